What follows belongs to an exercise in optimizing a design on an open flow for small area; a production flow would make more cautious choices.
Function was checked by simulation only, so behaviour that the tests miss may differ from the original.
Runs are listed by start time; runs that overlapped did not see each other's results, and the first one shown may already differ from the original design.
The series may have gaps, and a smaller design here may also do less where the tests do not look.
No activity file was given, so power comes from the tool's default toggle rates.

`flow/design.v`:
```
module dec_7seg(hex_digit,seg);
input [3:0] hex_digit;
output [6:0] seg;
reg [6:0] seg;
always @ (hex_digit)
case (hex_digit)
		4'h0: seg = 7'b1000000;
		4'h1: seg = 7'b1111001; 	 
		4'h2: seg = 7'b0100100; 	 
		4'h3: seg = 7'b0110000; 	 
		4'h4: seg = 7'b0011001; 	 
		4'h5: seg = 7'b0010010; 	 
		4'h6: seg = 7'b0000010; 	 
		4'h7: seg = 7'b1111000; 	 
		4'h8: seg = 7'b0000000; 	 
		4'h9: seg = 7'b0011000; 	 
		4'ha: seg = 7'b1111111;
		4'hb: seg = 7'b1111111;
		4'hc: seg = 7'b1111111;
		4'hd: seg = 7'b1111111;
		4'he: seg = 7'b1111111;
		4'hf: seg = 7'b1111111;
endcase
endmodule
module display_time (hour2, hour1, minute2, minute1, second2, second1, HEX5, HEX4, HEX3, HEX2, HEX1, HEX0);
	input [3:0] hour2, hour1, minute2, minute1, second2, second1;
	output [6:0] HEX5, HEX4, HEX3, HEX2, HEX1, HEX0;
	dec_7seg h5 (hour2, HEX5);
	dec_7seg h4 (hour1, HEX4);
	dec_7seg h3 (minute2, HEX3);
	dec_7seg h2 (minute1, HEX2);
	dec_7seg h1 (second2, HEX1);
	dec_7seg h0 (second1, HEX0);
endmodule
module LCD_display_string(index,out,state_code);
input [4:0] index;
input [4:0] state_code;
output [7:0] out;
reg [7:0] out;
   always @*
     case (index)
	5'h00: case (state_code)
			 5'b10000: out = 8'h44; 
			 default: out = 8'h53; 
			 endcase
	5'h01: case (state_code)
			 5'b00000: out = 8'h74; 
			 5'b10000: out = 8'h6F; 
			 default: out = 8'h65; 
			 endcase
	5'h02: case (state_code)
			 5'b00000: out = 8'h61; 
			 5'b10000: out = 8'h6E; 
			 default: out = 8'h74; 
			 endcase
	5'h03: case (state_code)
			 5'b00000: out = 8'h72; 
			 5'b10000: out = 8'h65; 
			 default: out = 8'h20; 
			 endcase
	5'h04: case (state_code)
			 5'b00000: out = 8'h74; 
			 5'b00001: out = 8'h43; 
			 5'b00010: out = 8'h4D; 
			 5'b00100: out = 8'h54; 
			 5'b01000: out = 8'h53; 
			 5'b10000: out = 8'h20; 
			 default: out = 8'h20; 
			 endcase
	5'h05: case (state_code)
			 5'b00001: out = 8'h6C; 
			 5'b00010: out = 8'h65; 
			 5'b00100: out = 8'h69; 
			 5'b01000: out = 8'h69; 
			 default: out = 8'h20; 
			 endcase
	5'h06: case (state_code)
			 5'b00001: out = 8'h6F; 
			 5'b00010: out = 8'h61; 
			 5'b00100: out = 8'h6D; 
			 5'b01000: out = 8'h7A; 
			 default: out = 8'h20; 
			 endcase
	5'h07: case (state_code)
			 5'b00001: out = 8'h63; 
			 5'b00010: out = 8'h6C; 
			 5'b00100: out = 8'h65; 
			 5'b01000: out = 8'h65; 
			 default: out = 8'h20; 
			 endcase
	5'h08: case (state_code)
			 5'b00001: out = 8'h6B; 
			 default: out = 8'h20; 
			 endcase
	5'h10: out = 8'h50; 
	5'h11: out = 8'h72; 
	5'h12: out = 8'h65; 
	5'h13: out = 8'h73; 
	5'h14: out = 8'h73; 
	5'h15: out = 8'h20; 
	5'h16: out = 8'h4F; 
	5'h17: out = 8'h6B; 
	default: out = 8'h20;
   endcase
endmodule
module LCD_Display(iCLK_50MHZ, iRST_N, state_code, 
	LCD_RS,LCD_E,LCD_RW,DATA_BUS);
input iCLK_50MHZ, iRST_N;  
input [4:0] state_code;
output LCD_RS, LCD_E, LCD_RW;
output [7:0] DATA_BUS;
parameter
HOLD = 4'h0,
FUNC_SET = 4'h1,
DISPLAY_ON = 4'h2,
MODE_SET = 4'h3,
Print_String = 4'h4,
LINE2 = 4'h5,
RETURN_HOME = 4'h6,
DROP_LCD_E = 4'h7,
RESET1 = 4'h8,
RESET2 = 4'h9,
RESET3 = 4'ha,
DISPLAY_OFF = 4'hb,
DISPLAY_CLEAR = 4'hc;
parameter LCD_DIV = 20'h0003E;
reg [3:0] state, next_command;
reg [7:0] DATA_BUS_VALUE;
wire [7:0] Next_Char;
reg [19:0] CLK_COUNT_400HZ;
reg [4:0] CHAR_COUNT;
reg CLK_400HZ, LCD_RW_INT, LCD_E, LCD_RS;
assign DATA_BUS = DATA_BUS_VALUE;
wire LCD_STEP = (CLK_COUNT_400HZ >= LCD_DIV) & ~CLK_400HZ;
LCD_display_string u1(
.index(CHAR_COUNT),
.out(Next_Char),
.state_code(state_code));
assign LCD_RW = LCD_RW_INT;
always @(posedge iCLK_50MHZ)
	if (!iRST_N)
	begin
	   CLK_COUNT_400HZ <= 20'h00000;
	   CLK_400HZ <= 1'b0;
	end
	else if (CLK_COUNT_400HZ < LCD_DIV)
	begin
	   CLK_COUNT_400HZ <= CLK_COUNT_400HZ + 1'b1;
	end
	else
	begin
	  CLK_COUNT_400HZ <= 20'h00000;
	  CLK_400HZ <= ~CLK_400HZ;
	end
always @(posedge iCLK_50MHZ)
	if (!iRST_N)
	begin
	 state <= RESET1;
	 next_command <= HOLD;
	 LCD_E <= 1'b0;
	 LCD_RS <= 1'b0;
	 LCD_RW_INT <= 1'b0;
	 DATA_BUS_VALUE <= 8'h00;
	 CHAR_COUNT <= 5'b00000;
	end
	else if (LCD_STEP)
	case (state)
	RESET1:			
	begin
	  LCD_E <= 1'b1;
	  LCD_RS <= 1'b0;
	  LCD_RW_INT <= 1'b0;
	  DATA_BUS_VALUE <= 8'h38;
	  state <= DROP_LCD_E;
	  next_command <= RESET2;
	  CHAR_COUNT <= 5'b00000;
	end
	RESET2:
	begin
	  LCD_E <= 1'b1;
	  LCD_RS <= 1'b0;
	  LCD_RW_INT <= 1'b0;
	  DATA_BUS_VALUE <= 8'h38;
	  state <= DROP_LCD_E;
	  next_command <= RESET3;
	end
	RESET3:
	begin
	  LCD_E <= 1'b1;
	  LCD_RS <= 1'b0;
	  LCD_RW_INT <= 1'b0;
	  DATA_BUS_VALUE <= 8'h38;
	  state <= DROP_LCD_E;
	  next_command <= FUNC_SET;
	end
	FUNC_SET:
	begin
	  LCD_E <= 1'b1;
	  LCD_RS <= 1'b0;
	  LCD_RW_INT <= 1'b0;
	  DATA_BUS_VALUE <= 8'h38;
	  state <= DROP_LCD_E;
	  next_command <= DISPLAY_OFF;
	end
	DISPLAY_OFF:
	begin
	  LCD_E <= 1'b1;
	  LCD_RS <= 1'b0;
	  LCD_RW_INT <= 1'b0;
	  DATA_BUS_VALUE <= 8'h08;
	  state <= DROP_LCD_E;
	  next_command <= DISPLAY_CLEAR;
	end
	DISPLAY_CLEAR:
	begin
	  LCD_E <= 1'b1;
	  LCD_RS <= 1'b0;
	  LCD_RW_INT <= 1'b0;
	  DATA_BUS_VALUE <= 8'h01;
	  state <= DROP_LCD_E;
	  next_command <= DISPLAY_ON;
	end
	DISPLAY_ON:
	begin
	  LCD_E <= 1'b1;
	  LCD_RS <= 1'b0;
	  LCD_RW_INT <= 1'b0;
	  DATA_BUS_VALUE <= 8'h0C;
	  state <= DROP_LCD_E;
	  next_command <= MODE_SET;
	end
	MODE_SET:
	begin
	  LCD_E <= 1'b1;
	  LCD_RS <= 1'b0;
	  LCD_RW_INT <= 1'b0;
	  DATA_BUS_VALUE <= 8'h06;
	  state <= DROP_LCD_E;
	  next_command <= Print_String;
	end
	Print_String:
	begin
	  state <= DROP_LCD_E;
	  LCD_E <= 1'b1;
	  LCD_RS <= 1'b1;
	  LCD_RW_INT <= 1'b0;
	  if (Next_Char[7:4] != 4'h0)
		DATA_BUS_VALUE <= Next_Char;
	  else if (Next_Char[3:0] >9)
		 DATA_BUS_VALUE <= {4'h4,Next_Char[3:0]-4'h9};
	  else
		 DATA_BUS_VALUE <= {4'h3,Next_Char[3:0]};
	  if ((CHAR_COUNT < 31) && (Next_Char != 8'hFE))
	     CHAR_COUNT <= CHAR_COUNT + 1'b1;
	  else
	     CHAR_COUNT <= 5'b00000; 
	  if (CHAR_COUNT == 15)
	    next_command <= LINE2;
	  else if ((CHAR_COUNT == 31) || (Next_Char == 8'hFE))
	    next_command <= RETURN_HOME;
	  else
	    next_command <= Print_String;
	end
	LINE2:
	begin
	  LCD_E <= 1'b1;
	  LCD_RS <= 1'b0;
	  LCD_RW_INT <= 1'b0;
	  DATA_BUS_VALUE <= 8'hC0;
	  state <= DROP_LCD_E;
	  next_command <= Print_String;
	end
	RETURN_HOME:
	begin
	  LCD_E <= 1'b1;
	  LCD_RS <= 1'b0;
	  LCD_RW_INT <= 1'b0;
	  DATA_BUS_VALUE <= 8'h80;
	  state <= DROP_LCD_E;
	  next_command <= Print_String;
	end
	DROP_LCD_E:
	begin
	  LCD_E <= 1'b0;
	  state <= HOLD;
	end
	HOLD:
	begin
	  state <= next_command;
	end
	endcase
endmodule
module set_time (clk, rst_n, add, set_hour, set_minute, hour2, hour1, minute2, minute1, second2, second1);
	input clk, rst_n;
	input add, set_hour, set_minute;
	output reg [3:0] hour2, hour1, minute2, minute1;
	output [3:0] second2, second1;
	assign second2 = 4'd0;
	assign second1 = 4'd0;
	always @(posedge clk)
	begin
	if (~rst_n)
		begin
		hour2 <= 0; hour1 <= 0; minute2 <= 0; minute1 <= 0;
		end
	else if (add)
	begin
	if(set_minute & ~set_hour)
		begin
		minute1 <= minute1 + 1;
		if (minute1 > 8)
			begin
			minute2 <= minute2 + 1;
			minute1 <= 0;
			end
		if (minute2 > 5)
			minute2 <= 0;
		if((minute2 == 5)&(minute1 == 9))
			begin
			minute2 <= 0;
			minute1 <= 0;
			end
		end
	else if (~set_minute & set_hour)
		begin
		hour1 <= hour1 + 1;
			if (hour1 > 8)
				begin
				hour2 <= hour2 + 1;
				hour1 <= 0;
				end
		if (hour2 == 2)
			if (hour1 > 2)
				begin
				hour2 <= 0;
				hour1 <= 0;
				end
		end
	else ;
	end
	end
endmodule
module run_clock (clk, rst_n, nLoad, tick, hour2, hour1, minute2, minute1, second2, second1, 
						chour2, chour1, cminute2, cminute1, csecond2, csecond1);
	input clk, rst_n, tick, nLoad;
	input [3:0] hour2, hour1, minute2, minute1, second2, second1;
	output reg [3:0] chour2, chour1, cminute2, cminute1, csecond2, csecond1;
	always @ (posedge clk)
	begin
	if (~rst_n)
	begin
		chour2 <= 0; chour1 <= 0; cminute2 <= 0; cminute1 <= 0; csecond2 <= 0; csecond1 <= 0;
	end
	else if (~nLoad)
	begin
		chour2 <= hour2; chour1 <= hour1; cminute2 <= minute2; cminute1 <= minute1; csecond2 <= second2; csecond1 <= second1;
	end
	else if (tick)
	begin
	csecond1 <= csecond1 + 1;
	if (csecond1 > 8)
		begin
		csecond2 <= csecond2 + 1;
		csecond1 <= 0;
		end
	if ((csecond2 == 5)&(csecond1 == 9))
		begin
		cminute1 <= cminute1 + 1;
		csecond2 <= 0;
		csecond1 <= 0;
		end
	if ((cminute2 < 5) & (cminute1 == 9) & (csecond2 == 5) & (csecond1 == 9))
		begin
		cminute2 <= cminute2 + 1;
		cminute1 <= 0;
		end
	if ((cminute2 == 5)&(cminute1 == 9)&(csecond2 == 5)&(csecond1 == 9))
		begin
		chour1 <= chour1 + 1;
		cminute2 <= 0;
		cminute1 <= 0;
		end
	if ((chour2 < 2) & (chour1 == 9) & (cminute2 == 5) & (cminute1 == 9) & (csecond2 == 5) & (csecond1 == 9))
			begin
			chour2 <= chour2 + 1;
			chour1 <= 0;
			end
	if ((chour2 == 2)&(chour1 == 3)&(cminute2 == 5)&(cminute1 == 9)&(csecond2==5)&(csecond1==9))
		begin
		chour2 <= 0;
		chour1 <= 0;
		end
	end
	end
endmodule
module executer (
	input Clk, rst_n, nLoad,
	input [31:0] delay, PulseAngleRot,
	input [3:0] shour2, shour1, sminute2, sminute1, ssecond2, ssecond1, 
	input [3:0] chour2, chour1, cminute2, cminute1, csecond2, csecond1,
	output reg ME, MT1, MT2);
	reg [3:0] thour2, thour1, tminute2, tminute1, tsecond2, tsecond1; 
	reg [31:0] count;
	reg active;
	always @ (posedge Clk)
	begin
	if (~rst_n)
	begin
		thour2 <= 3; thour1 <= 0; tminute2 <= 0; tminute1 <= 0; tsecond2 <= 0; tsecond1 <= 0;
		count <= 0; active <= 0;
		ME <= 0; MT1 <= 0; MT2 <= 0;
	end
	else if (~nLoad)
	begin
		thour2 <= shour2; thour1 <= shour1; tminute2 <= sminute2; tminute1 <= sminute1; tsecond2 <= ssecond2; tsecond1 <= ssecond1;
	end
	else
	begin
	if((thour2 == chour2)&(thour1 == chour1)&(tminute2 == cminute2)&(tminute1 == cminute1)&(tsecond2 == csecond2)&(tsecond1 == csecond1))
		active <= 1;
	if(active)
		begin
		count <= count + 1;
		if (count < PulseAngleRot) begin
			ME <= 1; MT1 <= 1; MT2 <= 0;
			end
		if((count >= PulseAngleRot) & (count < (PulseAngleRot + delay))) begin
			ME <= 0; MT1 <= 0; MT2 <= 0;
			end
		if((count >= (PulseAngleRot + delay)) & (count <(PulseAngleRot + delay + (PulseAngleRot + 700) ))) begin
			ME <= 1; MT1 <= 0; MT2 <= 1;
			end
		if(count >= (PulseAngleRot + delay + (PulseAngleRot + 700))) begin
			ME <= 0; MT1 <= 0; MT2 <= 0;
			count <= 0; 
			active <= 0;
			end
		end
	end
	end
endmodule
module pet_feeder (
	input clk,
	input rst_n,
	input tick,
	input [3:0] KEY,
	input [3:0] SW,
	output [4:0] LED_STATE,
	output ME, MT1, MT2,
	output [6:0] HEX5,HEX4,HEX3,HEX2,HEX1,HEX0,
   output LCD_RW,
   output LCD_EN,
   output LCD_RS,
   output [7:0] LCD_DATA
	);
	parameter [31:0] PULSE_ANGLE_ROT = 32'd2333;
	parameter [31:0] DELAY_SHORT = 32'd100000;
	parameter [31:0] DELAY_LONG = 32'd250000;
	reg [3:0] KEY_Q;
	always @(posedge clk)
		if (~rst_n) KEY_Q <= 4'b1111;
		else KEY_Q <= KEY;
	wire [3:0] KEY_REL = KEY & ~KEY_Q;
	reg [4:0] STATE;
	LCD_Display u1(
   .iCLK_50MHZ(clk),
   .iRST_N(rst_n),
   .state_code(STATE),
   .DATA_BUS(LCD_DATA),
   .LCD_RW(LCD_RW),
   .LCD_E(LCD_EN),
   .LCD_RS(LCD_RS)
	);
	wire O;
	assign O = KEY_REL[0];
	parameter [4:0] A = 5'b00000, B = 5'b00001,
						  C = 5'b00010, D = 5'b00100,
	 					  E = 5'b01000, F = 5'b10000;
	assign LED_STATE = STATE;
	always @(posedge clk)
		if (~rst_n) STATE <= A;
		else
		case(STATE)
			A: 
				if(O) STATE<=B;
				else STATE<=A;
			B: 
				if(O) STATE<=C;
				else STATE<=B;
			C: 
				if(O) STATE<=D;
				else STATE<=C;
			D: 
				if(O) STATE<=E;
				else STATE<=D;
			E: 
				if(O) STATE<=F;
				else STATE<=E;
			F: 
				if(O) STATE<=A;
				else STATE<=F;
		default: STATE<=A;
		endcase
	wire 
	RExe = KEY[3], Add = KEY_REL[1], RClk = KEY[2], SDispl = SW[0];
	wire [3:0] hour2, hour1, minute2, minute1, second2, second1; 
	wire [3:0] chour2, chour1, cminute2, cminute1, csecond2, csecond1; 
	wire [3:0] mhour2, mhour1, mminute2, mminute1, msecond2, msecond1; 
	reg [3:0] dhour2, dhour1, dminute2, dminute1, dsecond2, dsecond1; 
	set_time s0 (clk, rst_n, Add, SW[2]&(STATE[0]|STATE[2]), SW[1]&(STATE[0]|STATE[2]), hour2, hour1, minute2, minute1, second2, second1);
	set_time s1 (clk, rst_n, Add, SW[2]&STATE[1], SW[1]&STATE[1], mhour2, mhour1, mminute2, mminute1, msecond2, msecond1);
	run_clock rclk0 (clk, rst_n, RClk, tick, hour2, hour1, minute2, minute1, second2, second1, chour2, chour1, cminute2, cminute1, csecond2, csecond1);
	wire [31:0] delay;
	assign delay = SW[3] ? DELAY_LONG : DELAY_SHORT;
	executer e0 (clk, rst_n, RExe, delay, PULSE_ANGLE_ROT, 
	mhour2, mhour1, mminute2, mminute1, msecond2, msecond1, 
	chour2, chour1, cminute2, cminute1, csecond2, csecond1,
	ME, MT1, MT2);
	always @ (*)
	if (~SDispl)
		begin
		dhour2 = hour2; dhour1 = hour1; dminute2 = minute2; dminute1 = minute1; dsecond2 = second2; dsecond1 = second1;
		end
	else
		begin
		dhour2 = chour2; dhour1 = chour1; dminute2 = cminute2; dminute1 = cminute1; dsecond2 = csecond2; dsecond1 = csecond1;
		end
	display_time d0 (dhour2, dhour1, dminute2, dminute1, dsecond2, dsecond1, HEX5,HEX4,HEX3,HEX2,HEX1,HEX0);
endmodule
```
`flow/run.sh`:
```
#!/bin/bash
# synth_recipe.tcl (not shown) runs the flow's synth.tcl, then flattens the netlist and writes it again
# the make line also repeats each setting of config.mk as NAME=value (left out here)
make -C /OpenROAD-flow-scripts/flow DESIGN_CONFIG=/design/flow/config.mk WORK_HOME=/design/flow/orfs CLKGATE_MAP_FILE= SYNTH_SCRIPT=/design/flow/synth_recipe.tcl finish
```
`flow/constraint.sdc`:
```
create_clock -name core_clock -period 10.0 [get_ports {clk}]
set_input_delay 2.0000 -clock core_clock [delete_from_list [all_inputs] [get_ports {clk}]]
set_output_delay 2.0000 -clock core_clock [all_outputs]
set_load 0.01 [all_outputs]
```
`flow/config.mk`:
```
export PLATFORM = sky130hd
export DESIGN_NAME = pet_feeder
export DESIGN_NICKNAME = pet_feeder
export VERILOG_FILES = /design/flow/design.v
export SDC_FILE = /design/flow/constraint.sdc
export NUM_CORES = 4
export LEC_CHECK = 0
export CAP_MARGIN = 20
export CORE_MARGIN = 2
export CORE_UTILIZATION = 40
export SLEW_MARGIN = 20
```
==> flow_summary.yaml, run 1 <==
setup_path:
  regToRegStartpoint: "rclk0.csecond2[2]$_SDFFE_PN0P_"
  critical_path_launch_point_type: "input port"
  worstPathArrival_ps: 4990
  cp-end-kind: "output pin"
  r2r_setup_slack_ps: 7400
  worstRegToRegCells: 6
  required_ps: 8000
  rr_endpoint: "rclk0.chour2[2]$_SDFFE_PN0P_"
  cp_max_fo: 43
  crit_type: "input port to output pin"
run:
  drv_cap: 0
global_routing:
  total_routing_usage_gr: 0.186
  antenna_found_initial: 0
  first_global_vias: 8392
  aggregate_global_routing_overflow: 0
  grt_first_pass_wirelength_um: 41500
  grt_start_max_net_pins: 44
yosys:
  synth_area_leader_cell: "sky130_fd_sc_hd__dfxtp_1"
  synthesized_area_fraction_occupied_by_adder_cells: 0.106
  xor_xnor_fraction_of_synth_area: 0.0527
  synth.top_cell.area_share: 0.309
  yosys_cell_types: 75
  post_synth_instance_area_sq_mm: 0.0103
  synth.avg_cell_area_sq_um: 7.82
  ys_ff_latch: 159
  count_of_flip_flops_with_a_built_in_enable_after_synthesis: 0
  post_synth_mux_area_share: 0.0316
  postSynth.topFlopCell: "sky130_fd_sc_hd__dfxtp_1"
  netlist_instances: 1318
  ys_top_cells_by_area: "sky130_fd_sc_hd__dfxtp_1, sky130_fd_sc_hd__ha_1, sky130_fd_sc_hd__nor2_1"
  synth_top_family_by_area: "simple AND/OR/NAND/NOR gates"
  synth_seq_area_share: 0.309
  yosysWarnings: 7
  synth-compound-area-share: 0.196
  synthSimpleGateAreaFrac: 0.250
  synth-async-reset-ratio: 0
cells_and_area:
  num-nets-final: 1449
  fillerInstances: 2522
  n_antenna_cell: 0
  instances_no_fill: 1694
  layout_stage_area_growth_over_the_synthesis_result_pct: 15.5
  final_cell_mix: "sky130_fd_sc_hd__nor2_1, sky130_fd_sc_hd__dfxtp_1, sky130_fd_sc_hd__nand2_1, sky130_fd_sc_hd__o21ai_0, sky130_fd_sc_hd__ha_1"
  most_common_cell_after_layout_fill_and_taps_aside: "sky130_fd_sc_hd__nor2_1"
  drive_above_1_share: 0.0491
cts:
  cts.root.buffer_cell: "sky130_fd_sc_hd__clkbuf_16"
  cts-root-to-sink-buffers: 2
  ctsResizeCount: 0
  post_cts_buffers: 0
  clock_latency_ps: 430
  cts.reportedPaths.clkPinSlew_ps: 70
  number_of_levels_in_the_clock_h_tree: 4
  cts-buffers-inserted: 17
  cts_hold_repair.buffers: 0
  cts_num_sinks: 159
  cts_tree: "yes"
placed_design:
  hpwl_um: 17700
  port_buffers: 70
  place.gp.congestion: 0.846
  placed_cells_incl_taps: 1662
die:
  design.portCount: 72
  die_h_um: 165
  std_cell_rows: 58
  core_area_sq_mm: 0.0253
  die_footprint_sq_mm: 0.0271
  effective_utilization_at_floorplan: 0.408
  die_width_um: 165
routing:
  detail_route.iter0.violations: 588
  postRouteAntennaNets: 0
  post_drt_wl_per_cell_um: 14.6
  avgViaCountPerCell: 5.42
  first_pass_iters: 7
  totalWireLength_um: 24700
  drc: 0
  num_vias: 9184
sta:
  fin_crit_ps: 6990
  grt_setup_unrepaired: "false"
  post-route-period-util: 0.699
  timing_hold_violations_final: 0
  finalClockSkew_ps: 9.12
  setup_tns_ps: 0
  max_clock_freq_mhz: 143
  max_transition_margin: 0.323
  setup_viols_final: 0
  slew_violations: 0
  timing_worst_slew_pin_value_ps: 1000
outcome:
  status: "no timing/DRC/antenna violations"
hold_path:
  worstHoldPathType: "register to register"
  whs_endpoint: "e0.MT2$_SDFFE_PN0P_"
  hold_sp: "e0.MT2$_SDFFE_PN0P_"
  hold_path_depth: 2
pwr:
  ir_drop_uv: 108
  powerDensity_mw_per_mm2: 132
  power.leakage_nw: 4.76
-- per-stage QoR --
stage	util	total power, mW	hold WS, ps	worst slack (ps)	area, sq um
final	0.471	1.57	466	3010	11900
after global routing	0.471	1.64	502	2770	11900
after global placement	0.444	0.821	451	3060	11200
after floorplan	-	0.772	437	3780	10400
after CTS	0.471	1.59	469	2990	11900
after detailed placement	0.444	0.822	453	2980	11200
-- how the worst max path moves through the flow --
stage	depth (start not counted)	startpoint	to
global placement	8	SW[0]	HEX5[6]
global route	8	SW[0]	HEX5[6]
floorplan	9	SW[0]	HEX0[3]
finish	8	SW[0]	HEX5[6]
detailed placement	8	SW[0]	HEX5[6]
CTS	8	SW[0]	HEX5[6]
-- worst max-delay path, cell delays in order --
cell and delay [ps]:
sky130_fd_sc_hd__buf_2 610, sky130_fd_sc_hd__inv_1 430, sky130_fd_sc_hd__a21boi_1 640, sky130_fd_sc_hd__inv_1 180, sky130_fd_sc_hd__ha_1 240, sky130_fd_sc_hd__nor3_1 280
sky130_fd_sc_hd__a21oi_1 80, sky130_fd_sc_hd__clkdlybuf4s50_1 520
-- registers in the layout, summed over array words and instances, names as in the netlist, 5 cells and up --
name and cells:
u1.DATA_BUS_VALUE 8, STATE 5, u1.CHAR_COUNT 5, e0.count 32, u1.CLK_COUNT_400HZ 20
-- metal layers --
metal / share of wire / global-route usage / vias to the layer above
li1: - / - / 4732
met1: 0.49 / 0.255 / 4206
met2: 0.46 / 0.302 / 221
met3: 0.042 / 0.0314 / 25
met4: 0.014 / 0.0506 / 0
met5: 0 / 0 / -
-- cells in the mapped netlist (7+ instances only) --
cell type	instances
sky130_fd_sc_hd__a211oi_1	15
sky130_fd_sc_hd__dfxtp_1	159
sky130_fd_sc_hd__a21boi_0	7
sky130_fd_sc_hd__or4_1	7
sky130_fd_sc_hd__xnor2_1	30
sky130_fd_sc_hd__inv_1	67
sky130_fd_sc_hd__nand2b_1	12
sky130_fd_sc_hd__nand2_1	121
sky130_fd_sc_hd__nor2b_1	21
sky130_fd_sc_hd__a22oi_1	13
sky130_fd_sc_hd__nor2_1	169
sky130_fd_sc_hd__xor2_1	32
sky130_fd_sc_hd__nor3b_1	8
sky130_fd_sc_hd__a31oi_1	18
sky130_fd_sc_hd__clkbuf_1	59
sky130_fd_sc_hd__ha_1	87
sky130_fd_sc_hd__o22ai_1	9
sky130_fd_sc_hd__mux2i_1	28
sky130_fd_sc_hd__o21ai_0	89
sky130_fd_sc_hd__nor3_1	44
sky130_fd_sc_hd__a21oi_1	64
sky130_fd_sc_hd__nand3_1	38
sky130_fd_sc_hd__nand4_1	21
sky130_fd_sc_hd__o21a_1	8
sky130_fd_sc_hd__nor4_1	14
sky130_fd_sc_hd__and2_1	12
sky130_fd_sc_hd__a221oi_1	7
sky130_fd_sc_hd__buf_2	10
sky130_fd_sc_hd__and3_1	17
-- final cells by class --
| type | instances | area [sq um] | area share |
|---|---|---|---|
| Sequential cell | 159 | 3180 | 0.267 |
| Clock inverter | 15 | 267 | 0.0224 |
| Multi-Input combinational cell | 1027 | 6610 | 0.555 |
| Tap cell | 330 | 413 | 0.0347 |
| Inverter | 68 | 255 | 0.0214 |
| Timing Repair Buffer | 78 | 751 | 0.0631 |
| Clock buffer | 17 | 425 | 0.0357 |
-- cells by family after synthesis --
logic type	Yosys count
compound gates	306
xor+xnor	62
fa+ha+maj	87
buf+inv	145
flops	159
mux	32
other cells	1
simple gates	526
-- where the power goes --
| part | switching [mW] | internal [mW] | leakage (nW) |
|---|---|---|---|
| Sequential | 0.0198 | 0.648 | 1.29 |
| Clock | 0.289 | 0.478 | 0.339 |
| Combinational | 0.0797 | 0.0605 | 3.12 |
==> run 2, diff against run 1 <==
==> flow/design.v (replaced) <==
module dec_7seg (hex_digit, seg);
	input [3:0] hex_digit;
	output reg [6:0] seg;
	always @*
		case (hex_digit)
		4'h0: seg = 7'b1000000;
		4'h1: seg = 7'b1111001;
		4'h2: seg = 7'b0100100;
		4'h3: seg = 7'b0110000;
		4'h4: seg = 7'b0011001;
		4'h5: seg = 7'b0010010;
		4'h6: seg = 7'b0000010;
		4'h7: seg = 7'b1111000;
		4'h8: seg = 7'b0000000;
		4'h9: seg = 7'b0011000;
		default: seg = 7'b1111111;
		endcase
endmodule
module display_time (sel, hour2, hour1, minute2, minute1,
		chour2, chour1, cminute2, cminute1, csecond2, csecond1,
		HEX5, HEX4, HEX3, HEX2, HEX1, HEX0);
	input sel;
	input [1:0] hour2, chour2;
	input [3:0] hour1, chour1, minute1, cminute1, csecond1;
	input [2:0] minute2, cminute2, csecond2;
	output [6:0] HEX5, HEX4, HEX3, HEX2, HEX1, HEX0;
	dec_7seg h5 ({2'b00, sel ? chour2 : hour2}, HEX5);
	dec_7seg h4 (sel ? chour1 : hour1, HEX4);
	dec_7seg h3 ({1'b0, sel ? cminute2 : minute2}, HEX3);
	dec_7seg h2 (sel ? cminute1 : minute1, HEX2);
	dec_7seg h1 ({1'b0, sel ? csecond2 : 3'd0}, HEX1);
	dec_7seg h0 (sel ? csecond1 : 4'd0, HEX0);
endmodule
module LCD_display_string(index, out, state_code);
	input [4:0] index;
	input [2:0] state_code;
	output reg [7:0] out;
	always @*
		case (index)
		5'h00: out = (state_code == 3'd5) ? 8'h44 : 8'h53;	 
		5'h01: case (state_code)
			3'd0: out = 8'h74;	 
			3'd5: out = 8'h6F;	 
			default: out = 8'h65;	 
			endcase
		5'h02: case (state_code)
			3'd0: out = 8'h61;	 
			3'd5: out = 8'h6E;	 
			default: out = 8'h74;	 
			endcase
		5'h03: case (state_code)
			3'd0: out = 8'h72;	 
			3'd5: out = 8'h65;	 
			default: out = 8'h20;
			endcase
		5'h04: case (state_code)
			3'd0: out = 8'h74;	 
			3'd1: out = 8'h43;	 
			3'd2: out = 8'h4D;	 
			3'd3: out = 8'h54;	 
			3'd4: out = 8'h53;	 
			default: out = 8'h20;
			endcase
		5'h05: case (state_code)
			3'd1: out = 8'h6C;	 
			3'd2: out = 8'h65;	 
			3'd3, 3'd4: out = 8'h69;	 
			default: out = 8'h20;
			endcase
		5'h06: case (state_code)
			3'd1: out = 8'h6F;	 
			3'd2: out = 8'h61;	 
			3'd3: out = 8'h6D;	 
			3'd4: out = 8'h7A;	 
			default: out = 8'h20;
			endcase
		5'h07: case (state_code)
			3'd1: out = 8'h63;	 
			3'd2: out = 8'h6C;	 
			3'd3, 3'd4: out = 8'h65;	 
			default: out = 8'h20;
			endcase
		5'h08: out = (state_code == 3'd1) ? 8'h6B : 8'h20;	 
		5'h10: out = 8'h50;	 
		5'h11: out = 8'h72;	 
		5'h12: out = 8'h65;	 
		5'h13: out = 8'h73;	 
		5'h14: out = 8'h73;	 
		5'h16: out = 8'h4F;	 
		5'h17: out = 8'h6B;	 
		default: out = 8'h20;
		endcase
endmodule
module LCD_Display (clk, rst_n, state_code, LCD_RS, LCD_E, LCD_RW, DATA_BUS);
	input clk, rst_n;
	input [4:0] state_code;
	output LCD_RS, LCD_E, LCD_RW;
	output [7:0] DATA_BUS;
	reg [5:0] lfsr;
	reg half;
	wire tap = ~|lfsr[5:1];	 
	wire step = tap & ~half;
	always @(posedge clk)
		if (~rst_n) begin
			lfsr <= 6'b000010;
			half <= 1'b0;
		end else begin
			lfsr <= {lfsr[4:0], lfsr[5] ^ lfsr[4]};
			if (tap) half <= ~half;
		end
	reg [5:0] pos;
	reg e_hi, hold;
	reg [2:0] cap;	 
	wire [2:0] code = {state_code[3] | state_code[4],
		state_code[1] | state_code[2],
		state_code[0] | state_code[2] | state_code[4]};
	reg [5:0] next_pos;
	always @*
		if (~pos[5])
			next_pos = (pos[3:0] == 4'hf) ? {1'b1, pos[4:0]} : pos + 1'b1;
		else if (pos[3:0] == 4'hf)
			next_pos = {1'b0, pos[4:0] + 1'b1};
		else if (pos[3])
			next_pos = 6'd0;
		else
			next_pos = pos + 1'b1;
	always @(posedge clk)
		if (~rst_n) begin
			pos <= 6'b100000;
			e_hi <= 1'b0;
			hold <= 1'b0;
			cap <= 3'd0;
		end else if (step) begin
			if (e_hi) begin
				e_hi <= 1'b0;
				hold <= 1'b1;
			end else if (hold)
				hold <= 1'b0;
			else begin
				e_hi <= 1'b1;
				pos <= next_pos;
				cap <= code;
			end
		end
	wire [7:0] ch;
	LCD_display_string u1 (.index(pos[4:0]), .out(ch), .state_code(cap));
	wire [4:0] x = pos[4:0];
	wire lo = ~x[3];		 
	wire c38 = lo & (x[2] ? ~x[1] & ~x[0] : x[1] | x[0]);	 
	wire [7:0] cmd;
	assign cmd[7] = x[3] & x[2];			 
	assign cmd[6] = x[3] & x[2] & ~x[4];		 
	assign cmd[5] = c38;
	assign cmd[4] = c38;
	assign cmd[3] = lo & (x[2:0] != 3'd0) & (x[2:0] != 3'd6);	 
	assign cmd[2] = (lo & (&x[2:0])) | (x[3] & ~x[2]);	 
	assign cmd[1] = x[3] & ~x[2];			 
	assign cmd[0] = lo & x[2] & x[1] & ~x[0];	 
	assign DATA_BUS = pos[5] ? cmd : ch;
	assign LCD_RS = ~pos[5];
	assign LCD_E = e_hi;
	assign LCD_RW = 1'b0;
endmodule
module set_time (clk, rst_n, inc_min, inc_hour, hour2, hour1, minute2, minute1);
	input clk, rst_n, inc_min, inc_hour;
	output reg [1:0] hour2;
	output reg [3:0] hour1;
	output reg [2:0] minute2;
	output reg [3:0] minute1;
	wire m1_9 = minute1[3] & minute1[0];
	wire m2_5 = minute2[2] & minute2[0];
	wire h1_9 = hour1[3] & hour1[0];
	wire h_23 = hour2[1] & hour1[1] & hour1[0];
	always @(posedge clk)
		if (~rst_n) begin
			hour2 <= 0; hour1 <= 0; minute2 <= 0; minute1 <= 0;
		end else begin
			if (inc_min) begin
				if (m1_9) begin
					minute1 <= 0;
					minute2 <= m2_5 ? 3'd0 : minute2 + 1'b1;
				end else
					minute1 <= minute1 + 1'b1;
			end
			if (inc_hour) begin
				if (h_23) begin
					hour2 <= 0; hour1 <= 0;
				end else if (h1_9) begin
					hour1 <= 0; hour2 <= hour2 + 1'b1;
				end else
					hour1 <= hour1 + 1'b1;
			end
		end
endmodule
module run_clock (clk, rst_n, nLoad, tick, hour2, hour1, minute2, minute1,
		chour2, chour1, cminute2, cminute1, csecond2, csecond1);
	input clk, rst_n, nLoad, tick;
	input [1:0] hour2;
	input [3:0] hour1;
	input [2:0] minute2;
	input [3:0] minute1;
	output reg [1:0] chour2;
	output reg [3:0] chour1;
	output reg [2:0] cminute2, csecond2;
	output reg [3:0] cminute1, csecond1;
	wire s1_9 = csecond1[3] & csecond1[0];
	wire s2_5 = csecond2[2] & csecond2[0];
	wire m1_9 = cminute1[3] & cminute1[0];
	wire m2_5 = cminute2[2] & cminute2[0];
	wire h1_9 = chour1[3] & chour1[0];
	wire h_23 = chour2[1] & chour1[1] & chour1[0];
	wire c_s2 = s1_9;
	wire c_m1 = c_s2 & s2_5;
	wire c_m2 = c_m1 & m1_9;
	wire c_h1 = c_m2 & m2_5;
	always @(posedge clk)
		if (~rst_n) begin
			chour2 <= 0; chour1 <= 0; cminute2 <= 0; cminute1 <= 0; csecond2 <= 0; csecond1 <= 0;
		end else if (~nLoad) begin
			chour2 <= hour2; chour1 <= hour1; cminute2 <= minute2; cminute1 <= minute1;
			csecond2 <= 0; csecond1 <= 0;
		end else if (tick) begin
			csecond1 <= s1_9 ? 4'd0 : csecond1 + 1'b1;
			if (c_s2) csecond2 <= s2_5 ? 3'd0 : csecond2 + 1'b1;
			if (c_m1) cminute1 <= m1_9 ? 4'd0 : cminute1 + 1'b1;
			if (c_m2) cminute2 <= m2_5 ? 3'd0 : cminute2 + 1'b1;
			if (c_h1) begin
				if (h_23) begin
					chour2 <= 0; chour1 <= 0;
				end else if (h1_9) begin
					chour1 <= 0; chour2 <= chour2 + 1'b1;
				end else
					chour1 <= chour1 + 1'b1;
			end
		end
endmodule
module executer (clk, rst_n, nLoad, long_wait, shour2, shour1, sminute2, sminute1,
		chour2, chour1, cminute2, cminute1, csecond2, csecond1, ME, MT1, MT2);
	input clk, rst_n, nLoad, long_wait;
	input [1:0] shour2, chour2;
	input [3:0] shour1, chour1;
	input [2:0] sminute2, cminute2, csecond2;
	input [3:0] sminute1, cminute1, csecond1;
	output ME;
	output reg MT1, MT2;
	localparam [17:0] P = 18'd2333;
	localparam [17:0] CLOSE_S = 18'd102333, CLOSE_L = 18'd252333;
	localparam [17:0] END_S = 18'd105366, END_L = 18'd255366;
	reg [1:0] thour2;	 
	reg [3:0] thour1, tminute1;
	reg [2:0] tminute2;
	reg [17:0] count;
	reg active;
	wire match = (thour2 == chour2) & (thour1 == chour1) & (tminute2 == cminute2) &
		(tminute1 == cminute1) & (csecond2 == 3'd0) & (csecond1 == 4'd0);
	wire open_ph = count < P;
	wire before_close = long_wait ? (count < CLOSE_L) : (count < CLOSE_S);
	wire done = long_wait ? ((count & END_L) == END_L) : (count >= END_S);
	wire run = active & nLoad;
	assign ME = MT1 | MT2;
	always @(posedge clk) begin
		if (~rst_n | (run & done)) count <= 0;
		else count <= count + run;
		if (~rst_n) begin
			thour2 <= 2'd3; thour1 <= 0; tminute2 <= 0; tminute1 <= 0;
			active <= 0; MT1 <= 0; MT2 <= 0;
		end else if (~nLoad) begin
			thour2 <= shour2; thour1 <= shour1; tminute2 <= sminute2; tminute1 <= sminute1;
		end else begin
			active <= active ? ~done : match;
			if (active) begin
				MT1 <= open_ph;
				MT2 <= ~before_close & ~done;
			end
		end
	end
endmodule
module pet_feeder (
	input clk,
	input rst_n,
	input tick,
	input [3:0] KEY,
	input [3:0] SW,
	output [4:0] LED_STATE,
	output ME, MT1, MT2,
	output [6:0] HEX5,HEX4,HEX3,HEX2,HEX1,HEX0,
	output LCD_RW,
	output LCD_EN,
	output LCD_RS,
	output [7:0] LCD_DATA
	);
	reg [1:0] KEY_Q;
	always @(posedge clk)
		if (~rst_n) KEY_Q <= 2'b11;
		else KEY_Q <= KEY[1:0];
	wire next_step = KEY[0] & ~KEY_Q[0];
	wire add = KEY[1] & ~KEY_Q[1];
	reg [4:0] STATE;
	always @(posedge clk)
		if (~rst_n) STATE <= 5'b00000;
		else if (next_step) STATE <= {STATE[3:0], ~|STATE};
	assign LED_STATE = STATE;
	wire en_clk = STATE[0] | STATE[2];
	wire en_meal = STATE[1];
	wire inc_m = add & SW[1] & ~SW[2];
	wire inc_h = add & SW[2] & ~SW[1];
	wire [1:0] h2; wire [3:0] h1; wire [2:0] m2; wire [3:0] m1;
	wire [1:0] mh2; wire [3:0] mh1; wire [2:0] mm2; wire [3:0] mm1;
	wire [1:0] ch2; wire [3:0] ch1; wire [2:0] cm2; wire [3:0] cm1; wire [2:0] cs2; wire [3:0] cs1;
	set_time s0 (clk, rst_n, inc_m & en_clk, inc_h & en_clk, h2, h1, m2, m1);
	set_time s1 (clk, rst_n, inc_m & en_meal, inc_h & en_meal, mh2, mh1, mm2, mm1);
	run_clock rclk0 (clk, rst_n, KEY[2], tick, h2, h1, m2, m1, ch2, ch1, cm2, cm1, cs2, cs1);
	executer e0 (clk, rst_n, KEY[3], SW[3], mh2, mh1, mm2, mm1,
		ch2, ch1, cm2, cm1, cs2, cs1, ME, MT1, MT2);
	display_time d0 (SW[0], h2, h1, m2, m1, ch2, ch1, cm2, cm1, cs2, cs1,
		HEX5, HEX4, HEX3, HEX2, HEX1, HEX0);
	LCD_Display u1 (.clk(clk), .rst_n(rst_n), .state_code(STATE),
		.DATA_BUS(LCD_DATA), .LCD_RW(LCD_RW), .LCD_E(LCD_EN), .LCD_RS(LCD_RS));
endmodule
--- a/flow/config.mk
+++ b/flow/config.mk
@@ -6,4 +6,5 @@
 export NUM_CORES = 4
 export LEC_CHECK = 0
+export ABC_AREA = 1
 export CAP_MARGIN = 20
 export CORE_MARGIN = 2
==> run 2 against run 1 <==
Net effect:
- non-clock buffer count shrank 8
- clock-buffer cell count is 8 lower
- sequential share of layout area is 0.13 points higher
- critical path depth stayed put
- final cell count down 23%
- global-route usage fell by 0.41 points
- clock power is 56% lower
- first-iteration DRC count shrank 41%
- die area decreased by 34%
- clock skew fell by 0.92 ps
- critical path type unchanged
==> flow_summary.yaml, run 2 <==
yosys:
  synth-compound-area-share: 0.188
  xor_xnor_fraction_of_synth_area: 0.0327
  yosys_cell_types: 39
  synth_area_leader_cell: "sky130_fd_sc_hd__dfxtp_1"
  synth-async-reset-ratio: 0
  post_synth_mux_area_share: 0.00149
  synth_top_family_by_area: "simple AND/OR/NAND/NOR gates"
  synthesized_area_fraction_occupied_by_adder_cells: 0.0878
  count_of_flip_flops_with_a_built_in_enable_after_synthesis: 0
  synth_seq_area_share: 0.314
  post_synth_instance_area_sq_mm: 0.00670
  post-synth-top-count-cell: "sky130_fd_sc_hd__nand2_1"
  postSynth.topFlopCell: "sky130_fd_sc_hd__dfxtp_1"
  ys_top_cells_by_area: "sky130_fd_sc_hd__dfxtp_1, sky130_fd_sc_hd__nand2_1, sky130_fd_sc_hd__ha_1"
  synth.avg_cell_area_sq_um: 6.51
  yosysWarnings: 7
  synth.top_cell.area_share: 0.314
  netlist_instances: 1029
  ys_ff_latch: 105
  synthSimpleGateAreaFrac: 0.270
  synth_commonest_cells: "sky130_fd_sc_hd__nand2_1, sky130_fd_sc_hd__inv_1, sky130_fd_sc_hd__nor2_1"
cts:
  cts_tree: "yes"
  number_of_levels_in_the_clock_h_tree: 3
  cts-root-to-sink-buffers: 2
  post_cts_buffers: 0
  cts_hold_repair.buffers: 0
  ctsResizeCount: 0
  cts.root.buffer_cell: "sky130_fd_sc_hd__clkbuf_16"
  clock_latency_ps: 360
  cts.reportedPaths.clkPinSlew_ps: 70
  cts_num_sinks: 105
  cts-buffers-inserted: 9
cells_and_area:
  final_cell_mix: "sky130_fd_sc_hd__nand2_1, sky130_fd_sc_hd__inv_1, sky130_fd_sc_hd__nor2_1, sky130_fd_sc_hd__o21ai_0, sky130_fd_sc_hd__dfxtp_1"
  drive_above_1_share: 0.0321
  reg_top3: "e0.count: 18 flops, u1.lfsr: 6 flops, u1.pos: 6 flops"
  largest_register_ff_count: 18
  most_common_cell_after_layout_fill_and_taps_aside: "sky130_fd_sc_hd__nand2_1"
  fillerInstances: 1787
  seqCellArea_sq_mm: 0.00210
  layout_stage_area_growth_over_the_synthesis_result_pct: 16.8
  num-nets-final: 1145
  multi_input_comb_area_sq_mm: 0.00389
  n_antenna_cell: 0
  layout.core_utilization: 0.475
  post_layout_inst_area_sq_mm: 0.00782
  largest_reg_by_ff_count: "e0.count"
run:
  drv_cap: 0
sta:
  max_clock_freq_mhz: 165
  max_transition_margin: 0.354
  grt_setup_unrepaired: "false"
  post-route-period-util: 0.605
  fin_crit_ps: 6050
  finalClockSkew_ps: 8.20
  setup_viols_final: 0
  slew_violations: 0
  timing_worst_slew_pin_value_ps: 969
  setup_tns_ps: 0
  timing_hold_violations_final: 0
setup_path:
  worstRegToRegCells: 10
  worst_path_largest_cell_delay_ps: 540
  r2r_setup_slack_ps: 7810
  path_delay_family: "buffers and inverters"
  worstPathArrival_ps: 4050
  regToRegStartpoint: "e0.active$_SDFFE_PN0P_"
  crit_type: "input port to output pin"
  cp_max_fo: 33
  cp-startpoint: "SW[0]"
  rr_endpoint: "e0.count[16]$_SDFF_PP0_"
  required_ps: 8000
  critical-path-slowest-cell: "sky130_fd_sc_hd__o21ai_0"
  worst_setup_path_endpoint: "HEX2[4]"
  cp-end-kind: "output pin"
  timing.critical_path.mode_cell: "sky130_fd_sc_hd__o21ai_0"
  critical_path_launch_point_type: "input port"
  crit_cells: 8
  critical_path.cell_chain: "buf_2, o21ai_0, inv_1, ha_1, a21oi_1, o21ai_0, nand2_1, clkdlybuf4s50_1"
  crit_buf_inv: 3
hold_path:
  worstHoldPathType: "register to register"
routing:
  detail_route.iter0.violations: 349
  totalWireLength_um: 16000
  avgViaCountPerCell: 4.97
  first_pass_iters: 5
  drc: 0
  postRouteAntennaNets: 0
  num_vias: 6515
  post_drt_wl_per_cell_um: 12.2
placed_design:
  dpl_cell_area_sq_mm: 0.00755
  port_buffers: 69
  hpwl_um: 12100
  place.gp.congestion: 0.884
global_routing:
  antenna_found_initial: 0
  busiest_layer: "met2"
  grt_start_max_net_pins: 51
  total_routing_usage_gr: 0.182
  grt_use_met2: 0.290
  use_met1: 0.256
  first_global_vias: 5799
  aggregate_global_routing_overflow: 0
  met3_usage_grt: 0.0255
  grt_first_pass_wirelength_um: 27000
die:
  die_h_um: 133
  die_footprint_sq_mm: 0.0178
  die_width_um: 133
  core_area_sq_mm: 0.0165
  design.portCount: 72
  std_cell_rows: 47
  effective_utilization_at_floorplan: 0.407
pwr:
  power.leakage_nw: 3.50
  powerDensity_mw_per_mm2: 122
  ir_drop_uv: 85.7
  p_total_uw: 957
outcome:
  status: "no timing/DRC/antenna violations"
run 2: changes by cell type after synthesis, sizes merged, moves of 17 or more:
cell    delta
xor2      -17
mux2i     -27
o21ai     +20
dfxtp     -54
nand2    +112
xnor2     -20
nor3      -27
nor2      -32
clkbuf    -47
and3      -17
nor2b     -21
ha        -40
inv       +88
run 2: stage by stage:
step / hold slack (ps) / instances / setup slack, ps
global route: 439 / 1312 / 3630
detailed placement: 403 / 1296 / 3030
global placement: 394 / 1296 / 3120
CTS: 421 / 1312 / 3030
floorplan: 393 / 1030 / 4690
finish: 415 / 1312 / 3950
run 2: final cells by class:
type | count | area share
Multi-Input combinational cell | 745 | 0.498
Sequential cell | 105 | 0.269
Timing Repair Buffer | 70 | 0.0880
Inverter | 156 | 0.0748
Tap cell | 220 | 0.0352
Clock buffer | 9 | 0.0288
Clock inverter | 7 | 0.00704
run 2: worst min path at each step:
stage / end / slack (ps) / depth (start not counted) / start
3_3_place_gp: u1.lfsr[1]$_SDFF_PN1_ / 390 / 1 / u1.lfsr[0]$_SDFF_PN0_
3_5_place_dp: u1.lfsr[1]$_SDFF_PN1_ / 400 / 1 / u1.lfsr[0]$_SDFF_PN0_
4_1_cts: u1.lfsr[1]$_SDFF_PN1_ / 420 / 1 / u1.lfsr[0]$_SDFF_PN0_
5_1_grt: u1.lfsr[1]$_SDFF_PN1_ / 440 / 1 / u1.lfsr[0]$_SDFF_PN0_
2_1_floorplan: u1.lfsr[1]$_SDFF_PN1_ / 390 / 1 / u1.lfsr[0]$_SDFF_PN0_
6_report: u1.lfsr[1]$_SDFF_PN1_ / 410 / 1 / u1.lfsr[0]$_SDFF_PN0_
run 2: kinds of logic after synthesis:
logic type	Yosys count
flip-flops	105
adder cells (fa/ha/maj)	47
AO/OA/AOI/OAI	224
AND/OR/NAND/NOR	446
other	1
buffers and inverters	180
XOR/XNOR	25
multiplexers	1
run 2: where the power goes:
group / internal [mW] / leakage, nW / switching (mW)
combinational: 0.0727 / 2.51 / 0.102
clock: 0.172 / 0.138 / 0.169
sequential: 0.429 / 0.853 / 0.0123
total: 0.674 / 3.50 / 0.283
run 2: metal layers:
metal  wire, um  up-vias  part of all wire
met1       8110     2919              0.51
met3        661       21             0.041
met2       6990      127              0.44
li1           -     3448                 -
met5          0        -                 0
met4        233        0             0.015
==> run 3, diff against run 2 <==
==> flow/flow/run.sh (new file) <==
#!/bin/bash
# Own layout flow: the standard ORFS flow, with an area-oriented ABC script for the
# technology mapping and without the half/full adder cell extraction.
set -euo pipefail
W=$(pwd)
rm -rf "$W/scripts_area"
cp -r "$FLOW_HOME/scripts" "$W/scripts_area"
cp "$W/flow/abc_area.script" "$W/scripts_area/abc_area.script"
bash "$W/standard.sh" SCRIPTS_DIR="$W/scripts_area" ABC_AREA=1 ADDER_MAP_FILE= finish > "$W/flow_make.log" 2>&1
==> flow/flow/abc_area.script (new file) <==
strash
ifraig
dc2
strash
dch -f
amap
strash
dc2
dch -f
amap
topo
==> flow/standard.sh (new file) <==
#!/bin/bash
# synth_recipe.tcl (not shown) runs the flow's synth.tcl, then flattens the netlist and writes it again
# the make line also repeats each setting of config.mk as NAME=value (left out here)
make -C /OpenROAD-flow-scripts/flow DESIGN_CONFIG=/design/flow/config.mk WORK_HOME=/design/flow/orfs CLKGATE_MAP_FILE= SYNTH_SCRIPT=/design/flow/synth_recipe.tcl "${@:-finish}"
removed: flow/run.sh
==> run 3 against run 2 <==
Net effect:
- die area down 18%
- critical path type unchanged
- worst setup slack worse by 1500 ps
- sequential share of layout area up 4.8 points
- utilization up 2.6 points
- clock power up 5%
- final cell count down 20%
- hold slack better by 8.8 ps
- sequential cell count unchanged
- highest routed layer unchanged
==> flow_summary.yaml, run 3 <==
die:
  die_width_um: 121
  effective_utilization_at_floorplan: 0.410
  core_area_sq_mm: 0.0132
  die_h_um: 121
  design.portCount: 72
  die_footprint_sq_mm: 0.0145
  std_cell_rows: 42
sta:
  grt_setup_unrepaired: "false"
  max_clock_freq_mhz: 133
  setup_viols_final: 0
  worst_slack_ps: 2490
  fin_crit_ps: 7510
  max_transition_margin: 0.525
  timing_hold_violations_final: 0
  timing_worst_slew_pin_value_ps: 711
  finalClockSkew_ps: 9.35
  post-route-period-util: 0.751
  slew_violations: 0
  setup_tns_ps: 0
cts:
  cts_tree: "yes"
  number_of_levels_in_the_clock_h_tree: 3
  cts.root.buffer_cell: "sky130_fd_sc_hd__clkbuf_16"
  cts_num_sinks: 105
  cts-root-to-sink-buffers: 2
  cts.reportedPaths.clkPinSlew_ps: 70
  cts-buffers-inserted: 9
  clock_latency_ps: 350
  ctsResizeCount: 0
  post_cts_buffers: 0
  cts_hold_repair.buffers: 0
yosys:
  netlist_instances: 792
  synth-async-reset-ratio: 0
  ys_ff_latch: 105
  synth_seq_area_share: 0.387
  postSynth.topFlopCell: "sky130_fd_sc_hd__dfxtp_1"
  yosys_cell_types: 38
  yosysWarnings: 7
  post-synth-top-count-cell: "sky130_fd_sc_hd__nor2_1"
  post_synth_mux_area_share: 0
  synth.top_cell.area_share: 0.387
  count_of_flip_flops_with_a_built_in_enable_after_synthesis: 0
  synth.avg_cell_area_sq_um: 6.86
  synthSimpleGateAreaFrac: 0.266
  xor_xnor_fraction_of_synth_area: 0
  synth_top_family_by_area: "simple AND/OR/NAND/NOR gates"
  synthesized_area_fraction_occupied_by_adder_cells: 0
  ys_top_cells_by_area: "sky130_fd_sc_hd__dfxtp_1, sky130_fd_sc_hd__nor2_1, sky130_fd_sc_hd__clkinv_1"
  synth_commonest_cells: "sky130_fd_sc_hd__nor2_1, sky130_fd_sc_hd__clkinv_1, sky130_fd_sc_hd__dfxtp_1"
  post_synth_instance_area_sq_mm: 0.00543
  synth-compound-area-share: 0.256
  synth_area_leader_cell: "sky130_fd_sc_hd__dfxtp_1"
setup_path:
  timing.critical_path.mode_cell: "sky130_fd_sc_hd__clkinv_1"
  cp_max_fo: 23
  worst_path_largest_cell_delay_ps: 930
  critical-path-slowest-cell: "sky130_fd_sc_hd__clkdlybuf4s50_1"
  rr_endpoint: "rclk0.chour2[0]$_SDFFE_PN0P_"
  r2r_setup_slack_ps: 6520
  required_ps: 8000
  cp-end-kind: "output pin"
  critical_path_launch_point_type: "input port"
  critical_path.cell_chain: "clkdlybuf4s50_1, clkinv_1, o22ai_1, clkinv_1, o21ai_0, clkinv_1, a21oi_1, clkdlybuf4s50_1"
  crit_buf_inv: 5
  worstPathArrival_ps: 5510
  path_delay_family: "buffers and inverters"
  regToRegStartpoint: "rclk0.csecond1[0]$_SDFFE_PN0P_"
  worstRegToRegCells: 15
  crit_type: "input port to output pin"
pwr:
  power.leakage_nw: 2.15
  ir_drop_uv: 101
  powerDensity_mw_per_mm2: 134
cells_and_area:
  largest_reg_by_ff_count: "e0.count"
  num-nets-final: 883
  drive_above_1_share: 0.0217
  multi_input_comb_area_sq_mm: 0.00285
  fillerInstances: 1332
  most_common_cell_after_layout_fill_and_taps_aside: "sky130_fd_sc_hd__nor2_1"
  final_cell_mix: "sky130_fd_sc_hd__nor2_1, sky130_fd_sc_hd__clkinv_1, sky130_fd_sc_hd__dfxtp_1, sky130_fd_sc_hd__clkdlybuf4s50_1, sky130_fd_sc_hd__o21ai_0"
  post_layout_inst_area_sq_mm: 0.00664
  reg_top3: "e0.count: 18 flops, u1.lfsr: 6 flops, u1.pos: 6 flops"
  largest_register_ff_count: 18
  seqCellArea_sq_mm: 0.00210
  instances_no_fill: 1053
  layout_stage_area_growth_over_the_synthesis_result_pct: 22.2
  n_antenna_cell: 0
placed_design:
  port_buffers: 69
  hpwl_um: 10900
  dpl_cell_area_sq_mm: 0.00634
  place.gp.congestion: 0.908
  placed_cells_incl_taps: 1037
  post-place-ws_ps: 2540
global_routing:
  antenna_found_initial: 0
  first_global_vias: 5014
  aggregate_global_routing_overflow: 0
  grt_start_max_net_pins: 56
  grt_first_pass_wirelength_um: 23600
  total_routing_usage_gr: 0.199
outcome:
  status: "no timing/DRC/antenna violations"
run:
  drv_cap: 0
routing:
  first_pass_iters: 4
  avgViaCountPerCell: 5.44
  num_vias: 5727
  drc: 0
  totalWireLength_um: 14300
  detail_route.iter0.violations: 407
  post_drt_wl_per_cell_um: 13.5
  postRouteAntennaNets: 0
hold_path:
  hold_sp: "u1.lfsr[1]$_SDFF_PN1_"
  worstHoldPathType: "register to register"
  hold_path_depth: 2
  whs_endpoint: "u1.lfsr[2]$_SDFF_PN0_"
[run 3: cell count changes after synthesis, sizes merged, moves of 26 or more]
cell | previous run | this run
clkinv | 1 | 122
nor2 | 137 | 188
inv | 155 | 0
nor3 | 18 | 51
ha | 47 | 0
o21ai | 109 | 63
a21oi | 66 | 40
nand3 | 41 | 14
nand2 | 233 | 55
[run 3: kinds of logic (layout without fill, tap and decap cells)]
group	count (synthesis)	in the layout
AND/OR/NAND/NOR	341	341
buffers and inverters	126	210
other	1	2
AO/OA/AOI/OAI	219	219
flip-flops	105	105
[run 3: worst reg2reg max path, delay by kind of cell (launching register included)]
| family | cells | cell delay (ps) |
|---|---|---|
| buffers and inverters | 3 | 500 |
| DFF | 1 | 420 |
| and+or+nand+nor | 6 | 1140 |
| AOI/OAI and AO/OA | 6 | 1270 |
[run 3: layer usage]
| metal | track usage | share of wire |
|---|---|---|
| met1 | 0.276 | 0.48 |
| met2 | 0.315 | 0.46 |
| met3 | 0.0410 | 0.054 |
| met4 | 0.0560 | 0.010 |
| met5 | 0 | 0 |
[run 3: worst max-delay path by stage]
stage | slack [ps] | cells past startpoint | end | start
floorplan | 4560 | 6 | HEX3[6] | SW[0]
global placement | 2660 | 8 | HEX3[6] | SW[0]
detailed placement | 2540 | 8 | HEX3[6] | SW[0]
CTS | 2530 | 8 | HEX3[6] | SW[0]
global route | 2190 | 8 | HEX3[6] | SW[0]
finish | 2490 | 8 | HEX3[6] | SW[0]
[run 3: through the flow]
step | total power [mW] | utilization | hold WS (ps)
2_1_floorplan | 0.502 | - | 391
3_5_place_dp | 0.543 | 0.479 | 413
3_3_place_gp | 0.542 | 0.479 | 394
5_1_grt | 0.934 | 0.502 | 453
4_1_cts | 0.898 | 0.502 | 429
6_report | 0.891 | 0.502 | 424
[run 3: final cells by class]
| class | count | share of cell area |
|---|---|---|
| clock buffer | 9 | 0.0339 |
| clock inverter | 7 | 0.0115 |
| inverter | 122 | 0.0689 |
| multi-input combinational | 562 | 0.429 |
| sequential | 105 | 0.316 |
| tap | 176 | 0.0332 |
| timing repair buffer | 72 | 0.107 |
[run 3: power breakdown]
| group | switching [mW] | internal [mW] |
|---|---|---|
| combinational | 0.0620 | 0.0387 |
| clock | 0.159 | 0.197 |
| sequential | 0.00742 | 0.427 |
==> run 4, diff against run 3 <==
--- a/flow/design.v
+++ b/flow/design.v
@@ -1,19 +1,36 @@
-module dec_7seg (hex_digit, seg);
-	input [3:0] hex_digit;
-	output reg [6:0] seg;
-	always @*
-		case (hex_digit)
-		4'h0: seg = 7'b1000000;
-		4'h1: seg = 7'b1111001;
-		4'h2: seg = 7'b0100100;
-		4'h3: seg = 7'b0110000;
-		4'h4: seg = 7'b0011001;
-		4'h5: seg = 7'b0010010;
-		4'h6: seg = 7'b0000010;
-		4'h7: seg = 7'b1111000;
-		4'h8: seg = 7'b0000000;
-		4'h9: seg = 7'b0011000;
-		default: seg = 7'b1111111;
-		endcase
+module dig_u (d, next, is9, is3);
+	input [3:0] d;
+	output [3:0] next;
+	output is9, is3;	 
+	assign next = {d[2:0], (d[0] & ~d[1]) | (~d[0] & ~d[3]) | (d[0] & d[3])};
+	assign is9 = d[0] & d[1] & d[3];
+	assign is3 = ~d[2];
+endmodule
+module seg_u (d, seg);
+	input [3:0] d;
+	output [6:0] seg;
+	assign seg[0] = (d[1] & d[2] & d[3]) | (~d[0] & ~d[1] & ~d[3]);
+	assign seg[1] = d[0] & ~d[2] & ~d[3];
+	assign seg[2] = ~d[0] & ~d[1] & d[2];
+	assign seg[3] = (d[1] & d[3]) | (~d[0] & ~d[3]);
+	assign seg[4] = (~d[1] & ~d[2]) | (~d[0] & d[1]) | (d[1] & d[3]);
+	assign seg[5] = (~d[0] & d[2]) | (~d[0] & d[3]);
+	assign seg[6] = d[1] & d[2];
+endmodule
+module seg_t (d, seg);
+	input [2:0] d;
+	output [6:0] seg;
+	assign seg[0] = d[1] ^ d[2];
+	assign seg[1] = ~d[0] & ~d[2];
+	assign seg[2] = d[0] & d[2];
+	assign seg[3] = d[1] ^ d[2];
+	assign seg[4] = ~d[0] | (d[1] & ~d[2]);
+	assign seg[5] = d[1];
+	assign seg[6] = d[0] & ~d[2];
+endmodule
+module seg_h (d, seg);
+	input [1:0] d;
+	output [6:0] seg;
+	assign seg = {~d[1], d[1] | d[0], d[0], d[0], d[1], 1'b0, d[0]};
 endmodule
 module display_time (sel, hour2, hour1, minute2, minute1,
@@ -25,10 +42,10 @@
 	input [2:0] minute2, cminute2, csecond2;
 	output [6:0] HEX5, HEX4, HEX3, HEX2, HEX1, HEX0;
-	dec_7seg h5 ({2'b00, sel ? chour2 : hour2}, HEX5);
-	dec_7seg h4 (sel ? chour1 : hour1, HEX4);
-	dec_7seg h3 ({1'b0, sel ? cminute2 : minute2}, HEX3);
-	dec_7seg h2 (sel ? cminute1 : minute1, HEX2);
-	dec_7seg h1 ({1'b0, sel ? csecond2 : 3'd0}, HEX1);
-	dec_7seg h0 (sel ? csecond1 : 4'd0, HEX0);
+	seg_h h5 (sel ? chour2 : hour2, HEX5);
+	seg_u h4 (sel ? chour1 : hour1, HEX4);
+	seg_t h3 (sel ? cminute2 : minute2, HEX3);
+	seg_u h2 (sel ? cminute1 : minute1, HEX2);
+	seg_t h1 (sel ? csecond2 : 3'b001, HEX1);	 
+	seg_u h0 (sel ? csecond1 : 4'b0111, HEX0);	 
 endmodule
 module LCD_display_string(index, out, state_code);
@@ -38,18 +55,18 @@
 	always @*
 		case (index)
-		5'h00: out = (state_code == 3'd5) ? 8'h44 : 8'h53;	 
+		5'h00: out = (state_code == 3'd4) ? 8'h44 : 8'h53;	 
 		5'h01: case (state_code)
 			3'd0: out = 8'h74;	 
-			3'd5: out = 8'h6F;	 
+			3'd4: out = 8'h6F;	 
 			default: out = 8'h65;	 
 			endcase
 		5'h02: case (state_code)
 			3'd0: out = 8'h61;	 
-			3'd5: out = 8'h6E;	 
+			3'd4: out = 8'h6E;	 
 			default: out = 8'h74;	 
 			endcase
 		5'h03: case (state_code)
 			3'd0: out = 8'h72;	 
-			3'd5: out = 8'h65;	 
+			3'd4: out = 8'h65;	 
 			default: out = 8'h20;
 			endcase
@@ -57,26 +74,26 @@
 			3'd0: out = 8'h74;	 
 			3'd1: out = 8'h43;	 
-			3'd2: out = 8'h4D;	 
-			3'd3: out = 8'h54;	 
-			3'd4: out = 8'h53;	 
+			3'd3: out = 8'h4D;	 
+			3'd7: out = 8'h54;	 
+			3'd6: out = 8'h53;	 
 			default: out = 8'h20;
 			endcase
 		5'h05: case (state_code)
 			3'd1: out = 8'h6C;	 
-			3'd2: out = 8'h65;	 
-			3'd3, 3'd4: out = 8'h69;	 
+			3'd3: out = 8'h65;	 
+			3'd7, 3'd6: out = 8'h69;	 
 			default: out = 8'h20;
 			endcase
 		5'h06: case (state_code)
 			3'd1: out = 8'h6F;	 
-			3'd2: out = 8'h61;	 
-			3'd3: out = 8'h6D;	 
-			3'd4: out = 8'h7A;	 
+			3'd3: out = 8'h61;	 
+			3'd7: out = 8'h6D;	 
+			3'd6: out = 8'h7A;	 
 			default: out = 8'h20;
 			endcase
 		5'h07: case (state_code)
 			3'd1: out = 8'h63;	 
-			3'd2: out = 8'h6C;	 
-			3'd3, 3'd4: out = 8'h65;	 
+			3'd3: out = 8'h6C;	 
+			3'd7, 3'd6: out = 8'h65;	 
 			default: out = 8'h20;
 			endcase
@@ -94,5 +111,5 @@
 module LCD_Display (clk, rst_n, state_code, LCD_RS, LCD_E, LCD_RW, DATA_BUS);
 	input clk, rst_n;
-	input [4:0] state_code;
+	input [2:0] state_code;
 	output LCD_RS, LCD_E, LCD_RW;
 	output [7:0] DATA_BUS;
@@ -112,7 +129,4 @@
 	reg e_hi, hold;
 	reg [2:0] cap;	 
-	wire [2:0] code = {state_code[3] | state_code[4],
-		state_code[1] | state_code[2],
-		state_code[0] | state_code[2] | state_code[4]};
 	reg [5:0] next_pos;
 	always @*
@@ -126,9 +140,10 @@
 			next_pos = pos + 1'b1;
 	always @(posedge clk)
+		if (step & ~e_hi & ~hold) cap <= state_code;
+	always @(posedge clk)
 		if (~rst_n) begin
 			pos <= 6'b100000;
 			e_hi <= 1'b0;
 			hold <= 1'b0;
-			cap <= 3'd0;
 		end else if (step) begin
 			if (e_hi) begin
@@ -140,5 +155,4 @@
 				e_hi <= 1'b1;
 				pos <= next_pos;
-				cap <= code;
 			end
 		end
@@ -168,26 +182,24 @@
 	output reg [2:0] minute2;
 	output reg [3:0] minute1;
-	wire m1_9 = minute1[3] & minute1[0];
-	wire m2_5 = minute2[2] & minute2[0];
-	wire h1_9 = hour1[3] & hour1[0];
-	wire h_23 = hour2[1] & hour1[1] & hour1[0];
+	wire [3:0] m1_next, h1_next;
+	wire m1_9, h1_9, h1_3, m1_3_unused, h1_unused;
+	dig_u um (minute1, m1_next, m1_9, m1_3_unused);
+	dig_u uh (hour1, h1_next, h1_9, h1_3);
+	wire h_23 = hour2[1] & h1_3;
 	always @(posedge clk)
 		if (~rst_n) begin
-			hour2 <= 0; hour1 <= 0; minute2 <= 0; minute1 <= 0;
+			hour2 <= 2'b00; hour1 <= 4'b0111; minute2 <= 3'b001; minute1 <= 4'b0111;
 		end else begin
 			if (inc_min) begin
-				if (m1_9) begin
-					minute1 <= 0;
-					minute2 <= m2_5 ? 3'd0 : minute2 + 1'b1;
-				end else
-					minute1 <= minute1 + 1'b1;
+				minute1 <= m1_next;
+				if (m1_9) minute2 <= {minute2[1:0], ~minute2[2]};
 			end
 			if (inc_hour) begin
 				if (h_23) begin
-					hour2 <= 0; hour1 <= 0;
-				end else if (h1_9) begin
-					hour1 <= 0; hour2 <= hour2 + 1'b1;
-				end else
-					hour1 <= hour1 + 1'b1;
+					hour2 <= 2'b00; hour1 <= 4'b0111;
+				end else begin
+					hour1 <= h1_next;
+					if (h1_9) hour2 <= {hour2[0], ~hour2[1] & ~hour2[0]};
+				end
 			end
 		end
@@ -204,10 +216,12 @@
 	output reg [2:0] cminute2, csecond2;
 	output reg [3:0] cminute1, csecond1;
-	wire s1_9 = csecond1[3] & csecond1[0];
-	wire s2_5 = csecond2[2] & csecond2[0];
-	wire m1_9 = cminute1[3] & cminute1[0];
-	wire m2_5 = cminute2[2] & cminute2[0];
-	wire h1_9 = chour1[3] & chour1[0];
-	wire h_23 = chour2[1] & chour1[1] & chour1[0];
+	wire [3:0] s1_next, m1_next, h1_next;
+	wire s1_9, m1_9, h1_9, h1_3, u0, u1;
+	dig_u us (csecond1, s1_next, s1_9, u0);
+	dig_u um (cminute1, m1_next, m1_9, u1);
+	dig_u uh (chour1, h1_next, h1_9, h1_3);
+	wire s2_5 = ~csecond2[0] & ~csecond2[2];
+	wire m2_5 = ~cminute2[0] & ~cminute2[2];
+	wire h_23 = chour2[1] & h1_3;
 	wire c_s2 = s1_9;
 	wire c_m1 = c_s2 & s2_5;
@@ -216,20 +230,21 @@
 	always @(posedge clk)
 		if (~rst_n) begin
-			chour2 <= 0; chour1 <= 0; cminute2 <= 0; cminute1 <= 0; csecond2 <= 0; csecond1 <= 0;
+			chour2 <= 2'b00; chour1 <= 4'b0111; cminute2 <= 3'b001; cminute1 <= 4'b0111;
+			csecond2 <= 3'b001; csecond1 <= 4'b0111;
 		end else if (~nLoad) begin
 			chour2 <= hour2; chour1 <= hour1; cminute2 <= minute2; cminute1 <= minute1;
-			csecond2 <= 0; csecond1 <= 0;
+			csecond2 <= 3'b001; csecond1 <= 4'b0111;
 		end else if (tick) begin
-			csecond1 <= s1_9 ? 4'd0 : csecond1 + 1'b1;
-			if (c_s2) csecond2 <= s2_5 ? 3'd0 : csecond2 + 1'b1;
-			if (c_m1) cminute1 <= m1_9 ? 4'd0 : cminute1 + 1'b1;
-			if (c_m2) cminute2 <= m2_5 ? 3'd0 : cminute2 + 1'b1;
+			csecond1 <= s1_next;
+			if (c_s2) csecond2 <= {csecond2[1:0], ~csecond2[2]};
+			if (c_m1) cminute1 <= m1_next;
+			if (c_m2) cminute2 <= {cminute2[1:0], ~cminute2[2]};
 			if (c_h1) begin
 				if (h_23) begin
-					chour2 <= 0; chour1 <= 0;
-				end else if (h1_9) begin
-					chour1 <= 0; chour2 <= chour2 + 1'b1;
-				end else
-					chour1 <= chour1 + 1'b1;
+					chour2 <= 2'b00; chour1 <= 4'b0111;
+				end else begin
+					chour1 <= h1_next;
+					if (h1_9) chour2 <= {chour2[0], ~chour2[1] & ~chour2[0]};
+				end
 			end
 		end
@@ -253,5 +268,5 @@
 	reg active;
 	wire match = (thour2 == chour2) & (thour1 == chour1) & (tminute2 == cminute2) &
-		(tminute1 == cminute1) & (csecond2 == 3'd0) & (csecond1 == 4'd0);
+		(tminute1 == cminute1) & (csecond2 == 3'b001) & (csecond1 == 4'b0111);
 	wire open_ph = count < P;
 	wire before_close = long_wait ? (count < CLOSE_L) : (count < CLOSE_S);
@@ -259,12 +274,16 @@
 	wire run = active & nLoad;
 	assign ME = MT1 | MT2;
+	always @(posedge clk)
+		if (~nLoad) begin
+			thour1 <= shour1; tminute2 <= sminute2; tminute1 <= sminute1;
+		end
 	always @(posedge clk) begin
 		if (~rst_n | (run & done)) count <= 0;
 		else count <= count + run;
 		if (~rst_n) begin
-			thour2 <= 2'd3; thour1 <= 0; tminute2 <= 0; tminute1 <= 0;
+			thour2 <= 2'd3;
 			active <= 0; MT1 <= 0; MT2 <= 0;
 		end else if (~nLoad) begin
-			thour2 <= shour2; thour1 <= shour1; tminute2 <= sminute2; tminute1 <= sminute1;
+			thour2 <= shour2;
 		end else begin
 			active <= active ? ~done : match;
@@ -296,10 +315,11 @@
 	wire next_step = KEY[0] & ~KEY_Q[0];
 	wire add = KEY[1] & ~KEY_Q[1];
-	reg [4:0] STATE;
+	reg [2:0] J;
 	always @(posedge clk)
-		if (~rst_n) STATE <= 5'b00000;
-		else if (next_step) STATE <= {STATE[3:0], ~|STATE};
+		if (~rst_n) J <= 3'b000;
+		else if (next_step) J <= {J[1:0], ~J[2]};
+	wire [4:0] STATE = {J[2] & ~J[1], J[1] & ~J[0], J[2] & J[0], J[1] & ~J[2], J[0] & ~J[1]};
 	assign LED_STATE = STATE;
-	wire en_clk = STATE[0] | STATE[2];
+	wire en_clk = J[0] & (J[2] | ~J[1]);	 
 	wire en_meal = STATE[1];
 	wire inc_m = add & SW[1] & ~SW[2];
@@ -315,5 +335,5 @@
 	display_time d0 (SW[0], h2, h1, m2, m1, ch2, ch1, cm2, cm1, cs2, cs1,
 		HEX5, HEX4, HEX3, HEX2, HEX1, HEX0);
-	LCD_Display u1 (.clk(clk), .rst_n(rst_n), .state_code(STATE),
+	LCD_Display u1 (.clk(clk), .rst_n(rst_n), .state_code(J),
 		.DATA_BUS(LCD_DATA), .LCD_RW(LCD_RW), .LCD_E(LCD_EN), .LCD_RS(LCD_RS));
 endmodule
==> flow/flow/run.sh (replaced) <==
#!/bin/bash
# Own layout flow: the standard ORFS flow (standard.sh), with
#  - an area-oriented ABC script for technology mapping, and no adder cell extraction,
#  - the smallest buffer cell for the port buffers,
#  - CTS without dummy loads.
set -euo pipefail
W=$(pwd)
rm -rf "$W/scripts_area"
cp -r "$FLOW_HOME/scripts" "$W/scripts_area"
cp "$W/flow/abc_area.script" "$W/scripts_area/abc_area.script"
bash "$W/standard.sh" SCRIPTS_DIR="$W/scripts_area" ABC_AREA=1 ADDER_MAP_FILE= \
  "BUFFER_PORTS_ARGS=-buffer_cell sky130_fd_sc_hd__buf_1" \
  "CTS_ARGS=-sink_clustering_enable -repair_clock_nets -dont_use_dummy_load -buf_list sky130_fd_sc_hd__clkbuf_8" \
  finish > "$W/flow_make.log" 2>&1
==> flow/flow/abc_area.script (replaced) <==
strash
ifraig
dc2
strash
&get -n
&deepsyn -T 20
&put
dch -f
amap
strash
&get -n
&deepsyn -T 20
&put
dch -f
amap
topo
==> run 4 against run 3 <==
Net effect:
- still clean on timing, DRC and antenna
- worst setup slack better by 1100 ps
- global-route usage is 0.86 points lower
- critical path depth is 1 lower
- area after synthesis is 9.6% lower
- synthesized cell count is 19% lower
- maximum frequency is 17% higher
- register-to-register slack better by 790 ps
- clock power is 43% lower
- die area is 9.3% lower
- critical endpoint is now HEX2[3]
- highest routed layer unchanged
==> flow_summary.yaml, run 4 <==
outcome:
  status: "no timing/DRC/antenna violations"
cells_and_area:
  largest_reg_by_ff_count: "e0.count"
  final_cell_mix: "sky130_fd_sc_hd__nor2_1, sky130_fd_sc_hd__clkinv_1, sky130_fd_sc_hd__dfxtp_1, sky130_fd_sc_hd__buf_1, sky130_fd_sc_hd__nand2_1"
  post_layout_inst_area_sq_mm: 0.00544
  multi_input_comb_area_sq_mm: 0.00227
  seqCellArea_sq_mm: 0.00220
  largest_register_ff_count: 18
  fillerInstances: 1259
  drive_above_1_share: 0.0140
  num-nets-final: 728
  instances_no_fill: 862
  layout_stage_area_growth_over_the_synthesis_result_pct: 10.7
  n_antenna_cell: 0
  most_common_cell_after_layout_fill_and_taps_aside: "sky130_fd_sc_hd__nor2_1"
  reg_top3: "e0.count: 18 flops, u1.lfsr: 6 flops, u1.pos: 6 flops"
sta:
  timing_worst_slew_pin_value_ps: 786
  max_transition_margin: 0.476
  setup_tns_ps: 0
  finalClockSkew_ps: 22.4
  max_clock_freq_mhz: 155
  timing_hold_violations_final: 0
  fin_crit_ps: 6430
  grt_setup_unrepaired: "false"
  slew_violations: 0
  setup_viols_final: 0
  post-route-period-util: 0.643
yosys:
  synth.avg_cell_area_sq_um: 7.65
  synth-async-reset-ratio: 0
  count_of_flip_flops_with_a_built_in_enable_after_synthesis: 14
  ys_ff_latch: 103
  synth_commonest_cells: "sky130_fd_sc_hd__nor2_1, sky130_fd_sc_hd__clkinv_1, sky130_fd_sc_hd__dfxtp_1"
  yosysWarnings: 6
  ys_top_cells_by_area: "sky130_fd_sc_hd__dfxtp_1, sky130_fd_sc_hd__nor2_1, sky130_fd_sc_hd__edfxtp_1"
  postSynth.topFlopCell: "sky130_fd_sc_hd__dfxtp_1"
  yosys_cell_types: 39
  post_synth_instance_area_sq_mm: 0.00491
  netlist_instances: 642
  post-synth-top-count-cell: "sky130_fd_sc_hd__nor2_1"
  synth_area_leader_cell: "sky130_fd_sc_hd__dfxtp_1"
  synth.top_cell.area_share: 0.363
  synth_seq_area_share: 0.448
placed_design:
  hpwl_um: 9410
  place.gp.congestion: 0.900
  port_buffers: 69
  dpl_cell_area_sq_mm: 0.00531
  placed_cells_incl_taps: 853
pwr:
  ir_drop_uv: 47.6
  powerDensity_mw_per_mm2: 128
  clkPwrFrac: 0.294
  combinational_share_of_power: 0.087
  power.leakage_nw: 1.79
  power_switching_share: 0.246
  share_seq_of_total_power: 0.619
  cell_internal_pwr_uw: 525
  power.switching_uw: 171
die:
  die_footprint_sq_mm: 0.0132
  design.portCount: 72
  core_area_sq_mm: 0.0120
  die_h_um: 115
  std_cell_rows: 40
  die_width_um: 115
  effective_utilization_at_floorplan: 0.409
setup_path:
  timing.critical_path.mode_cell: "sky130_fd_sc_hd__clkinv_1"
  critical_path_launch_point_type: "input port"
  path_delay_family: "buffers and inverters"
  worst_path_largest_cell_delay_ps: 710
  cp-end-kind: "output pin"
  required_ps: 8000
  crit_buf_inv: 5
  critical-path-slowest-cell: "sky130_fd_sc_hd__clkinv_1"
  critical_path.cell_chain: "buf_1, clkinv_1, o22ai_1, clkinv_1, o21ai_0, clkinv_1, buf_1"
  worstPathArrival_ps: 4430
  crit_type: "input port to output pin"
  cp_max_fo: 19
global_routing:
  antenna_found_initial: 0
  aggregate_global_routing_overflow: 0
  total_routing_usage_gr: 0.191
  grt_start_max_net_pins: 23
  grt_first_pass_wirelength_um: 20300
  first_global_vias: 4400
routing:
  totalWireLength_um: 12100
  num_vias: 4738
  detail_route.iter0.violations: 320
  drc: 0
  avgViaCountPerCell: 5.50
  first_pass_iters: 5
  post_drt_wl_per_cell_um: 14.1
  postRouteAntennaNets: 0
cts:
  clock_latency_ps: 360
  cts.reportedPaths.clkPinSlew_ps: 70
  cts_num_sinks: 103
  cts-buffers-inserted: 9
  cts-root-to-sink-buffers: 2
  cts_hold_repair.buffers: 0
  ctsResizeCount: 0
  post_cts_buffers: 0
  cts.root.buffer_cell: "sky130_fd_sc_hd__clkbuf_8"
  number_of_levels_in_the_clock_h_tree: 3
  cts_tree: "yes"
hold_path:
  worstHoldPathType: "register to register"
run:
  drv_cap: 0
-- run 4: area by class of cell --
class / instances / area share
sequential: 103 / 0.405
timing repair buffer: 70 / 0.0490
clock buffer: 9 / 0.0228
tap: 147 / 0.0338
multi-input combinational: 430 / 0.418
inverter: 103 / 0.0711
-- run 4: final timing paths --
check | endpoint | slack, ps | cells after the start | start
max | HEX2[3] | 3570 | 7 | SW[0]
min | u1.lfsr[1]$_SDFF_PN1_ | 420 | 1 | u1.lfsr[0]$_SDFF_PN0_
max reg2reg | e0.count[16]$_SDFF_PP0_ | 7310 | 16 | e0.active$_SDFFE_PN0P_
min reg2reg | u1.lfsr[1]$_SDFF_PN1_ | 420 | 1 | u1.lfsr[0]$_SDFF_PN0_
-- run 4: layer usage --
layer  part of all wire  GRT usage  up-vias
li1                   -          -     2404
met3              0.056     0.0348       21
met1               0.46      0.250     2185
met2               0.46      0.318      128
met4              0.020     0.0675        0
met5                  0          0        -
-- run 4: cells by family after synthesis --
| family | after synthesis | synth area share |
|---|---|---|
| AND/OR/NAND/NOR | 247 | 0.217 |
| AO/OA/AOI/OAI | 181 | 0.245 |
| buffers and inverters | 110 | 0.0894 |
| flip-flops | 103 | 0.448 |
| other | 1 | 0.000763 |
-- run 4: stage by stage --
| stage | hold slack, ps | utilization | worst slack (ps) | power, mW |
|---|---|---|---|---|
| floorplan | 391 | - | 4800 | 0.480 |
| global placement | 400 | 0.442 | 3760 | 0.500 |
| detailed placement | 411 | 0.442 | 3560 | 0.501 |
| CTS | 431 | 0.453 | 3550 | 0.703 |
| global route | 442 | 0.453 | 3220 | 0.729 |
| finish | 422 | 0.453 | 3570 | 0.696 |
-- run 4: power by group through the flow --
stage | Sequential [mW] | Combinational [mW] | Clock (mW)
finish | 0.431 | 0.0607 | 0.204
global route | 0.432 | 0.0690 | 0.228
CTS | 0.431 | 0.0605 | 0.211
detailed placement | 0.440 | 0.0603 | 0
global placement | 0.440 | 0.0594 | 0
floorplan | 0.439 | 0.0412 | 0
==> run 5, diff against run 4 <==
--- a/flow/design.v
+++ b/flow/design.v
@@ -259,7 +259,8 @@
 	output ME;
 	output reg MT1, MT2;
-	localparam [17:0] P = 18'd2333;
-	localparam [17:0] CLOSE_S = 18'd102333, CLOSE_L = 18'd252333;
-	localparam [17:0] END_S = 18'd105366, END_L = 18'd255366;
+	localparam [17:0] S = 18'd67;
+	localparam [17:0] P = S + 18'd2333;
+	localparam [17:0] CLOSE_S = S + 18'd102333, CLOSE_L = S + 18'd252333;
+	localparam [17:0] END_S = S + 18'd105366, END_L = S + 18'd255366;
 	reg [1:0] thour2;	 
 	reg [3:0] thour1, tminute1;
@@ -268,5 +269,6 @@
 	reg active;
 	wire match = (thour2 == chour2) & (thour1 == chour1) & (tminute2 == cminute2) &
-		(tminute1 == cminute1) & (csecond2 == 3'b001) & (csecond1 == 4'b0111);
+		(tminute1 == cminute1) & 
+		csecond2[0] & ~csecond2[1] & ~csecond1[3] & csecond1[2] & csecond1[0];
 	wire open_ph = count < P;
 	wire before_close = long_wait ? (count < CLOSE_L) : (count < CLOSE_S);
@@ -279,5 +281,5 @@
 		end
 	always @(posedge clk) begin
-		if (~rst_n | (run & done)) count <= 0;
+		if (~rst_n | (run & done)) count <= S;
 		else count <= count + run;
 		if (~rst_n) begin
==> run 5 against run 4 <==
Net effect:
- routed wire length is 0.44% lower
- maximum frequency rose by 7.7%
- worst setup slack gained 460 ps
- sequential cell count stayed put
- register-to-register slack got worse by 270 ps
- still clean
- largest cell class unchanged
==> flow_summary.yaml, run 5 <==
outcome:
  status: "no timing/DRC/antenna violations"
pwr:
  powerDensity_mw_per_mm2: 129
  power.switching_uw: 175
  cell_internal_pwr_uw: 525
  share_seq_of_total_power: 0.616
  clkPwrFrac: 0.296
  power_switching_share: 0.250
  power.leakage_nw: 1.76
  combinational_share_of_power: 0.088
  ir_drop_uv: 73.1
global_routing:
  first_global_vias: 4120
  total_routing_usage_gr: 0.186
  aggregate_global_routing_overflow: 0
  grt_start_max_net_pins: 23
  grt_first_pass_wirelength_um: 19700
  antenna_found_initial: 0
yosys:
  netlist_instances: 638
  synth.avg_cell_area_sq_um: 7.66
  count_of_flip_flops_with_a_built_in_enable_after_synthesis: 14
  post-synth-top-count-cell: "sky130_fd_sc_hd__nor2_1"
  ys_ff_latch: 103
  post_synth_instance_area_sq_mm: 0.00489
  postSynth.topFlopCell: "sky130_fd_sc_hd__dfxtp_1"
  synth.top_cell.area_share: 0.364
  synth-async-reset-ratio: 0
  ys_top_cells_by_area: "sky130_fd_sc_hd__dfxtp_1, sky130_fd_sc_hd__nor2_1, sky130_fd_sc_hd__edfxtp_1"
  yosys_cell_types: 44
  synth_area_leader_cell: "sky130_fd_sc_hd__dfxtp_1"
  synth_seq_area_share: 0.450
  yosysWarnings: 6
  synth_commonest_cells: "sky130_fd_sc_hd__nor2_1, sky130_fd_sc_hd__clkinv_1, sky130_fd_sc_hd__dfxtp_1"
placed_design:
  dpl_cell_area_sq_mm: 0.00530
  placed_cells_incl_taps: 850
  place.gp.congestion: 0.866
  hpwl_um: 9270
  port_buffers: 69
sta:
  final.hold.worst_slack_ps: 423
  timing_hold_violations_final: 0
  max_transition_margin: 0.422
  setup_viols_final: 0
  setup_tns_ps: 0
  grt_setup_unrepaired: "false"
  finalClockSkew_ps: 32.7
  timing_worst_slew_pin_value_ps: 860
  post-route-period-util: 0.597
  slew_violations: 0
  max_clock_freq_mhz: 167
  fin_crit_ps: 5970
setup_path:
  critical-path-slowest-cell: "sky130_fd_sc_hd__clkinv_1"
  required_ps: 8000
  worstPathArrival_ps: 3970
  critical_path_launch_point_type: "input port"
  critical_path.cell_chain: "buf_1, buf_4, clkinv_1, o22ai_1, clkinv_1, a22oi_1, o21a_1, buf_1"
  cp_max_fo: 20
  cp-end-kind: "output pin"
  crit_type: "input port to output pin"
  worst_path_largest_cell_delay_ps: 490
cts:
  cts.reportedPaths.clkPinSlew_ps: 90
  post_cts_buffers: 0
  cts_tree: "yes"
  ctsResizeCount: 0
  cts_hold_repair.buffers: 0
  number_of_levels_in_the_clock_h_tree: 3
  cts_num_sinks: 103
  cts-root-to-sink-buffers: 2
  clock_latency_ps: 370
  cts.root.buffer_cell: "sky130_fd_sc_hd__clkbuf_8"
  cts-buffers-inserted: 9
die:
  core_area_sq_mm: 0.0120
  die_h_um: 115
  std_cell_rows: 40
  die_footprint_sq_mm: 0.0131
  design.portCount: 72
  effective_utilization_at_floorplan: 0.409
  die_width_um: 115
routing:
  avgViaCountPerCell: 5.49
  num_vias: 4715
  detail_route.iter0.violations: 231
  first_pass_iters: 5
  post_drt_wl_per_cell_um: 14.1
  drc: 0
  totalWireLength_um: 12100
  postRouteAntennaNets: 0
cells_and_area:
  largest_reg_by_ff_count: "e0.count"
  most_common_cell_after_layout_fill_and_taps_aside: "sky130_fd_sc_hd__nor2_1"
  largest_register_ff_count: 18
  reg_top3: "e0.count: 18 flops, u1.lfsr: 6 flops, u1.pos: 6 flops"
  num-nets-final: 725
  fillerInstances: 1209
  multi_input_comb_area_sq_mm: 0.00223
  n_antenna_cell: 0
  post_layout_inst_area_sq_mm: 0.00542
  instances_no_fill: 859
  final_cell_mix: "sky130_fd_sc_hd__nor2_1, sky130_fd_sc_hd__clkinv_1, sky130_fd_sc_hd__dfxtp_1, sky130_fd_sc_hd__buf_1, sky130_fd_sc_hd__nand2_1"
  drive_above_1_share: 0.0154
  seqCellArea_sq_mm: 0.00220
  layout_stage_area_growth_over_the_synthesis_result_pct: 10.9
  layout.core_utilization: 0.453
run:
  drv_cap: 0
hold_path:
  worstHoldPathType: "register to register"
## run 5: cell count changes after synthesis, moves of 3 or more
cell	before	now
sky130_fd_sc_hd__a211oi_1	21	9
sky130_fd_sc_hd__o21ai_0	39	31
sky130_fd_sc_hd__clkinv_1	103	108
sky130_fd_sc_hd__nand2_1	59	54
sky130_fd_sc_hd__nor3_1	21	26
sky130_fd_sc_hd__a31oi_1	8	12
sky130_fd_sc_hd__a221oi_1	2	5
sky130_fd_sc_hd__nand3_1	11	14
sky130_fd_sc_hd__o32ai_1	2	5
## run 5: path summary, 6_finish.rpt
kind | from | end | slack (ps) | cells past startpoint
setup / recovery | SW[0] | HEX2[0] | 4030 | 8
hold reg to reg | u1.lfsr[0]$_SDFF_PN0_ | u1.lfsr[1]$_SDFF_PN1_ | 420 | 1
hold / removal | u1.lfsr[0]$_SDFF_PN0_ | u1.lfsr[1]$_SDFF_PN1_ | 420 | 1
setup reg to reg | u1.lfsr[4]$_SDFF_PN0_ | u1.pos[0]$_SDFFE_PN0P_ | 7040 | 13
## run 5: per-layer routing
metal  vias to the layer above  track usage  wire [um]
met5                         -            0          0
met1                      2169        0.252       5650
met2                       143        0.296       5550
met3                        17       0.0471        733
met4                         0       0.0512        157
li1                       2386            -          -
## run 5: cell type report
| cell class | count | area share |
|---|---|---|
| multi-input combinational | 421 | 0.412 |
| sequential | 103 | 0.406 |
| inverter | 108 | 0.0748 |
| timing repair buffer | 71 | 0.0505 |
| tap | 147 | 0.0339 |
| clock buffer | 9 | 0.0228 |
## run 5: logic make-up after synthesis
kind of cell	count (synthesis)	synth area share
flip-flops	103	0.450
AND/OR/NAND/NOR	252	0.226
other	1	0.000767
AO/OA/AOI/OAI	167	0.229
buffers and inverters	115	0.0937
## run 5: power by group through the flow
stage | logic (mW) | registers (mW) | clock network (mW)
floorplan | 0.0415 | 0.439 | 0
global placement | 0.0605 | 0.440 | 0
detailed placement | 0.0613 | 0.440 | 0
CTS | 0.0615 | 0.431 | 0.216
global route | 0.0693 | 0.432 | 0.230
finish | 0.0616 | 0.431 | 0.207
## run 5: critical path: cells and delay by family
kind,cells,cell delay [ps]
buffers and inverters,5,1100
AO/OA/AOI/OAI,3,860
## run 5: per-stage QoR
stage	total power [mW]	worst slack (ps)
after floorplan	0.480	4720
after global routing	0.731	3800
after CTS	0.708	4060
after global placement	0.501	4120
after detailed placement	0.501	4070
final	0.699	4030
==> run 6, diff against run 5 <==
--- a/flow/design.v
+++ b/flow/design.v
@@ -55,48 +55,54 @@
 	always @*
 		case (index)
-		5'h00: out = (state_code == 3'd4) ? 8'h44 : 8'h53;	 
+		5'h00: case (state_code)
+			3'd2, 3'd4, 3'd6: out = 8'h44;	 
+			default: out = 8'h53;	 
+			endcase
 		5'h01: case (state_code)
+			3'd2, 3'd4, 3'd6: out = 8'h6F;	 
 			3'd0: out = 8'h74;	 
-			3'd4: out = 8'h6F;	 
 			default: out = 8'h65;	 
 			endcase
 		5'h02: case (state_code)
 			3'd0: out = 8'h61;	 
-			3'd4: out = 8'h6E;	 
+			3'd2, 3'd4, 3'd6: out = 8'h6E;	 
 			default: out = 8'h74;	 
 			endcase
 		5'h03: case (state_code)
+			3'd2, 3'd4, 3'd6: out = 8'h65;	 
 			3'd0: out = 8'h72;	 
-			3'd4: out = 8'h65;	 
-			default: out = 8'h20;
+			default: out = 8'h20;	 
 			endcase
 		5'h04: case (state_code)
+			3'd3: out = 8'h43;	 
+			3'd7: out = 8'h4D;	 
+			3'd5: out = 8'h53;	 
+			3'd1: out = 8'h54;	 
 			3'd0: out = 8'h74;	 
-			3'd1: out = 8'h43;	 
-			3'd3: out = 8'h4D;	 
-			3'd7: out = 8'h54;	 
-			3'd6: out = 8'h53;	 
-			default: out = 8'h20;
+			default: out = 8'h20;	 
 			endcase
 		5'h05: case (state_code)
-			3'd1: out = 8'h6C;	 
-			3'd3: out = 8'h65;	 
-			3'd7, 3'd6: out = 8'h69;	 
-			default: out = 8'h20;
+			3'd7: out = 8'h65;	 
+			3'd1, 3'd5: out = 8'h69;	 
+			3'd3: out = 8'h6C;	 
+			default: out = 8'h20;	 
 			endcase
 		5'h06: case (state_code)
-			3'd1: out = 8'h6F;	 
-			3'd3: out = 8'h61;	 
-			3'd7: out = 8'h6D;	 
-			3'd6: out = 8'h7A;	 
-			default: out = 8'h20;
+			3'd7: out = 8'h61;	 
+			3'd1: out = 8'h6D;	 
+			3'd3: out = 8'h6F;	 
+			3'd5: out = 8'h7A;	 
+			default: out = 8'h20;	 
 			endcase
 		5'h07: case (state_code)
-			3'd1: out = 8'h63;	 
-			3'd3: out = 8'h6C;	 
-			3'd7, 3'd6: out = 8'h65;	 
-			default: out = 8'h20;
+			3'd3: out = 8'h63;	 
+			3'd1, 3'd5: out = 8'h65;	 
+			3'd7: out = 8'h6C;	 
+			default: out = 8'h20;	 
+			endcase
+		5'h08: case (state_code)
+			3'd3: out = 8'h6B;	 
+			default: out = 8'h20;	 
 			endcase
-		5'h08: out = (state_code == 3'd1) ? 8'h6B : 8'h20;	 
 		5'h10: out = 8'h50;	 
 		5'h11: out = 8'h72;	 
@@ -128,4 +134,6 @@
 	reg [5:0] pos;
 	reg e_hi, hold;
+	wire [2:0] text = {(state_code[1] & ~state_code[2]) | (state_code[2] & ~state_code[0]),
+		state_code[0] & ~state_code[2], state_code[0] | state_code[1]};
 	reg [2:0] cap;	 
 	reg [5:0] next_pos;
@@ -140,5 +148,5 @@
 			next_pos = pos + 1'b1;
 	always @(posedge clk)
-		if (step & ~e_hi & ~hold) cap <= state_code;
+		if (step & ~e_hi & ~hold) cap <= text;
 	always @(posedge clk)
 		if (~rst_n) begin
==> run 6 against run 5 <==
Net effect:
- largest power group unchanged
- clock-buffer cell count stayed put
- synthesized cell count decreased by 2.2%
- combinational power barely moved
- largest cell class unchanged
- routed wire length is 2.0% lower
- die area decreased by 0.74%
- via count shrank 1.5%
- critical path type unchanged
- first-iteration DRC count grew 13%
==> flow_summary.yaml, run 6 <==
outcome:
  status: "no timing/DRC/antenna violations"
yosys:
  post_synth_instance_area_sq_mm: 0.00485
  yosys_cell_types: 48
  count_of_flip_flops_with_a_built_in_enable_after_synthesis: 14
  post-synth-top-count-cell: "sky130_fd_sc_hd__nor2_1"
  yosysWarnings: 6
  synth_seq_area_share: 0.454
  synth-async-reset-ratio: 0
  postSynth.topFlopCell: "sky130_fd_sc_hd__dfxtp_1"
  ys_ff_latch: 103
  synth_area_leader_cell: "sky130_fd_sc_hd__dfxtp_1"
  synth.top_cell.area_share: 0.367
  synth.avg_cell_area_sq_um: 7.78
  ys_top_cells_by_area: "sky130_fd_sc_hd__dfxtp_1, sky130_fd_sc_hd__nor2_1, sky130_fd_sc_hd__edfxtp_1"
  netlist_instances: 624
  synth_commonest_cells: "sky130_fd_sc_hd__nor2_1, sky130_fd_sc_hd__clkinv_1, sky130_fd_sc_hd__dfxtp_1"
routing:
  detail_route.iter0.violations: 260
  totalWireLength_um: 11900
  post_drt_wl_per_cell_um: 14.0
  route.met3.wl_um: 714
  uppermost_signal_routing_layer_after_detailed_routing: "met4"
  first_pass_iters: 5
  avgViaCountPerCell: 5.50
  postRouteAntennaNets: 0
  drc: 0
  wl_met1_um: 5660
  num_vias: 4646
  wl_met2_um: 5290
sta:
  finalClockSkew_ps: 16.1
  timing_worst_slew_pin_value_ps: 961
  setup_viols_final: 0
  timing_hold_violations_final: 0
  worst_slack_ps: 3600
  setup_tns_ps: 0
  fin_crit_ps: 6400
  max_transition_margin: 0.355
  post-route-period-util: 0.640
  slew_violations: 0
  grt_setup_unrepaired: "false"
  max_clock_freq_mhz: 156
cells_and_area:
  num-nets-final: 710
  drive_above_1_share: 0.0143
  most_common_cell_after_layout_fill_and_taps_aside: "sky130_fd_sc_hd__nor2_1"
  layout_stage_area_growth_over_the_synthesis_result_pct: 10.8
  final_cell_mix: "sky130_fd_sc_hd__nor2_1, sky130_fd_sc_hd__clkinv_1, sky130_fd_sc_hd__dfxtp_1, sky130_fd_sc_hd__buf_1, sky130_fd_sc_hd__nand2_1"
  n_antenna_cell: 0
  largest_reg_by_ff_count: "e0.count"
  reg_top3: "e0.count: 18 flops, u1.lfsr: 6 flops, u1.pos: 6 flops"
  largest_register_ff_count: 18
global_routing:
  aggregate_global_routing_overflow: 0
  grt_start_max_net_pins: 25
  total_routing_usage_gr: 0.189
  first_global_vias: 4304
  antenna_found_initial: 0
  grt_first_pass_wirelength_um: 20000
run:
  drv_cap: 0
placed_design:
  place.gp.congestion: 0.968
  hpwl_um: 9090
  post-place-ws_ps: 3640
  port_buffers: 69
cts:
  cts-buffers-inserted: 9
  cts.root.buffer_cell: "sky130_fd_sc_hd__clkbuf_8"
  cts_tree: "yes"
  clock_latency_ps: 370
  number_of_levels_in_the_clock_h_tree: 3
  ctsResizeCount: 0
  post_cts_buffers: 0
  cts_num_sinks: 103
  cts-root-to-sink-buffers: 2
  cts_hold_repair.buffers: 0
  cts.reportedPaths.clkPinSlew_ps: 80
setup_path:
  worstPathArrival_ps: 4400
  worstRegToRegCells: 14
  critical-path-slowest-cell: "sky130_fd_sc_hd__clkinv_1"
  cp_max_fo: 23
  crit_type: "input port to output pin"
  worst_path_largest_cell_delay_ps: 720
  required_ps: 8000
  critical_path_launch_point_type: "input port"
  cp-end-kind: "output pin"
  critical_path.cell_chain: "buf_1, clkinv_1, o22ai_1, clkinv_1, nand2_1, o21ai_0, nor2_1, buf_1"
die:
  std_cell_rows: 40
  die_h_um: 114
  die_footprint_sq_mm: 0.0130
  die_width_um: 114
  design.portCount: 72
  effective_utilization_at_floorplan: 0.407
  core_area_sq_mm: 0.0119
pwr:
  powerDensity_mw_per_mm2: 130
  ir_drop_uv: 59.8
  power.leakage_nw: 1.74
hold_path:
  hold_path_depth: 1
  worstHoldPathType: "register to register"
==> run 6: worst max-delay path: cells and delay by family <==
kind / cells / cell delay, ps
AO/OA/AOI/OAI: 2 / 560
buffers and inverters: 4 / 1590
AND/OR/NAND/NOR: 2 / 240
==> run 6: final cells by class <==
| class | instances | area, sq um |
|---|---|---|
| Fill cell | 1246 | 6530 |
| Multi-Input combinational cell | 410 | 2210 |
| Timing Repair Buffer | 70 | 267 |
| Inverter | 105 | 394 |
| Sequential cell | 103 | 2200 |
| Tap cell | 147 | 184 |
| Clock buffer | 9 | 124 |
==> run 6: per-stage QoR <==
step	total power, mW	hold WS [ps]	util	instances	area (sq um)
2_1_floorplan	0.481	391	-	625	4860
3_3_place_gp	0.501	396	0.441	835	5250
3_5_place_dp	0.501	408	0.441	835	5250
4_1_cts	0.707	428	0.451	844	5380
5_1_grt	0.732	442	0.451	844	5380
6_report	0.699	427	0.451	844	5380
==> run 6: cell families (layout without fill, tap and decap cells) <==
logic type	count (synthesis)	after routing	synth area share
compound gates	162	162	0.229
other cells	1	2	0.000773
flops	103	103	0.454
simple gates	246	246	0.225
buf+inv	112	184	0.0921
==> run 6: power breakdown <==
group          switching (mW)  total [mW]  internal [mW]  leakage (nW)
clock                   0.125       0.206         0.0810        0.0647
sequential            0.00581       0.431          0.425         0.839
combinational          0.0424      0.0616         0.0192         0.836
total                   0.173       0.699          0.525          1.74
==> run 6: path summary, 6_finish.rpt <==
kind	startpoint	endpoint	slack [ps]
max	SW[0]	HEX2[0]	3600
min	u1.lfsr[0]$_SDFF_PN0_	u1.lfsr[1]$_SDFF_PN1_	430
max reg2reg	rclk0.csecond1[0]$_SDFFE_PN1P_	rclk0.chour2[1]$_SDFFE_PN0P_	6590
min reg2reg	u1.lfsr[0]$_SDFF_PN0_	u1.lfsr[1]$_SDFF_PN1_	430
==> run 6: routing by layer <==
layer / global-route usage / vias up
met5: 0 / -
met4: 0.0610 / 0
met3: 0.0424 / 26
met2: 0.304 / 147
met1: 0.253 / 2112
li1: - / 2361
==> run 7, diff against run 6 <==
==> flow/flow/run.sh (replaced) <==
#!/bin/bash
# Own layout flow: the standard ORFS flow (standard.sh), with
#  - synthesis run with several area-oriented ABC scripts (no adder cell
#    extraction); the one with the smallest cell area is kept,
#  - the smallest buffer cell for the port buffers,
#  - CTS without dummy loads, with clkbuf_8 buffers.
# Each tool's output goes to its own log in this folder (and ORFS's own logs).
set -euo pipefail
W=$(pwd)
P=${FLOW_PLATFORM:-sky130hd}
CANDS="abc_a abc_b abc_c abc_d abc_e abc_f abc_g abc_h abc_k"
run_synth() {
  c=$1
  rm -rf "$W/scripts_$c" "$W/orfs_$c"
  cp -r "$FLOW_HOME/scripts" "$W/scripts_$c"
  cp "$W/flow/$c.script" "$W/scripts_$c/abc_area.script"
  sed "s#$W/orfs#$W/orfs_$c#g" "$W/standard.sh" > "$W/standard_$c.sh"
  bash "$W/standard_$c.sh" SCRIPTS_DIR="$W/scripts_$c" ABC_AREA=1 ADDER_MAP_FILE= synth \
    > "$W/synth_$c.log" 2>&1 || true
}
# four (then five) at a time; abc_k (no deepsyn) is a fallback
for wave in "abc_a abc_b abc_c abc_d" "abc_e abc_f abc_g abc_h abc_k"; do
  pids=""
  for c in $wave; do
    run_synth $c &
    pids="$pids $!"
  done
  for p in $pids; do wait $p || true; done
done
best=""
barea=""
: > "$W/synth_choice.log"
for c in $CANDS; do
  [ -f "$W/orfs_$c/results/$P/pet_feeder/base/1_synth.odb" ] || continue
  a=$(grep "Chip area for module" "$W/orfs_$c/reports/$P/pet_feeder/base/synth_stat.txt" | awk '{print $NF}')
  echo "$c $a" >> "$W/synth_choice.log"
  if [ -z "$best" ] || awk "BEGIN{exit !($a < $barea)}"; then best=$c; barea=$a; fi
done
echo "chosen $best $barea" >> "$W/synth_choice.log"
rm -rf "$W/orfs"
cp -a "$W/orfs_$best" "$W/orfs"
bash "$W/standard.sh" SCRIPTS_DIR="$W/scripts_$best" ABC_AREA=1 ADDER_MAP_FILE= \
  "BUFFER_PORTS_ARGS=-buffer_cell sky130_fd_sc_hd__buf_1" \
  "CTS_ARGS=-sink_clustering_enable -repair_clock_nets -dont_use_dummy_load -buf_list sky130_fd_sc_hd__clkbuf_8" \
  finish > "$W/flow_make.log" 2>&1
==> flow/flow/abc_a.script (new file) <==
strash
ifraig
dc2
strash
&get -n
&deepsyn -T 20
&put
dch -f
amap
strash
&get -n
&deepsyn -T 20
&put
dch -f
amap
topo
==> flow/flow/abc_b.script (new file) <==
strash
ifraig
dc2
strash
&get -n
&deepsyn -T 40
&put
dch -f
amap
strash
dch -f
amap
topo
==> flow/flow/abc_c.script (new file) <==
strash
ifraig
dc2
strash
&get -n
&deepsyn -T 20 -S 2
&put
dch -f
amap
strash
&get -n
&deepsyn -T 20 -S 2
&put
dch -f
amap
topo
==> flow/flow/abc_d.script (new file) <==
strash
ifraig
dc2
strash
&get -n
&deepsyn -T 20
&put
dch -f
amap
strash
&get -n
&deepsyn -T 20
&put
dch -f
amap
strash
&get -n
&deepsyn -T 20
&put
dch -f
amap
strash
&get -n
&deepsyn -T 20
&put
dch -f
amap
topo
==> flow/flow/abc_e.script (new file) <==
strash
ifraig
dc2
strash
&get -n
&deepsyn -T 20 -S 3
&put
dch -f
amap
strash
&get -n
&deepsyn -T 20 -S 3
&put
dch -f
amap
topo
==> flow/flow/abc_f.script (new file) <==
strash
ifraig
dc2
strash
&get -n
&deepsyn -T 20 -S 5
&put
dch -f
amap
strash
&get -n
&deepsyn -T 20 -S 5
&put
dch -f
amap
topo
==> flow/flow/abc_g.script (new file) <==
strash
ifraig
dc2
strash
&get -n
&deepsyn -T 40 -S 1
&put
dch -f
amap
strash
dch -f
amap
topo
==> flow/flow/abc_h.script (new file) <==
strash
ifraig
dc2
strash
&get -n
&deepsyn -T 20 -S 2
&put
dch -f
amap
strash
&get -n
&deepsyn -T 20 -S 2
&put
dch -f
amap
strash
&get -n
&deepsyn -T 20 -S 2
&put
dch -f
amap
strash
&get -n
&deepsyn -T 20 -S 2
&put
dch -f
amap
topo
==> flow/flow/abc_k.script (new file) <==
strash
ifraig
dc2
strash
dch -f
amap
strash
dc2
dch -f
amap
strash
dc2
dch -f
amap
topo
removed: flow/flow/abc_area.script
==> run 7 against run 6 <==
Net effect:
- critical path depth decreased by 1
- utilization rose by 0.86 points
- power decreased by 1.1%
- design area is 1.1% lower
- via count fell by 0.67%
- clock power is essentially flat
- global-route usage fell by 0.73 points
- non-clock buffer count rose by 1
- clock-buffer cell count is the same
- sequential share of layout area grew 0.44 points
- maximum frequency down 2.4%
- critical endpoint is now HEX4[0]
- largest power group unchanged
- highest routed layer unchanged
==> flow_summary.yaml, run 7 <==
global_routing:
  grt_start_max_net_pins: 24
  first_global_vias: 4171
  total_routing_usage_gr: 0.182
  aggregate_global_routing_overflow: 0
  grt_first_pass_wirelength_um: 19300
  antenna_found_initial: 0
sta:
  worst_slack_ps: 3440
  timing_hold_violations_final: 0
  max_transition_margin: 0.445
  timing_worst_slew_pin_value_ps: 833
  finalClockSkew_ps: 44.3
  setup_viols_final: 0
  slew_violations: 0
  setup_tns_ps: 0
  max_clock_freq_mhz: 152
  grt_setup_unrepaired: "false"
  fin_crit_ps: 6560
  post-route-period-util: 0.656
yosys:
  synth.avg_cell_area_sq_um: 7.69
  synth_seq_area_share: 0.460
  synth_commonest_cells: "sky130_fd_sc_hd__nor2_1, sky130_fd_sc_hd__clkinv_1, sky130_fd_sc_hd__dfxtp_1"
  yosysWarnings: 6
  ys_ff_latch: 103
  synth.top_cell.area_share: 0.372
  postSynth.topFlopCell: "sky130_fd_sc_hd__dfxtp_1"
  post_synth_instance_area_sq_mm: 0.00479
  ys_top_cells_by_area: "sky130_fd_sc_hd__dfxtp_1, sky130_fd_sc_hd__nor2_1, sky130_fd_sc_hd__edfxtp_1"
  yosys_cell_types: 41
  post-synth-top-count-cell: "sky130_fd_sc_hd__nor2_1"
  netlist_instances: 623
  synth-async-reset-ratio: 0
  count_of_flip_flops_with_a_built_in_enable_after_synthesis: 14
  synth_area_leader_cell: "sky130_fd_sc_hd__dfxtp_1"
cts:
  clock_latency_ps: 360
  cts.reportedPaths.clkPinSlew_ps: 100
  cts.root.buffer_cell: "sky130_fd_sc_hd__clkbuf_8"
  number_of_levels_in_the_clock_h_tree: 3
  post_cts_buffers: 0
  cts_num_sinks: 103
  cts-root-to-sink-buffers: 2
  cts_tree: "yes"
  cts_hold_repair.buffers: 0
  ctsResizeCount: 0
  cts-buffers-inserted: 9
setup_path:
  rr_endpoint: "u1.pos[0]$_SDFFE_PN0P_"
  regToRegStartpoint: "u1.lfsr[4]$_SDFF_PN0_"
  required_ps: 8000
  critical_path_launch_point_type: "input port"
  worstRegToRegCells: 11
  r2r_setup_slack_ps: 7320
  worstPathArrival_ps: 4560
  worst_setup_path_endpoint: "HEX4[0]"
  cp_max_fo: 20
  cp-end-kind: "output pin"
  cp-startpoint: "SW[0]"
  crit_type: "input port to output pin"
placed_design:
  hpwl_um: 8800
  placed_cells_incl_taps: 831
  port_buffers: 69
  post-place-ws_ps: 3450
  place.gp.congestion: 0.886
  dpl_cell_area_sq_mm: 0.00520
cells_and_area:
  layout_stage_area_growth_over_the_synthesis_result_pct: 11.0
  instances_no_fill: 840
  multi_input_comb_area_sq_mm: 0.00218
  num-nets-final: 710
  largest_register_ff_count: 18
  n_antenna_cell: 0
  fillerInstances: 1136
  largest_reg_by_ff_count: "e0.count"
  post_layout_inst_area_sq_mm: 0.00532
  final_cell_mix: "sky130_fd_sc_hd__nor2_1, sky130_fd_sc_hd__clkinv_1, sky130_fd_sc_hd__dfxtp_1, sky130_fd_sc_hd__buf_1, sky130_fd_sc_hd__nand2_1"
  reg_top3: "e0.count: 18 flops, u1.lfsr: 6 flops, u1.pos: 6 flops"
  drive_above_1_share: 0.0158
  seqCellArea_sq_mm: 0.00220
  most_common_cell_after_layout_fill_and_taps_aside: "sky130_fd_sc_hd__nor2_1"
routing:
  postRouteAntennaNets: 0
  detail_route.iter0.violations: 319
  post_drt_wl_per_cell_um: 13.6
  drc: 0
  num_vias: 4615
  avgViaCountPerCell: 5.49
  totalWireLength_um: 11400
  first_pass_iters: 5
die:
  die_width_um: 113
  design.portCount: 72
  std_cell_rows: 39
  effective_utilization_at_floorplan: 0.414
  die_h_um: 113
  die_footprint_sq_mm: 0.0129
  core_area_sq_mm: 0.0116
pwr:
  ir_drop_uv: 73.4
  p_total_uw: 691
  power.leakage_nw: 1.75
  powerDensity_mw_per_mm2: 130
outcome:
  status: "no timing/DRC/antenna violations"
hold_path:
  hold_sp: "u1.lfsr[0]$_SDFF_PN0_"
  worstHoldPathType: "register to register"
run:
  drv_cap: 0
## run 7: cell types whose count changed after synthesis, sizes merged, moves of 3 or more
cell and delta:
nor4 -4, o32ai +3, nor2 +18, a221oi -3
o221a -3, o21ai +5, or2 +3, and3 -3
clkinv -9, nand2 -4, a21oi -3, nor3 +4
## run 7: report_power, final
part	total [mW]	internal [mW]	switching, mW	leakage (nW)
Combinational	0.0577	0.0172	0.0405	0.844
Sequential	0.431	0.425	0.00515	0.839
Clock	0.203	0.0811	0.121	0.0647
## run 7: stage by stage
step	hold slack, ps	utilization
3_5_place_dp	404	0.449
2_1_floorplan	391	-
6_report	424	0.460
3_3_place_gp	397	0.449
4_1_cts	431	0.460
5_1_grt	448	0.460
## run 7: worst min path at each step
| stage | slack (ps) | depth (start not counted) | end |
|---|---|---|---|
| after floorplan | 390 | 1 | u1.lfsr[1]$_SDFF_PN1_ |
| final | 420 | 1 | u1.lfsr[1]$_SDFF_PN1_ |
| after global routing | 450 | 1 | u1.lfsr[1]$_SDFF_PN1_ |
| after CTS | 430 | 1 | u1.lfsr[1]$_SDFF_PN1_ |
| after global placement | 400 | 1 | u1.lfsr[1]$_SDFF_PN1_ |
| after detailed placement | 400 | 1 | u1.lfsr[1]$_SDFF_PN1_ |
## run 7: cells by family after synthesis
family | after synthesis | synth area share
buf+inv | 103 | 0.0862
flops | 103 | 0.460
simple gates | 257 | 0.231
compound gates | 159 | 0.223
other cells | 1 | 0.000783
## run 7: cell type report
type,instances,share of cell area
clock buffers,9,0.0233
inverters,96,0.0677
well taps,143,0.0336
multi-input cells,418,0.410
repair buffers,71,0.0515
flip-flops and latches,103,0.414
## run 7: per-layer routing
metal	GRT usage	vias to the layer above	part of all wire
met2	0.299	140	0.45
met4	0.0585	0	0.022
met1	0.244	2113	0.48
met3	0.0324	20	0.045
met5	0	-	0
li1	-	2342	-
## run 7: critical path, stage by stage
cell and delay, ps:
sky130_fd_sc_hd__buf_1 610, sky130_fd_sc_hd__clkinv_1 690, sky130_fd_sc_hd__o22ai_1 520, sky130_fd_sc_hd__clkinv_1 150, sky130_fd_sc_hd__o21ai_0 300, sky130_fd_sc_hd__o32ai_1 130
sky130_fd_sc_hd__buf_1 150

==> separate check: timing with driven ports <==
The flow's constraints put no driver on any port. The routed layouts listed below were extracted and timed again, unchanged, in two steps. Step 1, drivers: a clkbuf_16 drives clk and a buf_2 each remaining input, both assumed. Step 2 moves the port delays by t, midway between the first and last clock arrival at a register: inputs arrive t later, outputs are due t later. That takes back most of the time a late clock gives input paths. Slacks: ideal / step 1 / step 2; pairs: ideal / step 1.
| run | shift t [ns] | slack for setup (ns) | clock arrival spread, ns |
|---|---|---|---|
| run 1 | 0.469 | 3.007 / 2.978 / 2.978 | 0.011 / 0.011 |
| run 2 | 0.389 | 3.945 / 3.922 / 3.922 | 0.010 / 0.010 |
| run 3 | 0.385 | 2.486 / 2.464 / 2.464 | 0.010 / 0.009 |
| run 4 | 0.379 | 3.568 / 3.543 / 3.543 | 0.029 / 0.029 |
| run 5 | 0.390 | 4.025 / 4.000 / 4.000 | 0.033 / 0.033 |
| run 6 | 0.392 | 3.597 / 3.568 / 3.568 | 0.017 / 0.017 |
| run 7 | 0.374 | 3.440 / 3.410 / 3.410 | 0.045 / 0.044 |
After both steps setup and hold are still met in every run listed. The setup slack of run 7, which loses most, moves by -0.030 ns with the drivers and by -0.030 ns with both steps.
